Context: an optimization exercise on an open-source flow, tuned for small area. The choices shown serve that exercise and are no tape-out recipe. In this exercise RTL edits were held to simulation tests only and were not proved equivalent to the original. The runs stand in the order in which they began. Some may have run side by side, so a run need not build on the results above it, and the first need not be the original design. Some runs may be left out. An edit can pass the tests and still lose a function that they never use. No driver is modelled on the clock port, so clocking that relies on it looks cheaper here than on a real chip. Power figures rest on the tool's default switching activity, not on a simulated workload.

`design/flow/config.mk`:
```
export PLATFORM = sky130hd
export DESIGN_NAME = main
export DESIGN_NICKNAME = main
export VERILOG_FILES = /design/flow/design.v
export SDC_FILE = /design/flow/constraint.sdc
export NUM_CORES = 4
export LEC_CHECK = 0
export CAP_MARGIN = 20
export CORE_MARGIN = 2
export CORE_UTILIZATION = 40
export SLEW_MARGIN = 20
```
`design/flow/constraint.sdc`:
```
create_clock -name core_clock -period 8.0 [get_ports {clk}]
set_input_delay 1.6000 -clock core_clock [delete_from_list [all_inputs] [get_ports {clk}]]
set_output_delay 1.6000 -clock core_clock [all_outputs]
set_load 0.01 [all_outputs]
```
`design/flow/design.v`:
```
module transmitter(clk, rst, d0, d1, d2, d3, d4, d5, d6, d7, row, col0, col1, action0, action1, action2, tx, busy, cell0, cell1, cell2, cell3, cell4, cell5, cell6, cell7);
input clk;
input rst;
input d0, d1, d2, d3, d4, d5, d6, d7;
input row;
input col0, col1;
input action0, action1, action2;
output tx;
output busy;
output cell0, cell1, cell2, cell3, cell4, cell5, cell6, cell7;
reg tx;
reg busy;
reg cell0, cell1, cell2, cell3, cell4, cell5, cell6, cell7;
parameter W = 8;
parameter DIV = 3;
parameter PAR = 0;
wire [7:0] d = {d7, d6, d5, d4, d3, d2, d1, d0};
wire [1:0] col = {col1, col0};
wire [2:0] action = {action2, action1, action0};
reg [7:0] M00, M01, M02, M03;
reg [7:0] M10, M11, M12, M13;
wire [7:0] cell_val;
assign cell_val = (row == 0) ? 
                  (col == 0) ? M00 :
                  (col == 1) ? M01 :
                  (col == 2) ? M02 : M03
                : (col == 0) ? M10 :
                  (col == 1) ? M11 :
                  (col == 2) ? M12 : M13;
always @(cell_val) begin
    {cell7, cell6, cell5, cell4, cell3, cell2, cell1, cell0} = cell_val;
end
reg [2:0] state;
reg [7:0] bit_counter;
reg [7:0] div_counter;
reg [7:0] shift_reg;
reg parity_bit;
reg [1:0] tx_row;
reg [1:0] tx_col;
reg [2:0] tx_action;
reg [3:0] cells_to_send;
reg [3:0] cells_sent;
wire [7:0] data_to_send;
assign data_to_send = 
    (tx_row == 0) ? 
        (tx_col == 0) ? M00 :
        (tx_col == 1) ? M01 :
        (tx_col == 2) ? M02 : M03
    : (tx_col == 0) ? M10 :
        (tx_col == 1) ? M11 :
        (tx_col == 2) ? M12 : M13;
parameter IDLE = 0;
parameter START_BIT = 1;
parameter DATA_BITS = 2;
parameter PARITY_BIT = 3;
parameter STOP_BIT = 4;
parameter NEXT_CELL = 5;
always @(posedge clk or posedge rst) begin
    if (rst) begin
        M00 <= 0; M01 <= 0; M02 <= 0; M03 <= 0;
        M10 <= 0; M11 <= 0; M12 <= 0; M13 <= 0;
        tx <= 1;
        busy <= 0;
        state <= IDLE;
        bit_counter <= 0;
        div_counter <= 0;
        cells_sent <= 0;
        tx_row <= 0;
        tx_col <= 0;
    end else begin
        case (state)
            IDLE: begin
                tx <= 1;
                busy <= 0;
                bit_counter <= 0;
                div_counter <= 0;
                cells_sent <= 0;
                if (action == 1) begin
                    case ({row, col})
                        3'b000: M00 <= d;
                        3'b001: M01 <= d;
                        3'b010: M02 <= d;
                        3'b011: M03 <= d;
                        3'b100: M10 <= d;
                        3'b101: M11 <= d;
                        3'b110: M12 <= d;
                        3'b111: M13 <= d;
                    endcase
                end else if (action >= 2 && action <= 5) begin
                    busy <= 1;
                    tx_action <= action;
                    case (action)
                        2: begin
                            cells_to_send <= 1;
                            tx_row <= row;
                            tx_col <= col;
                        end
                        3: begin
                            cells_to_send <= 4;
                            tx_row <= row;
                            tx_col <= 0;
                        end
                        4: begin
                            cells_to_send <= 2;
                            tx_row <= 0;
                            tx_col <= col;
                        end
                        5: begin
                            cells_to_send <= 8;
                            tx_row <= 0;
                            tx_col <= 0;
                        end
                    endcase
                    state <= START_BIT;
                    tx <= 0;
                end
            end
            START_BIT: begin
                if (div_counter == DIV - 1) begin
                    div_counter <= 0;
                    state <= DATA_BITS;
                    shift_reg <= data_to_send;
                end else begin
                    div_counter <= div_counter + 1;
                end
            end
            DATA_BITS: begin
                if (div_counter == DIV - 1) begin
                    div_counter <= 0;
                    tx <= shift_reg[0];
                    shift_reg <= {1'b0, shift_reg[7:1]};
                    if (bit_counter == 7) begin
                        bit_counter <= 0;
                        if (PAR == 0) begin
                            state <= STOP_BIT;
                        end else begin
                            state <= PARITY_BIT;
                            if (PAR == 1) begin
                                parity_bit <= ^data_to_send;
                            end else begin
                                parity_bit <= ~(^data_to_send);
                            end
                        end
                    end else begin
                        bit_counter <= bit_counter + 1;
                    end
                end else begin
                    div_counter <= div_counter + 1;
                end
            end
            PARITY_BIT: begin
                if (div_counter == DIV - 1) begin
                    div_counter <= 0;
                    tx <= parity_bit;
                    state <= STOP_BIT;
                end else begin
                    div_counter <= div_counter + 1;
                end
            end
            STOP_BIT: begin
                if (div_counter == DIV - 1) begin
                    div_counter <= 0;
                    tx <= 1;
                    cells_sent <= cells_sent + 1;
                    if (cells_sent + 1 >= cells_to_send) begin
                        state <= IDLE;
                    end else begin
                        state <= NEXT_CELL;
                    end
                end else begin
                    div_counter <= div_counter + 1;
                end
            end
            NEXT_CELL: begin
                case (tx_action)
                    3: begin
                        if (tx_col == 3) begin
                            tx_col <= 0;
                        end else begin
                            tx_col <= tx_col + 1;
                        end
                    end
                    4: begin
                        if (tx_row == 1) begin
                            tx_row <= 0;
                        end else begin
                            tx_row <= tx_row + 1;
                        end
                    end
                    5: begin
                        if (tx_col == 3) begin
                            tx_col <= 0;
                            if (tx_row == 1) begin
                                tx_row <= 0;
                            end else begin
                                tx_row <= tx_row + 1;
                            end
                        end else begin
                            tx_col <= tx_col + 1;
                        end
                    end
                endcase
                state <= START_BIT;
                tx <= 0;
            end
            default: begin
                state <= IDLE;
            end
        endcase
    end
end
endmodule
module receiver(clk, rst, row, col0, col1, action0, action1, action2, rx, busy, cell0, cell1, cell2, cell3, cell4, cell5, cell6, cell7);
input clk;
input rst;
input row;
input col0, col1;
input action0, action1, action2;
input rx;
output busy;
output cell0, cell1, cell2, cell3, cell4, cell5, cell6, cell7;
reg busy;
reg cell0, cell1, cell2, cell3, cell4, cell5, cell6, cell7;
parameter W = 8;
parameter DIV = 3;
parameter PAR = 0;
wire [1:0] col = {col1, col0};
wire [2:0] action = {action2, action1, action0};
reg [7:0] M00, M01, M02, M03;
reg [7:0] M10, M11, M12, M13;
wire [7:0] cell_val;
assign cell_val = (row == 0) ? 
                  (col == 0) ? M00 :
                  (col == 1) ? M01 :
                  (col == 2) ? M02 : M03
                : (col == 0) ? M10 :
                  (col == 1) ? M11 :
                  (col == 2) ? M12 : M13;
always @(cell_val) begin
    {cell7, cell6, cell5, cell4, cell3, cell2, cell1, cell0} = cell_val;
end
reg [2:0] state;
reg [7:0] bit_counter;
reg [7:0] div_counter;
reg [7:0] shift_reg;
reg [2:0] cells_received;
reg [2:0] cells_to_receive;
reg [1:0] rx_row;
reg [1:0] rx_col;
reg [2:0] rx_action;
parameter IDLE = 0;
parameter DETECT_START = 1;
parameter RECEIVE_DATA = 2;
parameter RECEIVE_PARITY = 3;
parameter RECEIVE_STOP = 4;
parameter SAVE_CELL = 5;
parameter NEXT_RX_CELL = 6;
always @(posedge clk or posedge rst) begin
    if (rst) begin
        M00 <= 0; M01 <= 0; M02 <= 0; M03 <= 0;
        M10 <= 0; M11 <= 0; M12 <= 0; M13 <= 0;
        busy <= 0;
        state <= IDLE;
        bit_counter <= 0;
        div_counter <= 0;
        cells_received <= 0;
    end else begin
        case (state)
            IDLE: begin
                busy <= 0;
                bit_counter <= 0;
                div_counter <= 0;
                if (rx == 0) begin  
                    busy <= 1;
                    state <= DETECT_START;
                    rx_row <= row;
                    rx_col <= col;
                    rx_action <= action;
                    case (action)
                        2: cells_to_receive <= 1;
                        3: cells_to_receive <= 4;
                        4: cells_to_receive <= 2;
                        5: cells_to_receive <= 8;
                        default: cells_to_receive <= 0;
                    endcase
                end
            end
            DETECT_START: begin
                if (div_counter == (DIV/2) - 1) begin
                    div_counter <= 0;
                    state <= RECEIVE_DATA;
                end else begin
                    div_counter <= div_counter + 1;
                end
            end
            RECEIVE_DATA: begin
                if (div_counter == DIV - 1) begin
                    div_counter <= 0;
                    shift_reg[bit_counter] <= rx;
                    if (bit_counter == 7) begin
                        bit_counter <= 0;
                        if (PAR == 0) begin
                            state <= RECEIVE_STOP;
                        end else begin
                            state <= RECEIVE_PARITY;
                        end
                    end else begin
                        bit_counter <= bit_counter + 1;
                    end
                end else begin
                    div_counter <= div_counter + 1;
                end
            end
            RECEIVE_PARITY: begin
                if (div_counter == DIV - 1) begin
                    div_counter <= 0;
                    state <= RECEIVE_STOP;
                end else begin
                    div_counter <= div_counter + 1;
                end
            end
            RECEIVE_STOP: begin
                if (div_counter == DIV - 1) begin
                    div_counter <= 0;
                    state <= SAVE_CELL;
                end else begin
                    div_counter <= div_counter + 1;
                end
            end
            SAVE_CELL: begin
                case ({rx_row, rx_col})
                    3'b000: M00 <= shift_reg;
                    3'b001: M01 <= shift_reg;
                    3'b010: M02 <= shift_reg;
                    3'b011: M03 <= shift_reg;
                    3'b100: M10 <= shift_reg;
                    3'b101: M11 <= shift_reg;
                    3'b110: M12 <= shift_reg;
                    3'b111: M13 <= shift_reg;
                endcase
                cells_received <= cells_received + 1;
                if (cells_received + 1 >= cells_to_receive) begin
                    state <= IDLE;
                end else begin
                    state <= NEXT_RX_CELL;
                end
            end
            NEXT_RX_CELL: begin
                case (rx_action)
                    3: begin
                        if (rx_col == 3) begin
                            rx_col <= 0;
                        end else begin
                            rx_col <= rx_col + 1;
                        end
                    end
                    4: begin
                        if (rx_row == 1) begin
                            rx_row <= 0;
                        end else begin
                            rx_row <= rx_row + 1;
                        end
                    end
                    5: begin
                        if (rx_col == 3) begin
                            rx_col <= 0;
                            if (rx_row == 1) begin
                                rx_row <= 0;
                            end else begin
                                rx_row <= rx_row + 1;
                            end
                        end else begin
                            rx_col <= rx_col + 1;
                        end
                    end
                endcase
                state <= DETECT_START;
            end
            default: begin
                state <= IDLE;
            end
        endcase
    end
end
endmodule
module main(clk, rst, d0, d1, d2, d3, d4, d5, d6, d7, row, col0, col1, action0, action1, action2, t_busy, r_busy, t_cell0, t_cell1, t_cell2, t_cell3, t_cell4, t_cell5, t_cell6, t_cell7, r_cell0, r_cell1, r_cell2, r_cell3, r_cell4, r_cell5, r_cell6, r_cell7);
input clk;
input rst;
input d0, d1, d2, d3, d4, d5, d6, d7;
input row;
input col0, col1;
input action0, action1, action2;
output t_busy, r_busy;
output t_cell0, t_cell1, t_cell2, t_cell3, t_cell4, t_cell5, t_cell6, t_cell7;
output r_cell0, r_cell1, r_cell2, r_cell3, r_cell4, r_cell5, r_cell6, r_cell7;
wire tx_wire;
transmitter tx_inst(
    clk,
    rst,
    d0, d1, d2, d3, d4, d5, d6, d7,
    row,
    col0, col1,
    action0, action1, action2,
    tx_wire,
    t_busy,
    t_cell0, t_cell1, t_cell2, t_cell3, t_cell4, t_cell5, t_cell6, t_cell7
);
receiver rx_inst(
    clk,
    rst,
    row,
    col0, col1,
    action0, action1, action2,
    tx_wire,
    r_busy,
    r_cell0, r_cell1, r_cell2, r_cell3, r_cell4, r_cell5, r_cell6, r_cell7
);
endmodule
```
`design/flow/run.sh`:
```
#!/bin/bash
# synth_recipe.tcl (not shown) runs the flow's synth.tcl, then flattens the netlist and writes it again
# the make line also repeats each setting of config.mk as NAME=value (left out here)
make -C /OpenROAD-flow-scripts/flow DESIGN_CONFIG=/design/flow/config.mk WORK_HOME=/design/flow/orfs CLKGATE_MAP_FILE= SYNTH_SCRIPT=/design/flow/synth_recipe.tcl finish
```
==> Implementation_results.wiki, run 1 <==
{| class="wikitable"
! Metric !! Value
|-
| Status || complete, no violations
|-
| Count of buffers from port buffering || 33
|-
| Total congestion overflow after global routing || 0
|-
| Type of the worst setup path || input port to output pin
|-
| Critical Path End Type || output pin
|-
| Hold_sp || rx_inst.M01[2]
|-
| Average size of a mapped cell || 12.09 um2
|-
| Arr. time, crit path || 4.41 ns
|-
| Netlist area before placement || 11240 um2
|-
| Largest clock skew in the final design || 0.007380 ns
|-
| Library cells used by synthesis || 70
|-
| Maximum clock frequency || 166.4 MHz
|-
| Clock tree root driver cell || sky130_fd_sc_hd__clkbuf_16
|-
| Share of the synthesized area in the top cell type || 39.84%
|-
| Sequence of cells on the critical path || clkdlybuf4s50_1 -> nor2b_2 -> buf_4 -> mux4_2 -> mux2_2 -> clkdlybuf4s50_1
|-
| Post-layout minimum cycle time || 6.010 ns
|-
| Number of global-route vias before repair || 7392
|-
| Count of cells resized by post-cts repair || 0
|-
| Cell total after placement || 1303
|-
| Number of filler instances in the final layout || 2566
|-
| Worst slew margin relative to its limit || 37.51%
|-
| Final Net Count || 996
|-
| DRT antenna net count || 0
|-
| Hold violation count in the final report || 0
|-
| Synthesized instance count || 930
|-
| Total Neg Setup Slack || 0 ns
|-
| Number of synthesized flops with an enable pin || 33
|-
| Placeable core region || 27710 um2
|-
| CTS tree || built
|-
| Most common cell in the netlist || sky130_fd_sc_hd__dfrtp_1
|-
| Static power due to leakage || 5.498 nW
|-
| Number of non-filler instances in the completed layout || 1348
|-
| Largest net degree at the start of global routing || 110
|-
| Number of antenna violations at the first check in global routing || 1
|-
| Total I/O pin count || 34
|-
| Row count || 61
|-
| Stage delay of the slowest cell on the critical path || 0.74 ns
|-
| Setup repair after global routing missed its margin || no
|-
| Crit path max-delay cell type || sky130_fd_sc_hd__nor2b_2
|-
| Pre-Repair DR Iteration Count || 5
|-
| Kind of start point of the critical path || input port
|-
| Insertion delay to the later sink of the worst-skew pair || 0.51 ns
|-
| Data required time at the worst endpoint || 6.40 ns
|-
| Final worst-path cycle share || 75.12%
|-
| Number of buffers added by the clock tree synthesis step || 25
|-
| Worst-Margin Slew || 0.9373 ns
|-
| Clk buf depth || 3
|-
| Post-synthesis register bit count || 213
|-
| Total of hold buffers inserted after clock tree synthesis || 0
|-
| Fraction of registers with async set/reset || 84.51%
|-
| Global-route wire length before repair || 40.37 mm
|-
| Synth top cells by count || sky130_fd_sc_hd__dfrtp_1, sky130_fd_sc_hd__mux2_2, sky130_fd_sc_hd__nand2_1, sky130_fd_sc_hd__o21ai_0, sky130_fd_sc_hd__nand3_1
|-
| Vias per inst || 5.522
|-
| Clock sinks || 213
|-
| Post-CTS repair timing setup buffer count || 0
|-
| Average detailed-routed wire length per instance || 18.32 um
|-
| Worst setup startpoint || col1
|-
| Final Slew Violations || 0
|-
| Library cell occupying the most area in the post-synthesis netlist || sky130_fd_sc_hd__dfrtp_1
|-
| Total power divided by cell area || 302.7 nW/um2
|-
| Detailed placement HPWL || 15.69 mm
|-
| Number of DRC violations after detailed-routing iteration 0 || 426
|-
| Total track usage || 17.27%
|-
| Seq/Total Area, Yosys || 48.88%
|-
| Chip Height || 171.7 um
|-
| Worst supply voltage drop on vdd || 0.1605 mV
|-
| Maximum level of the CTS H-tree || 1
|-
| Die area || 29470 um2
|-
| Final wirelength || 24.69 mm
|-
| Routability congestion estimate || 0.7908
|-
| Top post-synthesis cells by area || sky130_fd_sc_hd__dfrtp_1, sky130_fd_sc_hd__mux2_2, sky130_fd_sc_hd__edfxtp_1, sky130_fd_sc_hd__mux4_2, sky130_fd_sc_hd__ha_1
|-
| Most instantiated flip-flop cell in the synthesis netlist || sky130_fd_sc_hd__dfrtp_1
|-
| Initial core utilization || 40.59%
|-
| Top fanout value on the critical path || 11
|-
| Synth Net Count || 973
|-
| Via count || 7444
|-
| Source of the worst register-to-register timing path || tx_inst.div_counter[0]
|-
| Number of DRC violations after detailed routing || 0
|-
| Die X-Extent || 171.7 um
|-
| Count of final setup violators || 0
|-
| Total of warnings raised by yosys || 3
|-
| Layout cells sized above 1 || 27.97%
|-
| Area overhead of the layout relative to synthesis || 12.60%
|-
| Max-Cap Viols || 0
|-
| CTS clock-pin slew for the worst setup and hold paths || 0.06 ns
|-
| Type of the worst min-delay path || flop to flop
|-
| Critical Path Most Common Cell || sky130_fd_sc_hd__clkdlybuf4s50_1
|}
## worst max-delay path: cells and delay by family
| family | cells | cell delay [ns] |
|---|---|---|
| buffers and inverters | 3 | 1.29 |
| muxes | 2 | 0.77 |
| and+or+nand+nor | 1 | 0.74 |
## layout by cell type (no fill, tap or decap), types with 7 or more instances in the layout
cell	instances
sky130_fd_sc_hd__nand2b_1	11
sky130_fd_sc_hd__o21ai_0	62
sky130_fd_sc_hd__o211ai_1	13
sky130_fd_sc_hd__clkdlybuf4s50_1	31
sky130_fd_sc_hd__nor2_1	34
sky130_fd_sc_hd__clkbuf_16	25
sky130_fd_sc_hd__dfrtp_1	179
sky130_fd_sc_hd__nor4_1	7
sky130_fd_sc_hd__xor2_1	10
sky130_fd_sc_hd__o31ai_1	8
sky130_fd_sc_hd__a31oi_1	9
sky130_fd_sc_hd__and3_1	9
sky130_fd_sc_hd__nand3_1	42
sky130_fd_sc_hd__nor2b_1	9
sky130_fd_sc_hd__mux4_2	32
sky130_fd_sc_hd__mux2i_1	13
sky130_fd_sc_hd__mux2_2	169
sky130_fd_sc_hd__buf_4	9
sky130_fd_sc_hd__edfxtp_1	33
sky130_fd_sc_hd__a21oi_1	14
sky130_fd_sc_hd__inv_1	23
sky130_fd_sc_hd__ha_1	27
sky130_fd_sc_hd__clkbuf_1	9
sky130_fd_sc_hd__nor3_1	13
sky130_fd_sc_hd__nand2_1	70
## report_power, final
group | switching [mW] | internal [mW]
Combinational | 0.562 | 0.600
Clock | 0.437 | 0.600
Sequential | 0.234 | 1.40
Total | 1.23 | 2.60
## final cells by class
class | count | area [um2] | area share [%]
diodes | 1 | 2.502 | 0.01976
well taps | 378 | 473.0 | 3.736
clock inverters | 6 | 28.78 | 0.2273
clock buffers | 37 | 700.7 | 5.534
multi-input cells | 645 | 5465 | 43.17
inverters | 25 | 101.3 | 0.8005
flip-flops and latches | 213 | 5497 | 43.41
repair buffers | 43 | 392.9 | 3.103
## routing by layer
layer / track usage, % / up-vias / wire (um)
met5: 0 / - / 0
met4: 3.979 / 0 / 461
met2: 28.34 / 111 / 11640
met1: 24.43 / 3794 / 11800
li1: - / 3514 / -
met3: 2.209 / 25 / 788
## path summary, 6_finish.rpt
check,to,slack [ns],cells after the start
worst max-delay path,t_cell5,1.99,6
worst min-delay path,rx_inst.M01[2],0.50,1
worst max register to register,tx_inst.shift_reg[5],5.10,6
worst min register to register,rx_inst.M01[2],0.50,1
max in group asynchronous,tx_inst.M03[3],4.52,3
min in group asynchronous,rx_inst.state[1],2.01,2
## logic make-up (layout without fill, tap and decap cells)
group | Yosys count | in the layout | synth area share [%]
compound gates | 146 | 146 | 8.257
simple gates | 242 | 242 | 11.46
xor+xnor | 16 | 16 | 1.246
mux | 214 | 214 | 24.49
other cells | 0 | 1 | 0
buf+inv | 72 | 111 | 2.659
fa+ha+maj | 27 | 27 | 3.004
flops | 213 | 213 | 48.88
## metrics by stage
stage,util [%],total power [mW],hold slack (ns),area [um2],worst slack [ns]
CTS,45.64,3.863,0.5029,12640,1.943
floorplan,-,2.490,0.4677,11240,1.340
detailed placement,43.01,2.809,0.4895,11920,1.948
global placement,42.99,2.787,0.4823,11910,1.960
global route,45.70,4.075,0.5140,12660,1.865
finish,45.70,3.833,0.5006,12660,1.990
==> run 2, diff against run 1 <==
==> design/flow/design.v (replaced) <==
module transmitter(clk, rst, d, row, col, action, tx, busy, cell_out);
input clk;
input rst;
input [7:0] d;
input row;
input [1:0] col;
input [2:0] action;
output tx;
output busy;
output [7:0] cell_out;
reg [7:0] M [0:7];
assign cell_out = M[{row, col}];
reg [3:0] slot;
reg [1:0] div;
reg       t_row;
reg [1:0] t_col;
reg [1:0] kind;    
localparam POST = 4'd0;
localparam IDLE = 4'd1;
localparam S0   = 4'd6;
wire [7:0] cur = M[{t_row, t_col}];
assign tx = slot[3] ? cur[slot[2:0]] : ~slot[2];
assign busy = (slot != IDLE);
wire last = (kind == 2'd0) |
            ((kind == 2'd1) & (t_col == 2'd3)) |
            ((kind == 2'd2) & t_row) |
            ((kind == 2'd3) & t_row & (t_col == 2'd3));
wire idle_like = (slot == IDLE) | ((slot == POST) & last);
wire start = (action >= 3'd2) && (action <= 3'd5);
integer i;
always @(posedge clk or posedge rst) begin
    if (rst) begin
        for (i = 0; i < 8; i = i + 1) M[i] <= 8'd0;
    end else if (idle_like && action == 3'd1) begin
        M[{row, col}] <= d;
    end
end
always @(posedge clk or posedge rst) begin
    if (rst) begin
        slot <= IDLE;
        div <= 2'd0;
    end else if (idle_like) begin
        div <= 2'd0;
        slot <= start ? S0 : IDLE;
    end else if (slot == POST) begin
        div <= 2'd0;
        slot <= S0;
    end else if (div == 2'd2) begin
        div <= 2'd0;
        slot <= slot + 4'd1;
    end else begin
        div <= div + 2'd1;
    end
end
always @(posedge clk) begin
    if (idle_like) begin
        if (start) begin
            kind <= action[1:0] + 2'd2;
            t_row <= (action == 3'd2 || action == 3'd3) ? row : 1'b0;
            t_col <= (action == 3'd2 || action == 3'd4) ? col : 2'd0;
        end
    end else if (slot == POST) begin
        if (kind[0]) begin
            t_col <= t_col + 2'd1;
            if (kind[1] && t_col == 2'd3) t_row <= ~t_row;
        end else begin
            t_row <= ~t_row;
        end
    end
end
endmodule
module receiver(clk, rst, row, col, action, rx, busy, cell_out);
input clk;
input rst;
input row;
input [1:0] col;
input [2:0] action;
input rx;
output busy;
output [7:0] cell_out;
reg [7:0] M [0:7];
assign cell_out = M[{row, col}];
reg [3:0] slot;
reg [1:0] div;
reg [7:0] shift;
reg [2:0] count;
reg       r_row;
reg [1:0] r_col;
reg [1:0] kind;    
localparam STOP = 4'd0;
localparam SAVE = 4'd1;
localparam POST = 4'd2;
localparam IDLE = 4'd3;
localparam D0   = 4'd8;
assign busy = (slot != IDLE);
wire last = (kind == 2'd0) |
            ((kind == 2'd1) & (count[2] | (count[1:0] == 2'd0))) |
            ((kind == 2'd2) & (count != 3'd1));
wire idle_like = (slot == IDLE) | ((slot == POST) & last);
integer i;
always @(posedge clk or posedge rst) begin
    if (rst) begin
        for (i = 0; i < 8; i = i + 1) M[i] <= 8'd0;
    end else if (slot == SAVE) begin
        M[{r_row, r_col}] <= shift;
    end
end
always @(posedge clk or posedge rst) begin
    if (rst) begin
        slot <= IDLE;
        div <= 2'd0;
        count <= 3'd0;
    end else begin
        if (slot == SAVE) count <= count + 3'd1;
        if (idle_like) begin
            if (!rx) begin
                slot <= D0;
                div <= 2'd3;
            end else begin
                slot <= IDLE;
            end
        end else if (slot == POST) begin
            slot <= D0;
            div <= 2'd3;
        end else if (slot == SAVE) begin
            slot <= POST;
        end else if (div == 2'd2) begin
            div <= 2'd0;
            slot <= (slot == STOP) ? SAVE : slot + 4'd1;
        end else begin
            div <= div + 2'd1;
        end
    end
end
always @(posedge clk) begin
    if (slot[3] && div == 2'd2) shift <= {rx, shift[7:1]};
end
always @(posedge clk) begin
    if (idle_like) begin
        if (!rx) begin
            r_row <= row;
            r_col <= col;
            kind <= (action == 3'd3) ? 2'd1 : (action == 3'd4) ? 2'd2 : 2'd0;
        end
    end else if (slot == POST) begin
        if (kind[0]) r_col <= r_col + 2'd1;
        else r_row <= ~r_row;
    end
end
endmodule
module main(clk, rst, d0, d1, d2, d3, d4, d5, d6, d7, row, col0, col1, action0, action1, action2, t_busy, r_busy, t_cell0, t_cell1, t_cell2, t_cell3, t_cell4, t_cell5, t_cell6, t_cell7, r_cell0, r_cell1, r_cell2, r_cell3, r_cell4, r_cell5, r_cell6, r_cell7);
input clk;
input rst;
input d0, d1, d2, d3, d4, d5, d6, d7;
input row;
input col0, col1;
input action0, action1, action2;
output t_busy, r_busy;
output t_cell0, t_cell1, t_cell2, t_cell3, t_cell4, t_cell5, t_cell6, t_cell7;
output r_cell0, r_cell1, r_cell2, r_cell3, r_cell4, r_cell5, r_cell6, r_cell7;
wire [7:0] d = {d7, d6, d5, d4, d3, d2, d1, d0};
wire [1:0] col = {col1, col0};
wire [2:0] action = {action2, action1, action0};
wire [7:0] t_cell, r_cell;
wire tx_line;
assign {t_cell7, t_cell6, t_cell5, t_cell4, t_cell3, t_cell2, t_cell1, t_cell0} = t_cell;
assign {r_cell7, r_cell6, r_cell5, r_cell4, r_cell3, r_cell2, r_cell1, r_cell0} = r_cell;
transmitter tx_inst(
    .clk(clk), .rst(rst), .d(d), .row(row), .col(col), .action(action),
    .tx(tx_line), .busy(t_busy), .cell_out(t_cell)
);
receiver rx_inst(
    .clk(clk), .rst(rst), .row(row), .col(col), .action(action),
    .rx(tx_line), .busy(r_busy), .cell_out(r_cell)
);
endmodule
==> Implementation_results.wiki, run 2 <==
{| class="wikitable"
! Metric !! Value
|-
| Initial core utilization || 40.53% (-0.053 points)
|-
| Worst supply voltage drop on vdd || 0.1604 mV (about the same)
|-
| Cell Area, Placed || 8686 um2 (-27%)
|-
| Average detailed-routed wire length per instance || 20.69 um (+13%)
|-
| Status || complete, no violations
|-
| Clk buf depth || 2 (-1)
|-
| Share of the core filled with cells || 45.74% (+0.046 points)
|-
| Largest net degree at the start of global routing || 86 (-22%)
|-
| Final instance area || 9226 um2 (-27%)
|-
| Number of synthesized flops with an enable pin || 18 (-45%)
|-
| Top post-synthesis cells by area || sky130_fd_sc_hd__dfrtp_1, sky130_fd_sc_hd__mux2_2, sky130_fd_sc_hd__edfxtp_1, sky130_fd_sc_hd__nor2_1, sky130_fd_sc_hd__mux2i_1
|-
| Largest registers || rx_inst.M x64, tx_inst.M x64, rx_inst.shift x8
|-
| Type of the worst min-delay path || flop to flop
|-
| Antenna diode count || 0 (-1)
|-
| Post-synthesis register bit count || 161 (-24%)
|-
| Critical Path End Type || output pin
|-
| Chip Height || 147.0 um (-14%)
|-
| Layout cells sized above 1 || 26.08% (-1.9 points)
|-
| Final critical-path setup slack || 2.542 ns (+0.5521 ns)
|-
| Seq/Total Area, Yosys || 50.43% (+1.5 points)
|-
| Top fanout value on the critical path || 27 (+16)
|-
| Netlist area before placement || 8175 um2 (-27%)
|-
| Worst reg-to-reg path cell count || 7 (+1)
|-
| Clock tree root driver cell || sky130_fd_sc_hd__clkbuf_16
|-
| Die area || 21600 um2 (-27%)
|-
| Total of warnings raised by yosys || 4 (+1)
|-
| Global-route wire length before repair || 33.39 mm (-17%)
|-
| Number of non-filler instances in the completed layout || 987 (-27%)
|-
| Hold violation count in the final report || 0 (unchanged)
|-
| Total power divided by cell area || 239.7 nW/um2 (-21%)
|-
| Final worst-path cycle share || 68.22% (-6.9 points)
|-
| Most instantiated flip-flop cell in the synthesis netlist || sky130_fd_sc_hd__dfrtp_1
|-
| Post-CTS repair timing setup buffer count || 0 (unchanged)
|-
| Final wirelength || 20.42 mm (-17%)
|-
| Vias per inst || 5.857 (+6.1%)
|-
| Total Neg Setup Slack || 0 ns (unchanged)
|-
| Final Slew Violations || 0 (unchanged)
|-
| Via count || 5781 (-22%)
|-
| Detailed placement HPWL || 13.20 mm (-16%)
|-
| Fraction of registers with async set/reset || 88.82% (+4.3 points)
|-
| Max-Cap Viols || 0 (unchanged)
|-
| CTS tree || built
|-
| Number of DRC violations after detailed-routing iteration 0 || 550 (+29%)
|-
| Synthesized instance count || 685 (-26%)
|-
| Commonest cells after routing, fill and taps aside || sky130_fd_sc_hd__dfrtp_1, sky130_fd_sc_hd__mux2_2, sky130_fd_sc_hd__nor2_1
|-
| Endpoint of the worst hold-timing path || tx_inst.div[0]
|-
| Worst-Margin Slew || 1.057 ns (+0.1200 ns)
|-
| Placement Setup Slack || 2.584 ns (+0.6360 ns)
|-
| Number of buffers added by the clock tree synthesis step || 17 (-32%)
|-
| Library cells used by synthesis || 56 (-20%)
|-
| Hold depth || 1 (unchanged)
|-
| Count of cells resized by post-cts repair || 0 (unchanged)
|-
| Most common library cell in the layout ignoring fill and taps || sky130_fd_sc_hd__dfrtp_1
|-
| Synth Net Count || 716 (-26%)
|-
| CTS clock-pin slew for the worst setup and hold paths || 0.06 ns (about the same)
|-
| Cell total after placement || 955 (-27%)
|-
| Number of antenna violations at the first check in global routing || 0 (-1)
|-
| Worst setup startpoint || col0
|-
| Maximum clock frequency || 183.2 MHz (+10%)
|-
| Number of global-route vias before repair || 6031 (-18%)
|-
| Routability congestion estimate || 0.8423 (+6.5%)
|-
| Final Net Count || 735 (-26%)
|-
| Total congestion overflow after global routing || 0 (unchanged)
|-
| Number of DRC violations after detailed routing || 0 (unchanged)
|-
| Placeable core region || 20170 um2 (-27%)
|-
| Area overhead of the layout relative to synthesis || 12.86%
|-
| FF-to-FF setup slack || 4.32 ns (-0.78 ns)
|-
| Tightest hold margin || 0.4682 ns (-0.03237 ns)
|-
| Setup repair after global routing missed its margin || no
|-
| Static power due to leakage || 4.153 nW (-24%)
|-
| Row count || 52 (-15%)
|-
| Post-layout minimum cycle time || 5.458 ns (-0.5521 ns)
|-
| Source of the worst register-to-register timing path || tx_inst.t_col[0]
|-
| Total power after layout || 2.212 mW (-42%)
|-
| Library cell occupying the most area in the post-synthesis netlist || sky130_fd_sc_hd__dfrtp_1
|-
| Largest clock skew in the final design || 0.006660 ns (-0.0007204 ns)
|-
| Synth top cells by count || sky130_fd_sc_hd__dfrtp_1, sky130_fd_sc_hd__mux2_2, sky130_fd_sc_hd__nor2_1, sky130_fd_sc_hd__nand2_1, sky130_fd_sc_hd__a21oi_1
|-
| Total I/O pin count || 34 (unchanged)
|-
| Clock sinks || 161 (-24%)
|-
| Insertion delay to the later sink of the worst-skew pair || 0.43 ns (-0.08 ns)
|-
| Pre-Repair DR Iteration Count || 5 (unchanged)
|-
| Share of the synthesized area in the top cell type || 42.85% (+3.0 points)
|-
| Worst slew margin relative to its limit || 29.51% (-8.0 points)
|-
| Count of buffers from port buffering || 33 (unchanged)
|-
| Most common cell in the netlist || sky130_fd_sc_hd__dfrtp_1
|-
| Total track usage || 19.82% (+2.5 points)
|-
| Arr. time, crit path || 3.86 ns (-0.55 ns)
|-
| Type of the worst setup path || input port to output pin
|-
| Destination of the worst register-to-register timing path || tx_inst.M[7][4]
|-
| Total of hold buffers inserted after clock tree synthesis || 0 (unchanged)
|-
| Die X-Extent || 147.0 um (-14%)
|-
| Average size of a mapped cell || 11.93 um2 (-1.3%)
|-
| Kind of start point of the critical path || input port
|-
| Maximum level of the CTS H-tree || 4 (+3)
|-
| Hold_sp || tx_inst.div[0]
|-
| Count of final setup violators || 0 (unchanged)
|-
| Data required time at the worst endpoint || 6.40 ns (about the same)
|-
| DRT antenna net count || 0 (unchanged)
|}
[run 2: changes by cell type in the layout (fill, tap and decap cells not counted), sizes merged, moves of 14 or more]
cell    previous run  this run
a21oi             14        33
a221oi             0        14
clkbuf            38        21
dfrtp            179       140
edfxtp            33        18
mux2             169       132
mux4              32         8
nand2             72        41
nand3             43        17
nor2              37        63
o21ai             62        11
[run 2: worst max-delay path by stage]
stage | to | slack, ns | depth (start not counted)
floorplan | rx_inst.M[0][0] | 2.57 | 1
global placement | t_cell7 | 2.61 | 6
detailed placement | r_cell7 | 2.58 | 8
CTS | r_cell2 | 2.57 | 8
global route | r_cell0 | 2.41 | 6
finish | t_cell6 | 2.54 | 6
[run 2: cell families after synthesis]
group | count (synthesis) | synth area share, %
AO/OA/AOI/OAI | 124 | 10.96
XOR/XNOR | 4 | 0.4285
adder cells (fa/ha/maj) | 15 | 2.296
buffers and inverters | 58 | 3.137
flip-flops | 161 | 50.43
multiplexers | 162 | 23.45
AND/OR/NAND/NOR | 161 | 9.305
[run 2: critical path, stage by stage]
cell                              delay, ns
sky130_fd_sc_hd__buf_2                 0.48
sky130_fd_sc_hd__nor2_1                0.15
sky130_fd_sc_hd__nand2_1               0.75
sky130_fd_sc_hd__nor2_1                0.09
sky130_fd_sc_hd__nor2_1                0.19
sky130_fd_sc_hd__clkdlybuf4s50_1       0.57
[run 2: final cells by class]
type                    instances  area, um2
clock buffers                  21      450.4
clock inverters                11      90.09
fillers                      1865      10940
inverters                      21      83.83
multi-input cells             466       3796
flip-flops and latches        161       4123
well taps                     270      337.8
repair buffers                 37      345.3
[run 2: report_power, final]
part           switching [mW]  leakage [nW]  internal (mW)
Sequential              0.107          2.07          0.927
Combinational           0.237          1.81          0.178
Clock                   0.329         0.267          0.433
[run 2: per-layer routing]
metal	routed length [um]	up-vias	share of wire [%]	global-route usage [%]
li1	-	2567	-	-
met1	9448	2988	46	27.83
met2	9510	193	47	31.10
met3	1054	33	5.2	3.540
met4	411	0	2.0	7.067
met5	0	-	0	0
==> run 3, diff against run 2 <==
--- a/design/flow/design.v
+++ b/design/flow/design.v
@@ -9,7 +9,7 @@
 output busy;
 output [7:0] cell_out;
 reg [7:0] M [0:7];
-assign cell_out = M[{row, col}];
+reg [7:0] valid;
 reg [3:0] slot;
 reg [1:0] div;
 reg       t_row;
@@ -18,8 +18,23 @@
 localparam POST = 4'd0;
 localparam IDLE = 4'd1;
 localparam S0   = 4'd6;
-wire [7:0] cur = M[{t_row, t_col}];
-assign tx = slot[3] ? cur[slot[2:0]] : ~slot[2];
+wire [7:0] sel  = 8'd1 << {row, col};
+wire [7:0] tsel = 8'd1 << {t_row, t_col};
+wire [7:0] bsel = 8'd1 << slot[2:0];
+reg [7:0] cell_or;
+reg       tx_or;
+integer c, b;
+always @(*) begin
+    cell_or = 8'd0;
+    tx_or = 1'b0;
+    for (c = 0; c < 8; c = c + 1) begin
+        cell_or = cell_or | ({8{sel[c] & valid[c]}} & M[c]);
+        for (b = 0; b < 8; b = b + 1)
+            tx_or = tx_or | (tsel[c] & valid[c] & bsel[b] & M[c][b]);
+    end
+end
+assign cell_out = cell_or;
+assign tx = slot[3] ? tx_or : ~slot[2];
 assign busy = (slot != IDLE);
 wire last = (kind == 2'd0) |
             ((kind == 2'd1) & (t_col == 2'd3)) |
@@ -27,13 +42,15 @@
             ((kind == 2'd3) & t_row & (t_col == 2'd3));
 wire idle_like = (slot == IDLE) | ((slot == POST) & last);
 wire start = (action >= 3'd2) && (action <= 3'd5);
+wire write = idle_like && action == 3'd1;
 integer i;
-always @(posedge clk or posedge rst) begin
-    if (rst) begin
-        for (i = 0; i < 8; i = i + 1) M[i] <= 8'd0;
-    end else if (idle_like && action == 3'd1) begin
-        M[{row, col}] <= d;
-    end
+always @(posedge clk) begin
+    for (i = 0; i < 8; i = i + 1)
+        if (write && sel[i]) M[i] <= d;
+end
+always @(posedge clk or posedge rst) begin
+    if (rst) valid <= 8'd0;
+    else if (write) valid <= valid | sel;
 end
 always @(posedge clk or posedge rst) begin
     if (rst) begin
@@ -79,7 +96,7 @@
 output busy;
 output [7:0] cell_out;
 reg [7:0] M [0:7];
-assign cell_out = M[{row, col}];
+reg [7:0] valid;
 reg [3:0] slot;
 reg [1:0] div;
 reg [7:0] shift;
@@ -92,18 +109,30 @@
 localparam POST = 4'd2;
 localparam IDLE = 4'd3;
 localparam D0   = 4'd8;
+wire [7:0] sel  = 8'd1 << {row, col};
+wire [7:0] wsel = 8'd1 << {r_row, r_col};
+reg [7:0] cell_or;
+integer c;
+always @(*) begin
+    cell_or = 8'd0;
+    for (c = 0; c < 8; c = c + 1)
+        cell_or = cell_or | ({8{sel[c] & valid[c]}} & M[c]);
+end
+assign cell_out = cell_or;
 assign busy = (slot != IDLE);
 wire last = (kind == 2'd0) |
             ((kind == 2'd1) & (count[2] | (count[1:0] == 2'd0))) |
             ((kind == 2'd2) & (count != 3'd1));
 wire idle_like = (slot == IDLE) | ((slot == POST) & last);
+wire save = (slot == SAVE);
 integer i;
-always @(posedge clk or posedge rst) begin
-    if (rst) begin
-        for (i = 0; i < 8; i = i + 1) M[i] <= 8'd0;
-    end else if (slot == SAVE) begin
-        M[{r_row, r_col}] <= shift;
-    end
+always @(posedge clk) begin
+    for (i = 0; i < 8; i = i + 1)
+        if (save && wsel[i]) M[i] <= shift;
+end
+always @(posedge clk or posedge rst) begin
+    if (rst) valid <= 8'd0;
+    else if (save) valid <= valid | wsel;
 end
 always @(posedge clk or posedge rst) begin
     if (rst) begin
@@ -111,7 +140,7 @@
         div <= 2'd0;
         count <= 3'd0;
     end else begin
-        if (slot == SAVE) count <= count + 3'd1;
+        if (save) count <= count + 3'd1;
         if (idle_like) begin
             if (!rx) begin
                 slot <= D0;
@@ -122,7 +151,7 @@
         end else if (slot == POST) begin
             slot <= D0;
             div <= 2'd3;
-        end else if (slot == SAVE) begin
+        end else if (save) begin
             slot <= POST;
         end else if (div == 2'd2) begin
             div <= 2'd0;
==> Implementation_results.wiki, run 3 <==
{| class="wikitable"
! Metric !! Value
|-
| Status || complete, no violations
|-
| Post-layout minimum cycle time || 5.803 ns (+0.3453 ns)
|-
| Synthesized instance count || 531 (-22%)
|-
| Total Neg Setup Slack || 0 ns (unchanged)
|-
| Global routing met2 resource utilization || 29.06% (-2.0 points)
|-
| CTS tree || built
|-
| Pre-Repair DR Iteration Count || 6 (+1)
|-
| Clk buf depth || 2 (unchanged)
|-
| Number of filler instances in the final layout || 1631 (-13%)
|-
| Row count || 50 (-3.8%)
|-
| Initial core utilization || 40.49% (-0.047 points)
|-
| Worst-Margin Slew || 1.078 ns (+0.02051 ns)
|-
| Setup repair after global routing missed its margin || no
|-
| Average size of a mapped cell || 14.12 um2 (+18%)
|-
| Largest registers || rx_inst.M x64, tx_inst.M x64
|-
| Die X-Extent || 140.9 um (-4.1%)
|-
| Critical Path End Type || output pin
|-
| Worst supply voltage drop on vdd || 0.1540 mV (-4.0%)
|-
| Global routing's busiest layer || met2
|-
| Routability congestion estimate || 0.8645 (+2.6%)
|-
| Number of DRC violations after detailed routing || 0 (unchanged)
|-
| Total of warnings raised by yosys || 4 (unchanged)
|-
| Top fanout value on the critical path || 16 (-41%)
|-
| Total I/O pin count || 34 (unchanged)
|-
| Largest net degree at the start of global routing || 32 (-63%)
|-
| Static power due to leakage || 3.070 nW (-26%)
|-
| Top post-synthesis cells by area || sky130_fd_sc_hd__edfxtp_1, sky130_fd_sc_hd__dfrtp_1, sky130_fd_sc_hd__a222oi_1, sky130_fd_sc_hd__a22oi_1, sky130_fd_sc_hd__ha_1
|-
| Via count || 4822 (-17%)
|-
| Area overhead of the layout relative to synthesis || 14.95%
|-
| Most instantiated flip-flop cell in the synthesis netlist || sky130_fd_sc_hd__edfxtp_1
|-
| Share of the synthesized area in the top cell type || 58.48% (+16 points)
|-
| Number of synthesized flops with an enable pin || 146 (+128)
|-
| Most common cell in the netlist || sky130_fd_sc_hd__edfxtp_1
|-
| Final Net Count || 595 (-19%)
|-
| Clock tree root driver cell || sky130_fd_sc_hd__clkbuf_16
|-
| Vias per inst || 5.975 (+2.0%)
|-
| Number of buffers added by the clock tree synthesis step || 17 (unchanged)
|-
| Clock sinks || 177 (+9.9%)
|-
| Count of buffers from port buffering || 33 (unchanged)
|-
| CTS clock-pin slew for the worst setup and hold paths || 0.06 ns (about the same)
|-
| Final Slew Violations || 0 (unchanged)
|-
| Worst reg-to-reg path cell count || 5 (-2)
|-
| Hold violation count in the final report || 0 (unchanged)
|-
| Layout cells sized above 1 || 11.17% (-15 points)
|-
| Netlist area before placement || 7497 um2 (-8.3%)
|-
| Placeable core region || 18520 um2 (-8.2%)
|-
| Global-route met1 utilization || 25.87% (-2.0 points)
|-
| Count of final setup violators || 0 (unchanged)
|-
| Final worst-path cycle share || 72.54% (+4.3 points)
|-
| Number of global-route vias before repair || 4789 (-21%)
|-
| Buf+Inv Stages, Crit Path || 2 (unchanged)
|-
| Max-Cap Viols || 0 (unchanged)
|-
| Total congestion overflow after global routing || 0 (unchanged)
|-
| Stage delay of the slowest cell on the critical path || 0.88 ns (+0.13 ns)
|-
| Fraction of registers with async set/reset || 17.51% (-71 points)
|-
| Synth top cells by count || sky130_fd_sc_hd__edfxtp_1, sky130_fd_sc_hd__a22oi_1, sky130_fd_sc_hd__nand2_1, sky130_fd_sc_hd__a222oi_1, sky130_fd_sc_hd__nand3_1
|-
| Maximum level of the CTS H-tree || 4 (unchanged)
|-
| Crit path max-delay cell type || sky130_fd_sc_hd__clkdlybuf4s50_1
|-
| Stages on the worst setup path || 6 (unchanged)
|-
| Kind of start point of the critical path || input port
|-
| Data required time at the worst endpoint || 6.40 ns (about the same)
|-
| Total track usage || 18.82% (-1.0 points)
|-
| Most common library cell in the layout ignoring fill and taps || sky130_fd_sc_hd__edfxtp_1
|-
| Final wirelength || 18.05 mm (-12%)
|-
| Library cells used by synthesis || 56 (unchanged)
|-
| Synth Net Count || 565 (-21%)
|-
| Total of hold buffers inserted after clock tree synthesis || 0 (unchanged)
|-
| Count of cells resized by post-cts repair || 0 (unchanged)
|-
| Final instance area || 8618 um2 (-6.6%)
|-
| Post-CTS repair timing setup buffer count || 0 (unchanged)
|-
| Family with the most delay on the worst path || buffers and inverters
|-
| Total power divided by cell area || 285.5 nW/um2 (+19%)
|-
| Number of DRC violations after detailed-routing iteration 0 || 575 (+4.5%)
|-
| Detailed placement HPWL || 11.87 mm (-10%)
|-
| Largest clock skew in the final design || 0.01098 ns (+0.004319 ns)
|-
| Antenna diode count || 0 (unchanged)
|-
| Type of the worst setup path || input port to output pin
|-
| Maximum clock frequency || 172.3 MHz (-5.9%)
|-
| Worst slew margin relative to its limit || 27.88% (-1.6 points)
|-
| Commonest cells after routing, fill and taps aside || sky130_fd_sc_hd__edfxtp_1, sky130_fd_sc_hd__a22oi_1, sky130_fd_sc_hd__nand2_1, sky130_fd_sc_hd__clkdlybuf4s50_1
|-
| Global-route wire length before repair || 27.86 mm (-17%)
|-
| Die area || 19850 um2 (-8.1%)
|-
| Number of antenna violations at the first check in global routing || 0 (unchanged)
|-
| Post-synthesis register bit count || 177 (+9.9%)
|-
| Insertion delay to the later sink of the worst-skew pair || 0.43 ns (about the same)
|-
| Chip Height || 140.9 um (-4.1%)
|-
| Sequence of cells on the critical path || clkdlybuf4s50_1 -> nor2b_1 -> and3b_1 -> a22oi_1 -> nand3_1 -> clkdlybuf4s50_1
|-
| Met3 usage in global routing || 4.518% (+0.98 points)
|-
| DRT antenna net count || 0 (unchanged)
|-
| Critical Path Most Common Cell || sky130_fd_sc_hd__clkdlybuf4s50_1
|-
| Arr. time, crit path || 4.20 ns (+0.34 ns)
|-
| Type of the worst min-delay path || flop to flop
|-
| Seq/Total Area, Yosys || 68.88% (+18 points)
|-
| Average detailed-routed wire length per instance || 22.36 um (+8.1%)
|-
| Hold depth || 1 (unchanged)
|-
| Library cell occupying the most area in the post-synthesis netlist || sky130_fd_sc_hd__edfxtp_1
|-
| Cell Area, Placed || 8039 um2 (-7.4%)
|}
-- run 3: changes by cell type after synthesis, moves of 21 or more --
cell / change
sky130_fd_sc_hd__mux2_2: -123
sky130_fd_sc_hd__dfrtp_1: -112
sky130_fd_sc_hd__a222oi_1: +25
sky130_fd_sc_hd__mux2i_1: -21
sky130_fd_sc_hd__a22oi_1: +27
sky130_fd_sc_hd__nor2_1: -39
sky130_fd_sc_hd__edfxtp_1: +128
-- run 3: cells by family after synthesis --
| logic type | share of synthesized area, % |
|---|---|
| AOI/OAI and AO/OA | 13.43 |
| xor gates and xnor gates | 0.5841 |
| adders and majority gates | 3.004 |
| buffers and inverters | 2.753 |
| DFF | 68.88 |
| muxes | 0.4839 |
| and+or+nand+nor | 10.86 |
-- run 3: final timing paths --
| kind | startpoint | end | slack, ns |
|---|---|---|---|
| min | rx_inst.valid[5] | rx_inst.valid[5] | 0.46 |
| min reg2reg | rx_inst.valid[5] | rx_inst.valid[5] | 0.46 |
| max in group asynchronous | rst | rx_inst.slot[1] | 6.09 |
| max reg2reg | tx_inst.slot[0] | tx_inst.M[2][4] | 4.44 |
| max | row | t_cell4 | 2.20 |
| min in group asynchronous | rst | tx_inst.div[0] | 1.57 |
-- run 3: metrics by stage --
step | hold slack, ns | setup WS [ns] | instances | utilization (%) | total power [mW]
2_1_floorplan | 0.4301 | 3.537 | 531 | - | 1.523
3_3_place_gp | 0.4439 | 2.372 | 776 | 43.41 | 1.632
3_5_place_dp | 0.4462 | 2.307 | 776 | 43.41 | 1.649
4_1_cts | 0.4623 | 2.259 | 807 | 46.54 | 2.467
5_1_grt | 0.4798 | 2.107 | 807 | 46.54 | 2.576
6_report | 0.4625 | 2.197 | 807 | 46.54 | 2.461
-- run 3: report_power, final --
part	total [mW]	internal, mW	switching, mW
Clock	0.822	0.464	0.358
Combinational	0.454	0.178	0.276
Sequential	1.18	1.09	0.0908
-- run 3: routing by layer --
metal / routed length [um] / up-vias
met2: 8591 / 236
li1: - / 2158
met1: 7817 / 2407
met4: 262 / 0
met5: 0 / -
met3: 1374 / 21
-- run 3: area by class of cell --
class | count | area [um2] | share of cell area, %
Multi-Input combinational cell | 308 | 2132 | 24.74
Clock inverter | 14 | 153.9 | 1.786
Timing Repair Buffer | 41 | 390.4 | 4.530
Sequential cell | 177 | 5164 | 59.92
Clock buffer | 17 | 425.4 | 4.936
Inverter | 16 | 60.06 | 0.6969
Tap cell | 234 | 292.8 | 3.397
==> run 4, diff against run 3 <==
--- a/design/flow/design.v
+++ b/design/flow/design.v
@@ -10,37 +10,36 @@
 output [7:0] cell_out;
 reg [7:0] M [0:7];
 reg [7:0] valid;
+reg       busy;
 reg [3:0] slot;
 reg [1:0] div;
 reg       t_row;
 reg [1:0] t_col;
 reg [1:0] kind;    
-localparam POST = 4'd0;
-localparam IDLE = 4'd1;
-localparam S0   = 4'd6;
+localparam S0 = 4'd6;
+localparam D7 = 4'd15;
 wire [7:0] sel  = 8'd1 << {row, col};
 wire [7:0] tsel = 8'd1 << {t_row, t_col};
 wire [7:0] bsel = 8'd1 << slot[2:0];
 reg [7:0] cell_or;
-reg       tx_or;
-integer c, b;
+reg [7:0] cur;
+integer c;
 always @(*) begin
     cell_or = 8'd0;
-    tx_or = 1'b0;
+    cur = 8'd0;
     for (c = 0; c < 8; c = c + 1) begin
         cell_or = cell_or | ({8{sel[c] & valid[c]}} & M[c]);
-        for (b = 0; b < 8; b = b + 1)
-            tx_or = tx_or | (tsel[c] & valid[c] & bsel[b] & M[c][b]);
+        cur = cur | ({8{tsel[c] & valid[c]}} & M[c]);
     end
 end
 assign cell_out = cell_or;
-assign tx = slot[3] ? tx_or : ~slot[2];
-assign busy = (slot != IDLE);
+wire post = busy & (div == 2'd3);
+assign tx = ~busy | post | (slot[3] & |(cur & bsel));
 wire last = (kind == 2'd0) |
             ((kind == 2'd1) & (t_col == 2'd3)) |
             ((kind == 2'd2) & t_row) |
             ((kind == 2'd3) & t_row & (t_col == 2'd3));
-wire idle_like = (slot == IDLE) | ((slot == POST) & last);
+wire idle_like = ~busy | (post & last);
 wire start = (action >= 3'd2) && (action <= 3'd5);
 wire write = idle_like && action == 3'd1;
 integer i;
@@ -53,18 +52,21 @@
     else if (write) valid <= valid | sel;
 end
 always @(posedge clk or posedge rst) begin
-    if (rst) begin
-        slot <= IDLE;
+    if (rst) busy <= 1'b0;
+    else if (idle_like) busy <= start;
+end
+always @(posedge clk) begin
+    if (idle_like || post) begin
+        slot <= S0;
         div <= 2'd0;
-    end else if (idle_like) begin
-        div <= 2'd0;
-        slot <= start ? S0 : IDLE;
-    end else if (slot == POST) begin
-        div <= 2'd0;
-        slot <= S0;
     end else if (div == 2'd2) begin
-        div <= 2'd0;
-        slot <= slot + 4'd1;
+        if (slot == D7) begin
+            slot <= S0;
+            div <= 2'd3;
+        end else begin
+            slot <= slot + 4'd1;
+            div <= 2'd0;
+        end
     end else begin
         div <= div + 2'd1;
     end
@@ -72,11 +74,11 @@
 always @(posedge clk) begin
     if (idle_like) begin
         if (start) begin
-            kind <= action[1:0] + 2'd2;
+            kind <= {action[2], action[0]};
             t_row <= (action == 3'd2 || action == 3'd3) ? row : 1'b0;
             t_col <= (action == 3'd2 || action == 3'd4) ? col : 2'd0;
         end
-    end else if (slot == POST) begin
+    end else if (post) begin
         if (kind[0]) begin
             t_col <= t_col + 2'd1;
             if (kind[1] && t_col == 2'd3) t_row <= ~t_row;
@@ -97,6 +99,7 @@
 output [7:0] cell_out;
 reg [7:0] M [0:7];
 reg [7:0] valid;
+reg       busy;
 reg [3:0] slot;
 reg [1:0] div;
 reg [7:0] shift;
@@ -104,11 +107,9 @@
 reg       r_row;
 reg [1:0] r_col;
 reg [1:0] kind;    
-localparam STOP = 4'd0;
-localparam SAVE = 4'd1;
-localparam POST = 4'd2;
-localparam IDLE = 4'd3;
-localparam D0   = 4'd8;
+localparam D0   = 4'd0;
+localparam STOP = 4'd8;
+localparam SPD  = 4'd9;
 wire [7:0] sel  = 8'd1 << {row, col};
 wire [7:0] wsel = 8'd1 << {r_row, r_col};
 reg [7:0] cell_or;
@@ -119,12 +120,13 @@
         cell_or = cell_or | ({8{sel[c] & valid[c]}} & M[c]);
 end
 assign cell_out = cell_or;
-assign busy = (slot != IDLE);
+wire spd  = (slot == SPD);
+wire save = busy & spd & (div == 2'd0);
+wire post = busy & spd & (div == 2'd1);
 wire last = (kind == 2'd0) |
             ((kind == 2'd1) & (count[2] | (count[1:0] == 2'd0))) |
             ((kind == 2'd2) & (count != 3'd1));
-wire idle_like = (slot == IDLE) | ((slot == POST) & last);
-wire save = (slot == SAVE);
+wire idle_like = ~busy | (post & last);
 integer i;
 always @(posedge clk) begin
     for (i = 0; i < 8; i = i + 1)
@@ -135,34 +137,26 @@
     else if (save) valid <= valid | wsel;
 end
 always @(posedge clk or posedge rst) begin
-    if (rst) begin
-        slot <= IDLE;
+    if (rst) count <= 3'd0;
+    else if (save) count <= count + 3'd1;
+end
+always @(posedge clk or posedge rst) begin
+    if (rst) busy <= 1'b0;
+    else if (idle_like) busy <= ~rx;
+end
+always @(posedge clk) begin
+    if (~busy) begin
+        slot <= SPD;
+        div <= 2'd2;
+    end else if (div == 2'd2) begin
         div <= 2'd0;
-        count <= 3'd0;
+        slot <= spd ? D0 : slot + 4'd1;
     end else begin
-        if (save) count <= count + 3'd1;
-        if (idle_like) begin
-            if (!rx) begin
-                slot <= D0;
-                div <= 2'd3;
-            end else begin
-                slot <= IDLE;
-            end
-        end else if (slot == POST) begin
-            slot <= D0;
-            div <= 2'd3;
-        end else if (save) begin
-            slot <= POST;
-        end else if (div == 2'd2) begin
-            div <= 2'd0;
-            slot <= (slot == STOP) ? SAVE : slot + 4'd1;
-        end else begin
-            div <= div + 2'd1;
-        end
+        div <= div + 2'd1;
     end
 end
 always @(posedge clk) begin
-    if (slot[3] && div == 2'd2) shift <= {rx, shift[7:1]};
+    if (busy && !slot[3] && div == 2'd2) shift <= {rx, shift[7:1]};
 end
 always @(posedge clk) begin
     if (idle_like) begin
@@ -171,7 +165,7 @@
             r_col <= col;
             kind <= (action == 3'd3) ? 2'd1 : (action == 3'd4) ? 2'd2 : 2'd0;
         end
-    end else if (slot == POST) begin
+    end else if (post) begin
         if (kind[0]) r_col <= r_col + 2'd1;
         else r_row <= ~r_row;
     end
==> design/flow/flow/run.sh (new file) <==
#!/bin/bash
# Own layout flow: the standard flow (standard.sh), with
#  - synthesis re-mapped by an area-oriented ABC script (flow/area.abc) and
#    without the adder mapping step; registers are mapped before ABC runs,
#    so they are the standard synthesis's own;
#  - input/output port buffers of the smallest buffer cell (buf_1);
#  - a clock tree of clkbuf_4 cells without dummy loads, where clock
#    buffers with slow sinks are upsized afterwards (flow/post_cts.tcl).
# Each step's output goes to its own log file in the work folder.
set -euo pipefail
W="$(cd "$(dirname "${BASH_SOURCE[0]}")/.." && pwd)"
F="$W/flow"
cd "$W"

# ORFS synth.tcl with the ABC script replaced after the preamble sets it.
sed 's#^source \$::env(SCRIPTS_DIR)/synth_preamble.tcl$#&\nset abc_args [lreplace $abc_args 1 1 '"$F"'/area.abc]#' \
  "$FLOW_HOME/scripts/synth.tcl" > "$W/own_synth_body.tcl"
grep -q "area.abc" "$W/own_synth_body.tcl"
sed "s#source \$::env(SCRIPTS_DIR)/synth.tcl#source $W/own_synth_body.tcl#" \
  "$W/synth_recipe.tcl" > "$W/own_synth.tcl"
grep -q "own_synth_body.tcl" "$W/own_synth.tcl"

bash standard.sh SYNTH_SCRIPT="$W/own_synth.tcl" ADDER_MAP_FILE= synth > "$W/synth.log" 2>&1

export BUFFER_PORTS_ARGS="-buffer_cell sky130_fd_sc_hd__buf_1"
export CTS_ARGS="-sink_clustering_enable -repair_clock_nets -dont_use_dummy_load -buf_list sky130_fd_sc_hd__clkbuf_4"
export POST_CTS_TCL="$F/post_cts.tcl"
bash standard.sh finish > "$W/layout.log" 2>&1
==> design/flow/flow/area.abc (new file) <==
strash
dc2
dch -f
map -a
strash
dch -f
map -a
topo
==> design/flow/flow/post_cts.tcl (new file) <==
estimate_parasitics -placement
set_propagated_clock [all_clocks]
set limit 115
set n 0
foreach inst [get_cells *] {
  if {[get_property $inst ref_name] ne "sky130_fd_sc_hd__clkbuf_4"} { continue }
  set out [get_pins [get_property $inst full_name]/X]
  set worst 0
  foreach p [get_pins -of_objects [get_nets -of_objects $out] -filter "direction==input"] {
    foreach e {rise fall} {
      set worst [expr {max($worst, 1000.0 * [get_property $p slew_max_$e])}]
    }
  }
  puts "clock buffer [get_property $inst full_name]: worst sink slew $worst ps"
  if {$worst > $limit} {
    replace_cell $inst sky130_fd_sc_hd__clkbuf_8
    incr n
  }
}
puts "upsized $n clock buffers"
if {$n > 0} {
  detailed_placement
  estimate_parasitics -placement
}
==> design/flow/standard.sh (new file) <==
#!/bin/bash
# synth_recipe.tcl (not shown) runs the flow's synth.tcl, then flattens the netlist and writes it again
# the make line also repeats each setting of config.mk as NAME=value (left out here)
make -C /OpenROAD-flow-scripts/flow DESIGN_CONFIG=/design/flow/config.mk WORK_HOME=/design/flow/orfs CLKGATE_MAP_FILE= SYNTH_SCRIPT=/design/flow/synth_recipe.tcl "${@:-finish}"
removed: design/flow/run.sh
==> Implementation_results.wiki, run 4 <==
{| class="wikitable"
! Metric !! Value
|-
| Switching Power || 526.4 uW (-27%)
|-
| Vias per inst || 5.811 (-2.7%)
|-
| Chip Height || 137.0 um (-2.8%)
|-
| Worst reg-to-reg path cell count || 12 (+7)
|-
| Count of buffers from port buffering || 33 (unchanged)
|-
| Top post-synthesis cells by area || sky130_fd_sc_hd__edfxtp_1, sky130_fd_sc_hd__a22oi_1, sky130_fd_sc_hd__dfrtp_1, sky130_fd_sc_hd__nor2_1, sky130_fd_sc_hd__dfxtp_1
|-
| Top fanout value on the critical path || 8 (-8)
|-
| Hold violation count in the final report || 0 (unchanged)
|-
| Final Net Count || 614 (+3.2%)
|-
| Number of synthesized flops with an enable pin || 146 (unchanged)
|-
| Share of the core filled with cells || 44.47% (-2.1 points)
|-
| Number of filler instances in the final layout || 1600 (-1.9%)
|-
| Kind of start point of the critical path || input port
|-
| Area taken by multi-input logic gates || 1684 um2 (-21%)
|-
| Area overhead of the layout relative to synthesis || 8.777%
|-
| Sequence of cells on the critical path || buf_1 -> clkinv_1 -> nor3_1 -> clkinv_1 -> nor2_1 -> clkinv_1 -> o21ai_0 -> a221oi_1 -> nand3_1 -> buf_1
|-
| Data required time at the worst endpoint || 6.40 ns (about the same)
|-
| Final Slew Violations || 0 (unchanged)
|-
| Clock network fraction of design power || 21.7% (-12 points)
|-
| Family with the most delay on the worst path || simple AND/OR/NAND/NOR gates
|-
| Switching part of the total power || 28.20% (-1.2 points)
|-
| Type of the worst min-delay path || flop to flop
|-
| Maximum clock frequency || 187.4 MHz (+8.8%)
|-
| Worst slew margin relative to its limit || 25.15% (-2.7 points)
|-
| Final worst-path cycle share || 66.69% (-5.8 points)
|-
| Synthesized instance count || 541 (+1.9%)
|-
| Source of the worst register-to-register timing path || tx_inst.t_row
|-
| Setup repair after global routing missed its margin || no
|-
| Pre-Repair DR Iteration Count || 5 (-1)
|-
| Number of global-route vias before repair || 4577 (-4.4%)
|-
| Most instantiated flip-flop cell in the synthesis netlist || sky130_fd_sc_hd__edfxtp_1
|-
| Internal power || 1.341 mW (-23%)
|-
| Die X-Extent || 137.0 um (-2.8%)
|-
| Antenna diode count || 0 (unchanged)
|-
| Static power due to leakage || 2.378 nW (-23%)
|-
| Share of the synthesized area in the top cell type || 62.01% (+3.5 points)
|-
| Number of non-filler instances in the completed layout || 821 (+1.7%)
|-
| Insertion delay to the later sink of the worst-skew pair || 0.46 ns (+0.03 ns)
|-
| Layout cells sized above 1 || 4.027% (-7.1 points)
|-
| Seq/Total Area, Yosys || 72.84% (+4.0 points)
|-
| DRT antenna net count || 0 (unchanged)
|-
| Total of warnings raised by yosys || 4 (unchanged)
|-
| Number of antenna violations at the first check in global routing || 0 (unchanged)
|-
| CTS tree || built
|-
| Average size of a mapped cell || 13.07 um2 (-7.4%)
|-
| Critical Path End Type || output pin
|-
| Crit path max-delay cell type || sky130_fd_sc_hd__nor2_1
|-
| Most common library cell in the layout ignoring fill and taps || sky130_fd_sc_hd__edfxtp_1
|-
| Total track usage || 19.00% (+0.18 points)
|-
| Largest net degree at the start of global routing || 22 (-31%)
|-
| Arr. time, crit path || 3.74 ns (-0.46 ns)
|-
| Sequential Power Share || 62.2% (+14 points)
|-
| Die area || 18760 um2 (-5.5%)
|-
| Netlist area before placement || 7071 um2 (-5.7%)
|-
| Placeable core region || 17300 um2 (-6.6%)
|-
| Total I/O pin count || 34 (unchanged)
|-
| Total Neg Setup Slack || 0 ns (unchanged)
|-
| Initial core utilization || 40.88% (+0.39 points)
|-
| Count of final setup violators || 0 (unchanged)
|-
| Combined flip-flop and latch cell area || 5150 um2 (-0.27%)
|-
| Hold depth || 1 (unchanged)
|-
| Synth Net Count || 557 (-1.4%)
|-
| Row count || 48 (-4.0%)
|-
| Average detailed-routed wire length per instance || 20.73 um (-7.3%)
|-
| Destination of the worst register-to-register timing path || rx_inst.r_col[0]
|-
| Clock sinks || 179 (+1.1%)
|-
| Global-route wire length before repair || 25.66 mm (-7.9%)
|-
| Stage delay of the slowest cell on the critical path || 0.65 ns (-0.23 ns)
|-
| Number of DRC violations after detailed-routing iteration 0 || 564 (-1.9%)
|-
| Worst-Margin Slew || 1.119 ns (+0.04083 ns)
|-
| Hold_sp || rx_inst.div[1]
|-
| Status || complete, no violations
|-
| Type of the worst setup path || input port to output pin
|-
| Final wirelength || 17.02 mm (-5.7%)
|-
| Via count || 4771 (-1.1%)
|-
| Largest clock skew in the final design || 0.03421 ns (+0.02323 ns)
|-
| Total power divided by cell area || 242.8 nW/um2 (-15%)
|-
| Number of DRC violations after detailed routing || 0 (unchanged)
|-
| Buf+Inv Stages, Crit Path || 5 (+3)
|-
| Most common cell in the netlist || sky130_fd_sc_hd__edfxtp_1
|-
| CTS clock-pin slew for the worst setup and hold paths || 0.08 ns (+0.02 ns)
|-
| Library cell occupying the most area in the post-synthesis netlist || sky130_fd_sc_hd__edfxtp_1
|-
| Largest registers || rx_inst.M x64, tx_inst.M x64
|-
| Max-Cap Viols || 0 (unchanged)
|-
| Total congestion overflow after global routing || 0 (unchanged)
|-
| Synth top cells by count || sky130_fd_sc_hd__edfxtp_1, sky130_fd_sc_hd__a22oi_1, sky130_fd_sc_hd__nor2_1, sky130_fd_sc_hd__clkinv_1, sky130_fd_sc_hd__o21ai_0
|-
| Fraction of power consumed by combinational cells || 16.1% (-2.4 points)
|-
| Routability congestion estimate || 0.8465 (-2.1%)
|-
| Post-layout minimum cycle time || 5.335 ns (-0.4678 ns)
|-
| Endpoint of the worst hold-timing path || rx_inst.div[0]
|-
| Fraction of registers with async set/reset || 11.73% (-5.8 points)
|-
| Detailed placement HPWL || 10.88 mm (-8.3%)
|-
| Library cells used by synthesis || 26 (-54%)
|-
| Critical Path Most Common Cell || sky130_fd_sc_hd__clkinv_1
|-
| Cell total after placement || 804 (+3.6%)
|-
| Post-synthesis register bit count || 179 (+1.1%)
|-
| FF-to-FF setup slack || 4.47 ns (+0.03 ns)
|-
| Commonest cells after routing, fill and taps aside || sky130_fd_sc_hd__edfxtp_1, sky130_fd_sc_hd__a22oi_1, sky130_fd_sc_hd__nor2_1
|-
| Worst supply voltage drop on vdd || 0.09666 mV (-37%)
|}
## run 4: changes by cell type in the layout (fill, tap and decap cells not counted), sizes merged, moves of 22 or more
| cell | delta |
|---|---|
| clkdlybuf4s50 | -33 |
| nor2 | +42 |
| nand3 | -22 |
| clkinv | +60 |
| o21ai | +22 |
| a22oi | +53 |
| a222oi | -32 |
| buf | +30 |
| inv | -22 |
## run 4: how the worst max path moves through the flow
stage / start / endpoint / cells past startpoint
after global placement: col0 / t_cell4 / 10
final: col0 / t_cell4 / 10
after detailed placement: col0 / t_cell4 / 10
after floorplan: col1 / t_cell4 / 8
after global routing: col0 / t_cell4 / 10
## run 4: cells by family (layout without fill, tap and decap cells)
| kind of cell | count (synthesis) | after routing | synth area share [%] |
|---|---|---|---|
| simple gates | 146 | 146 | 9.007 |
| compound gates | 151 | 151 | 14.56 |
| flops | 179 | 179 | 72.84 |
| buf+inv | 63 | 118 | 3.345 |
| xor+xnor | 2 | 2 | 0.2478 |
## run 4: power groups by stage
stage	clock network (mW)	registers, mW	logic, mW
global placement	0	1.18	0.288
global route	0.449	1.17	0.339
detailed placement	0	1.18	0.297
floorplan	0	1.17	0.201
finish	0.405	1.16	0.300
## run 4: final cells by class
class	instances	share of cell area, %
Clock buffer	17	2.310
Inverter	63	3.075
Multi-Input combinational cell	299	21.90
Sequential cell	179	66.96
Tap cell	225	3.660
Timing Repair Buffer	38	2.099
## run 4: through the flow
step	area [um2]	power, mW	setup slack (ns)	hold slack (ns)
after floorplan	7071	1.366	3.638	0.4293
after global placement	7513	1.465	2.726	0.4375
after detailed placement	7513	1.479	2.702	0.4618
after global routing	7691	1.960	2.484	0.4974
final	7691	1.867	2.665	0.4785
## run 4: metal layers
layer / track usage (%) / vias to the layer above / wire (um)
met3: 5.333 / 35 / 1496
met5: 0 / - / 0
met1: 26.33 / 2342 / 7461
met4: 7.789 / 0 / 391
met2: 28.25 / 232 / 7674
li1: - / 2162 / -
==> run 5, diff against run 4 <==
--- a/design/flow/flow/run.sh
+++ b/design/flow/flow/run.sh
@@ -3,6 +3,9 @@
 #  - synthesis re-mapped by an area-oriented ABC script (flow/area.abc) and
 #    without the adder mapping step; registers are mapped before ABC runs,
 #    so they are the standard synthesis's own;
+#  - 8-input AND-OR trees that ABC maps as nand4 of four a22oi re-mapped
+#    as nand3(a222oi, a222oi, a22oi) (flow/aoi_merge.py), smaller cells of
+#    the same function;
 #  - input/output port buffers of the smallest buffer cell (buf_1);
 #  - a clock tree of clkbuf_4 cells without dummy loads, where clock
 #    buffers with slow sinks are upsized afterwards (flow/post_cts.tcl).
@@ -22,6 +25,20 @@
 
 bash standard.sh SYNTH_SCRIPT="$W/own_synth.tcl" ADDER_MAP_FILE= synth > "$W/synth.log" 2>&1
 
+# Re-map the AND-OR trees in the netlist; make then rebuilds 1_synth.odb
+# from the newer netlist.
+NETLIST="$W/orfs/results/$FLOW_PLATFORM/main/base/1_2_yosys.v"
+cp "$NETLIST" "$W/1_2_yosys_abc.v"
+python3 "$F/aoi_merge.py" "$NETLIST" > "$W/aoi_merge.log" 2>&1
+LIB="$(ls "$FLOW_HOME"/platforms/$FLOW_PLATFORM/lib/sky130_fd_sc_hd__tt_025C_1v80.lib)"
+sed -e "s#LIBERTY#$LIB#" -e "s#BEFORE#$W/1_2_yosys_abc.v#" -e "s#AFTER#$NETLIST#" "$F/equiv.ys" > "$W/equiv.ys"
+if ! yosys -q -l "$W/equiv.log" "$W/equiv.ys" > /dev/null 2>&1; then
+  echo "re-mapped netlist not proven equal; keeping ABC's" >> "$W/aoi_merge.log"
+  cp "$W/1_2_yosys_abc.v" "$NETLIST"
+fi
+sleep 1
+touch "$NETLIST"
+
 export BUFFER_PORTS_ARGS="-buffer_cell sky130_fd_sc_hd__buf_1"
 export CTS_ARGS="-sink_clustering_enable -repair_clock_nets -dont_use_dummy_load -buf_list sky130_fd_sc_hd__clkbuf_4"
 export POST_CTS_TCL="$F/post_cts.tcl"
==> design/flow/flow/aoi_merge.py (new file) <==
#!/usr/bin/env python3
"""Re-map 8-input AND-OR trees in a mapped netlist: a nand4 whose four inputs
are each driven by an a22oi that drives nothing else computes
OR of 8 AND2 terms; it is rewritten as nand3(a222oi, a222oi, a22oi), the same
function in less area. Nets keep their names; usage: aoi_merge.py NETLIST."""
import re
import sys

path = sys.argv[1]
text = open(path).read()
inst_re = re.compile(r'^  (sky130_fd_sc_hd__\w+) (\S+) \((.*?)\n  \);\n', re.S | re.M)
pin_re = re.compile(r'\.(\w+)\((.*?)\)(?:,\s*\n|\s*\n|$)', re.S)

insts = []
for m in inst_re.finditer(text):
    pins = {p: n.strip() for p, n in pin_re.findall(m.group(3) + '\n')}
    insts.append((m.start(), m.end(), m.group(1), m.group(2), pins))

# fanout of each net over instance pins, plus module port use
use = {}
for _, _, cell, name, pins in insts:
    for p, n in pins.items():
        use[n] = use.get(n, 0) + 1
drv = {}
for i, (_, _, cell, name, pins) in enumerate(insts):
    if cell == 'sky130_fd_sc_hd__a22oi_1':
        drv[pins['Y']] = i
ports = set()
hdr = text[:text.index(');')]
for w in re.findall(r'\b(\w+)\b', hdr):
    ports.add(w)

def fmt(cell, name, pins):
    body = ',\n'.join('    .%s(%s%s)' % (p, n, ' ' if n.startswith('\\') else '') for p, n in pins)
    return '  %s %s (\n%s\n  );\n' % (cell, name, body)

edits = {}
newwires = []
removed = set()
count = 0
for i, (s, e, cell, name, pins) in enumerate(insts):
    if cell != 'sky130_fd_sc_hd__nand4_1':
        continue
    ins = [pins[p] for p in 'ABCD']
    if len(set(ins)) != 4:
        continue
    srcs = [drv.get(n) for n in ins]
    if any(x is None or x in removed for x in srcs):
        continue
    if any(use.get(n, 0) != 2 or n in ports for n in ins):
        continue
    terms = []
    for x in srcs:
        p = insts[x][4]
        terms += [(p['A1'], p['A2']), (p['B1'], p['B2'])]
    n1, n2, n3 = ['aoim_%d_%d' % (count, k) for k in range(3)]
    newwires += [n1, n2, n3]
    names = ['aoim_%d_g%d' % (count, k) for k in range(3)]
    new = fmt('sky130_fd_sc_hd__a222oi_1', names[0],
              [('A1', terms[0][0]), ('A2', terms[0][1]), ('B1', terms[1][0]), ('B2', terms[1][1]),
               ('C1', terms[2][0]), ('C2', terms[2][1]), ('Y', n1)])
    new += fmt('sky130_fd_sc_hd__a222oi_1', names[1],
               [('A1', terms[3][0]), ('A2', terms[3][1]), ('B1', terms[4][0]), ('B2', terms[4][1]),
                ('C1', terms[5][0]), ('C2', terms[5][1]), ('Y', n2)])
    new += fmt('sky130_fd_sc_hd__a22oi_1', names[2],
               [('A1', terms[6][0]), ('A2', terms[6][1]), ('B1', terms[7][0]), ('B2', terms[7][1]),
                ('Y', n3)])
    new += fmt('sky130_fd_sc_hd__nand3_1', 'aoim_%d_g3' % count,
               [('A', n1), ('B', n2), ('C', n3), ('Y', pins['Y'])])
    edits[i] = new
    for x in srcs:
        edits[x] = ''
        removed.add(x)
    count += 1

out = []
last = 0
for i, (s, e, cell, name, pins) in enumerate(insts):
    if i in edits:
        out.append(text[last:s])
        out.append(edits[i])
        last = e
out.append(text[last:])
res = ''.join(out)
if newwires:
    k = res.index(');') + 3
    res = res[:k] + ''.join('  wire %s;\n' % w for w in newwires) + res[k:]
open(path, 'w').write(res)
print('aoi_merge: rewrote %d AND-OR trees' % count)
==> design/flow/flow/equiv.ys (new file) <==
# Prove the re-mapped netlist equal to ABC's: every net and register pin
# that both netlists share must carry the same function.
read_liberty -ignore_miss_func LIBERTY
read_verilog BEFORE
rename main gold
read_verilog AFTER
rename main gate
flatten
async2sync
equiv_make gold gate eq
hierarchy -top eq
equiv_simple
equiv_status -assert
==> Implementation_results.wiki, run 5 <==
{| class="wikitable"
! Metric !! Value
|-
| Data required time at the worst endpoint || 6.40 ns (about the same)
|-
| Arr. time, crit path || 3.86 ns (+0.12 ns)
|-
| Worst slew margin relative to its limit || 28.10% (+3.0 points)
|-
| Count of buffers from port buffering || 33 (unchanged)
|-
| Die area || 18610 um2 (-0.77%)
|-
| Area overhead of the layout relative to synthesis || 8.812% (about the same)
|-
| Most common library cell in the layout ignoring fill and taps || sky130_fd_sc_hd__edfxtp_1
|-
| Total congestion overflow after global routing || 0 (unchanged)
|-
| Row count || 48 (unchanged)
|-
| Final critical-path setup slack || 2.542 ns (-0.1227 ns)
|-
| Placement Setup Slack || 2.676 ns (-0.02551 ns)
|-
| Total I/O pin count || 34 (unchanged)
|-
| DRT antenna net count || 0 (unchanged)
|-
| Initial core utilization || 40.69% (-0.18 points)
|-
| Total track usage || 19.08% (+0.076 points)
|-
| Final instance area || 7632 um2 (-0.76%)
|-
| Netlist area before placement || 7014 um2 (-0.80%)
|-
| Pre-Repair DR Iteration Count || 7 (+2)
|-
| Type of the worst min-delay path || flop to flop
|-
| Average size of a mapped cell || 13.34 um2 (+2.0%)
|-
| Via count || 4747 (-0.50%)
|-
| Total of warnings raised by yosys || 4 (unchanged)
|-
| Critical Path End Type || output pin
|-
| Number of DRC violations after detailed-routing iteration 0 || 708 (+26%)
|-
| FF-to-FF setup slack || 4.40 ns (-0.07 ns)
|-
| Average detailed-routed wire length per instance || 21.03 um (+1.4%)
|-
| Chip Height || 136.4 um (-0.39%)
|-
| Number of global-route vias before repair || 4576 (-0.022%)
|-
| Die X-Extent || 136.4 um (-0.39%)
|-
| Clock sinks || 179 (unchanged)
|-
| Largest net degree at the start of global routing || 22 (unchanged)
|-
| Maximum clock frequency || 183.2 MHz (-2.2%)
|-
| Static power due to leakage || 2.395 nW (+0.74%)
|-
| Final Slew Violations || 0 (unchanged)
|-
| Worst supply voltage drop on vdd || 0.1227 mV (+27%)
|-
| CTS tree || built
|-
| Post-layout minimum cycle time || 5.458 ns (+0.1227 ns)
|-
| CTS clock-pin slew for the worst setup and hold paths || 0.08 ns (about the same)
|-
| Routability congestion estimate || 0.8298 (-2.0%)
|-
| Tightest hold margin || 0.4553 ns (-0.02325 ns)
|-
| Setup repair after global routing missed its margin || no
|-
| Final wirelength || 16.93 mm (-0.56%)
|-
| Placeable core region || 17240 um2 (-0.35%)
|-
| Layout cells sized above 1 || 4.138% (+0.11 points)
|-
| Sequence of cells on the critical path || buf_1 -> clkinv_1 -> nor3_1 -> clkinv_1 -> nor2_1 -> clkinv_1 -> o21ai_0 -> a221oi_1 -> nand3_1 -> buf_1
|-
| Global-route wire length before repair || 25.57 mm (-0.35%)
|-
| Final Net Count || 598 (-2.6%)
|-
| Largest registers || rx_inst.M x64, tx_inst.M x64
|-
| Total power divided by cell area || 243.9 nW/um2 (+0.46%)
|-
| Number of DRC violations after detailed routing || 0 (unchanged)
|-
| Detailed placement HPWL || 10.81 mm (-0.71%)
|-
| Total Neg Setup Slack || 0 ns (unchanged)
|-
| Kind of start point of the critical path || input port
|-
| Type of the worst setup path || input port to output pin
|-
| Commonest cells after routing, fill and taps aside || sky130_fd_sc_hd__edfxtp_1, sky130_fd_sc_hd__nor2_1, sky130_fd_sc_hd__clkinv_1
|-
| Cell Area, Placed || 7455 um2 (-0.78%)
|-
| Vias per inst || 5.897 (+1.5%)
|-
| Final worst-path cycle share || 68.22% (+1.5 points)
|-
| Top fanout value on the critical path || 8 (unchanged)
|-
| Hold violation count in the final report || 0 (unchanged)
|-
| Worst-Margin Slew || 1.074 ns (-0.04417 ns)
|-
| Stage delay of the slowest cell on the critical path || 0.72 ns (+0.07 ns)
|-
| Largest clock skew in the final design || 0.04095 ns (+0.006735 ns)
|-
| Critical Path Most Common Cell || sky130_fd_sc_hd__clkinv_1
|-
| Number of antenna violations at the first check in global routing || 0 (unchanged)
|-
| Antenna diode count || 0 (unchanged)
|-
| Status || complete, no violations
|-
| Synth Net Count || 542 (-2.7%)
|-
| Insertion delay to the later sink of the worst-skew pair || 0.45 ns (about the same)
|-
| Max-Cap Viols || 0 (unchanged)
|-
| Count of final setup violators || 0 (unchanged)
|-
| Total power after layout || 1.861 mW (-0.31%)
|-
| Crit path max-delay cell type || sky130_fd_sc_hd__nor2_1
|-
| Synthesized instance count || 526 (-2.8%)
|}
run 5: path summary, 6_finish.rpt:
check                          startpoint                to  cells past startpoint
setup / recovery                     col0           t_cell4                     10
hold / removal             rx_inst.div[1]    rx_inst.div[0]                      1
setup reg to reg            tx_inst.t_row  rx_inst.r_col[0]                     12
hold reg to reg            rx_inst.div[1]    rx_inst.div[0]                      1
max in group asynchronous             rst  rx_inst.valid[0]                      2
min in group asynchronous             rst  rx_inst.valid[4]                      2
run 5: metal layers:
layer  vias to the layer above  wire (um)  share of wire (%)  global-route usage [%]
li1                       2143          -                  -                       -
met1                      2278       7176                 42                   26.90
met2                       281       7567                 45                   27.75
met3                        45       1755                 10                   5.779
met4                         0        427                2.5                   7.407
met5                         -          0                  0                       0
run 5: metrics by stage:
stage,utilization [%],std cells
finish,44.28,805
global route,44.28,805
detailed placement,43.25,788
global placement,43.25,788
floorplan,-,526
run 5: final cells by class:
type / instances / area (um2)
well taps: 225 / 281.5
inverters: 63 / 236.5
fillers: 1541 / 9604
clock buffers: 17 / 177.7
flip-flops and latches: 179 / 5150
repair buffers: 37 / 153.9
multi-input cells: 284 / 1633
run 5: critical path: cells and delay by family:
family | cells | cell delay (ns)
AND/OR/NAND/NOR | 3 | 1.05
buffers and inverters | 5 | 0.93
AO/OA/AOI/OAI | 2 | 0.28
run 5: power by group:
| group | internal [mW] | total [mW] | switching [mW] |
|---|---|---|---|
| Clock | 0.141 | 0.400 | 0.258 |
| Sequential | 1.10 | 1.16 | 0.0612 |
| Combinational | 0.0967 | 0.298 | 0.202 |
==> run 6, diff against run 5 <==
--- a/design/flow/flow/run.sh
+++ b/design/flow/flow/run.sh
@@ -3,12 +3,14 @@
 #  - synthesis re-mapped by an area-oriented ABC script (flow/area.abc) and
 #    without the adder mapping step; registers are mapped before ABC runs,
 #    so they are the standard synthesis's own;
-#  - 8-input AND-OR trees that ABC maps as nand4 of four a22oi re-mapped
-#    as nand3(a222oi, a222oi, a22oi) (flow/aoi_merge.py), smaller cells of
-#    the same function;
+#  - 8-input AND-OR trees that ABC maps with four a22oi re-mapped with
+#    two a222oi and one a22oi, and inverters after a NAND/NOR gate merged
+#    into an AND/OR cell (flow/aoi_merge.py): smaller cells of the same
+#    function, checked equal by Yosys (flow/equiv.ys);
 #  - input/output port buffers of the smallest buffer cell (buf_1);
-#  - a clock tree of clkbuf_4 cells without dummy loads, where clock
-#    buffers with slow sinks are upsized afterwards (flow/post_cts.tcl).
+#  - a clock tree of clkbuf_4 cells without dummy loads, whose root and
+#    whose leaf buffers with slow sinks are upsized afterwards
+#    (flow/post_cts.tcl).
 # Each step's output goes to its own log file in the work folder.
 set -euo pipefail
 W="$(cd "$(dirname "${BASH_SOURCE[0]}")/.." && pwd)"
--- a/design/flow/flow/aoi_merge.py
+++ b/design/flow/flow/aoi_merge.py
@@ -1,8 +1,10 @@
 #!/usr/bin/env python3
-"""Re-map 8-input AND-OR trees in a mapped netlist: a nand4 whose four inputs
-are each driven by an a22oi that drives nothing else computes
-OR of 8 AND2 terms; it is rewritten as nand3(a222oi, a222oi, a22oi), the same
-function in less area. Nets keep their names; usage: aoi_merge.py NETLIST."""
+"""Re-map 8-input AND-OR trees in a mapped netlist. A nand4 whose four inputs
+are each driven by an a22oi that drives nothing else computes the OR of 8 AND2
+terms; it is rewritten as nand3(a222oi, a222oi, a22oi), the same function in
+less area. Likewise a41oi(four such a22oi, B1) becomes
+a31oi(a222oi, a222oi, a22oi, B1). Existing nets keep their names; the new
+cells and nets get new names. Usage: aoi_merge.py NETLIST."""
 import re
 import sys
 
@@ -39,9 +41,12 @@
 removed = set()
 count = 0
 for i, (s, e, cell, name, pins) in enumerate(insts):
-    if cell != 'sky130_fd_sc_hd__nand4_1':
+    if cell == 'sky130_fd_sc_hd__nand4_1':
+        ins = [pins[p] for p in 'ABCD']
+    elif cell == 'sky130_fd_sc_hd__a41oi_1':
+        ins = [pins[p] for p in ('A1', 'A2', 'A3', 'A4')]
+    else:
         continue
-    ins = [pins[p] for p in 'ABCD']
     if len(set(ins)) != 4:
         continue
     srcs = [drv.get(n) for n in ins]
@@ -65,8 +70,12 @@
     new += fmt('sky130_fd_sc_hd__a22oi_1', names[2],
                [('A1', terms[6][0]), ('A2', terms[6][1]), ('B1', terms[7][0]), ('B2', terms[7][1]),
                 ('Y', n3)])
-    new += fmt('sky130_fd_sc_hd__nand3_1', 'aoim_%d_g3' % count,
-               [('A', n1), ('B', n2), ('C', n3), ('Y', pins['Y'])])
+    if cell == 'sky130_fd_sc_hd__nand4_1':
+        new += fmt('sky130_fd_sc_hd__nand3_1', 'aoim_%d_g3' % count,
+                   [('A', n1), ('B', n2), ('C', n3), ('Y', pins['Y'])])
+    else:
+        new += fmt('sky130_fd_sc_hd__a31oi_1', 'aoim_%d_g3' % count,
+                   [('A1', n1), ('A2', n2), ('A3', n3), ('B1', pins['B1']), ('Y', pins['Y'])])
     edits[i] = new
     for x in srcs:
         edits[x] = ''
@@ -85,5 +94,54 @@
 if newwires:
     k = res.index(');') + 3
     res = res[:k] + ''.join('  wire %s;\n' % w for w in newwires) + res[k:]
+
+# Second pass: an inverter whose input comes from a NAND/NOR gate that drives
+# nothing else is merged with that gate into the AND/OR cell of the same
+# inputs (or3 for inv(nor3), and3 for inv(nand3), ...), which is smaller.
+MERGE = {
+    'sky130_fd_sc_hd__nor2_1': 'sky130_fd_sc_hd__or2_1',
+    'sky130_fd_sc_hd__nor3_1': 'sky130_fd_sc_hd__or3_1',
+    'sky130_fd_sc_hd__nor4_1': 'sky130_fd_sc_hd__or4_1',
+    'sky130_fd_sc_hd__nand2_1': 'sky130_fd_sc_hd__and2_1',
+    'sky130_fd_sc_hd__nand3_1': 'sky130_fd_sc_hd__and3_1',
+    'sky130_fd_sc_hd__nand4_1': 'sky130_fd_sc_hd__and4_1',
+}
+INV = ('sky130_fd_sc_hd__inv_1', 'sky130_fd_sc_hd__clkinv_1')
+text = res
+insts = []
+for m in inst_re.finditer(text):
+    pins = {p: n.strip() for p, n in pin_re.findall(m.group(3) + '\n')}
+    insts.append((m.start(), m.end(), m.group(1), m.group(2), pins))
+use = {}
+for _, _, cell, name, pins in insts:
+    for p, n in pins.items():
+        use[n] = use.get(n, 0) + 1
+drv = {}
+for i, (_, _, cell, name, pins) in enumerate(insts):
+    if cell in MERGE:
+        drv[pins['Y']] = i
+edits = {}
+merged = 0
+for i, (s0, e0, cell, name, pins) in enumerate(insts):
+    if cell not in INV:
+        continue
+    n = pins['A']
+    j = drv.get(n)
+    if j is None or j in edits or use.get(n, 0) != 2 or n in ports:
+        continue
+    g = insts[j]
+    gp = [(p, v) for p, v in g[4].items() if p != 'Y'] + [('X', pins['Y'])]
+    edits[j] = fmt(MERGE[g[2]], g[3], gp)
+    edits[i] = ''
+    merged += 1
+out = []
+last = 0
+for i, (s0, e0, cell, name, pins) in enumerate(insts):
+    if i in edits:
+        out.append(text[last:s0])
+        out.append(edits[i])
+        last = e0
+out.append(text[last:])
+res = ''.join(out)
 open(path, 'w').write(res)
-print('aoi_merge: rewrote %d AND-OR trees' % count)
+print('aoi_merge: rewrote %d AND-OR trees, merged %d inverters' % (count, merged))
==> design/flow/flow/post_cts.tcl (replaced) <==
proc sink_slew_ps {inst} {
  set out [get_pins [get_property $inst full_name]/X]
  set worst 0
  foreach p [get_pins -of_objects [get_nets -of_objects $out] -filter "direction==input"] {
    foreach e {rise fall} {
      set worst [expr {max($worst, 1000.0 * [get_property $p slew_max_$e])}]
    }
  }
  return $worst
}
proc clock_buffers {} {
  set bufs {}
  foreach inst [get_cells *] {
    if {[get_property $inst ref_name] eq "sky130_fd_sc_hd__clkbuf_4"} { lappend bufs $inst }
  }
  return $bufs
}
set_propagated_clock [all_clocks]
set n 0
foreach inst [clock_buffers] {
  set leaves 0
  set out [get_pins [get_property $inst full_name]/X]
  foreach p [get_pins -of_objects [get_nets -of_objects $out] -filter "direction==input"] {
    set c [get_cells -of_objects $p]
    if {[llength $c] == 1 && [get_property $c ref_name] eq "sky130_fd_sc_hd__clkbuf_4"} { incr leaves }
  }
  if {$leaves > 0} {
    puts "root clock buffer [get_property $inst full_name] drives $leaves buffers"
    replace_cell $inst sky130_fd_sc_hd__clkbuf_8
    incr n
  }
}
estimate_parasitics -placement
set limit 110
foreach inst [clock_buffers] {
  set worst [sink_slew_ps $inst]
  puts "clock buffer [get_property $inst full_name]: worst sink slew $worst ps"
  if {$worst > $limit} {
    replace_cell $inst sky130_fd_sc_hd__clkbuf_8
    incr n
  }
}
puts "upsized $n clock buffers"
if {$n > 0} {
  detailed_placement
  estimate_parasitics -placement
}
--- a/design/flow/config.mk
+++ b/design/flow/config.mk
@@ -7,5 +7,7 @@
 export LEC_CHECK = 0
 export CAP_MARGIN = 20
 export CORE_MARGIN = 2
-export CORE_UTILIZATION = 40
+export CORE_UTILIZATION = 65
+export GPL_TIMING_DRIVEN = 0
+export PLACE_DENSITY = 0.75
 export SLEW_MARGIN = 20
==> Implementation_results.wiki, run 6 <==
{| class="wikitable"
! Metric !! Value
|-
| Status || complete, no violations
|-
| Largest registers || rx_inst.M x64, tx_inst.M x64
|-
| Total Neg Setup Slack || 0 ns (unchanged)
|-
| Die X-Extent || 107.5 um (-21%)
|-
| Detailed placement HPWL || 10.65 mm (-1.4%)
|-
| Placement Setup Slack || 2.675 ns (-0.001330 ns)
|-
| Synthesized instance count || 512 (-2.7%)
|-
| Worst supply voltage drop on vdd || 0.1977 mV (+61%)
|-
| Worst setup startpoint || row
|-
| Type of the worst min-delay path || flop to flop
|-
| Average detailed-routed wire length per instance || 23.25 um (+11%)
|-
| Routability congestion estimate || 0.8771 (+5.7%)
|-
| Total power divided by cell area || 248.9 nW/um2 (+2.1%)
|-
| Fraction of power consumed by combinational cells || 16.3% (+0.3 points)
|-
| Number of antenna violations at the first check in global routing || 0 (unchanged)
|-
| Global-route wire length before repair || 24.64 mm (-3.6%)
|-
| Layout cells sized above 1 || 4.093% (-0.045 points)
|-
| Final worst-path cycle share || 67.86% (-0.36 points)
|-
| Chip Height || 107.5 um (-21%)
|-
| Kind of start point of the critical path || input port
|-
| Final critical-path setup slack || 2.571 ns (+0.02875 ns)
|-
| Top fanout value on the critical path || 8 (unchanged)
|-
| Number of global-route vias before repair || 4566 (-0.22%)
|-
| Commonest cells after routing, fill and taps aside || sky130_fd_sc_hd__edfxtp_1, sky130_fd_sc_hd__nor2_1, sky130_fd_sc_hd__clkinv_1
|-
| Final Net Count || 580 (-3.0%)
|-
| Count of final setup violators || 0 (unchanged)
|-
| Synth Net Count || 528 (-2.6%)
|-
| Sequence of cells on the critical path || buf_1 -> clkinv_1 -> or3_1 -> nor2_1 -> clkinv_1 -> o21ai_0 -> a221oi_1 -> nand3_1 -> buf_1
|-
| Final wirelength || 16.23 mm (-4.1%)
|-
| Clock network fraction of design power || 21.1% (-0.4 points)
|-
| CTS tree || built
|-
| Largest clock skew in the final design || 0.03646 ns (-0.004482 ns)
|-
| Total track usage || 29.81% (+11 points)
|-
| Buf+Inv Stages, Crit Path || 4 (-1)
|-
| Area overhead of the layout relative to synthesis || 7.058%
|-
| Switching part of the total power || 27.94% (-0.066 points)
|-
| Sequential Power Share || 62.7% (+0.2 points)
|-
| Maximum clock frequency || 184.2 MHz (+0.53%)
|-
| Via count || 4713 (-0.72%)
|-
| Number of DRC violations after detailed routing || 0 (unchanged)
|-
| Family with the most delay on the worst path || simple AND/OR/NAND/NOR gates
|-
| Most common library cell in the layout ignoring fill and taps || sky130_fd_sc_hd__edfxtp_1
|-
| Count of buffers from port buffering || 33 (unchanged)
|-
| Placeable core region || 10370 um2 (-40%)
|-
| Worst-Margin Slew || 1.154 ns (+0.07980 ns)
|-
| Insertion delay to the later sink of the worst-skew pair || 0.44 ns (about the same)
|-
| Average size of a mapped cell || 13.61 um2 (+2.0%)
|-
| Die area || 11560 um2 (-38%)
|-
| Initial core utilization || 67.18% (+26 points)
|-
| Crit path max-delay cell type || sky130_fd_sc_hd__nor2_1
|-
| Tightest hold margin || 0.4615 ns (+0.006261 ns)
|-
| DRT antenna net count || 0 (unchanged)
|-
| Number of DRC violations after detailed-routing iteration 0 || 837 (+18%)
|-
| Hold_sp || rx_inst.div[1]
|-
| CTS clock-pin slew for the worst setup and hold paths || 0.07 ns (about the same)
|-
| Critical Path End Type || output pin
|-
| Data required time at the worst endpoint || 6.40 ns (about the same)
|-
| Final Slew Violations || 0 (unchanged)
|-
| Source of the worst register-to-register timing path || tx_inst.t_col[0]
|-
| Largest net degree at the start of global routing || 22 (unchanged)
|-
| Antenna diode count || 0 (unchanged)
|-
| Internal power || 1.338 mW (-0.18%)
|-
| Post-layout minimum cycle time || 5.429 ns (-0.02875 ns)
|-
| Total of warnings raised by yosys || 4 (unchanged)
|-
| Row count || 37 (-23%)
|-
| Stage delay of the slowest cell on the critical path || 0.63 ns (-0.09 ns)
|-
| Netlist area before placement || 6967 um2 (-0.68%)
|-
| Vias per inst || 6.752 (+15%)
|-
| Clock sinks || 179 (unchanged)
|-
| Switching Power || 518.5 uW (-0.51%)
|-
| Pre-Repair DR Iteration Count || 9 (+2)
|-
| Hold violation count in the final report || 0 (unchanged)
|-
| Total congestion overflow after global routing || 0 (unchanged)
|-
| Setup repair after global routing missed its margin || no
|-
| Worst slew margin relative to its limit || 22.46% (-5.6 points)
|-
| Max-Cap Viols || 0 (unchanged)
|-
| Static power due to leakage || 2.391 nW (-0.18%)
|-
| Total I/O pin count || 34 (unchanged)
|-
| Type of the worst setup path || input port to output pin
|-
| Arr. time, crit path || 3.83 ns (-0.03 ns)
|}
[run 6: area by class of cell]
cell class	instances	area, um2
clock buffer	17	177.7
fill	737	2912
inverter	54	202.7
multi-input combinational	279	1634
sequential	179	5150
tap	136	170.2
timing repair buffer	33	123.9
[run 6: per-layer routing]
| layer | up-vias | GRT usage [%] | wire [um] |
|---|---|---|---|
| met3 | 27 | 6.961 | 1973 |
| met5 | - | 0 | 0 |
| met1 | 2262 | 44.92 | 6507 |
| met2 | 328 | 43.49 | 7514 |
| li1 | 2096 | - | - |
| met4 | 0 | 10.16 | 232 |
[run 6: path summary, 6_finish.rpt]
check	end	slack (ns)	cells after the start
max in group asynchronous	rx_inst.busy	6.40	2
worst max-delay path	t_cell4	2.57	9
worst min-delay path	rx_inst.div[0]	0.46	1
worst max register to register	rx_inst.r_col[0]	4.09	14
min in group asynchronous	rx_inst.valid[5]	1.19	2
worst min register to register	rx_inst.div[0]	0.46	1
[run 6: power by group through the flow]
stage | Clock [mW] | Sequential [mW] | Combinational [mW]
after global placement | 0 | 1.18 | 0.277
after global routing | 0.432 | 1.17 | 0.333
after detailed placement | 0 | 1.18 | 0.294
final | 0.391 | 1.16 | 0.302
after floorplan | 0 | 1.17 | 0.200
[run 6: through the flow]
step	util (%)	total power, mW	std cells	cell area, um2
finish	71.92	1.856	698	7458
global placement	70.02	1.453	681	7261
global route	71.92	1.938	698	7458
floorplan	-	1.365	512	6967
detailed placement	70.16	1.476	681	7276

==> what the ideal ports hide <==
How much do the figures lean on ideal ports? The routed layouts below were timed once more, with nothing changed but the port constraints.
Step 1 sets driving cells, clkbuf_16 on the clock port and buf_2 on the other inputs (assumed; they add their load-dependent delay and slew).
Step 2, shift: input delay + t, output delay - t, t = (earliest + latest rising clock arrival at the registers) / 2. This alone moves slack from input paths to output paths.
Three values: ideal, step 1, step 2; two values: the first two.
| run | t (ns) | setup slack, ns | hold WS [ns] | cell pins on the clock port's net |
|---|---|---|---|---|
| run 1 | 0.558 | 1.990 / 1.966 / 1.966 | 0.501 / 0.501 / 0.501 | 1 |
| run 2 | 0.466 | 2.542 / 2.511 / 2.511 | 0.468 / 0.468 / 0.468 | 1 |
| run 3 | 0.468 | 2.197 / 2.171 / 2.171 | 0.463 / 0.463 / 0.463 | 1 |
| run 4 | 0.484 | 2.665 / 2.644 / 2.644 | 0.479 / 0.479 / 0.479 | 1 |
| run 5 | 0.471 | 2.542 / 2.520 / 2.520 | 0.455 / 0.455 / 0.455 | 1 |
| run 6 | 0.461 | 2.571 / 2.549 / 2.549 | 0.462 / 0.462 / 0.462 | 1 |
After both steps every run listed still meets setup and hold. The setup slack of run 2, which loses most, moves by -0.031 ns with the drivers and by -0.031 ns with both steps.
